Context: an optimization exercise on an open-source flow, tuned for small area. The choices shown serve that exercise and are no tape-out recipe.
Function was checked by simulation only, so behaviour that the tests miss may differ from the original.
The runs stand in the order in which they began. Some may have run side by side, so a run need not build on the results above it, and the first need not be the original design.
Some runs may be left out. An edit can pass the tests and still lose a function that they never use.
The clock cells of runs 5 to 11 come from the design's own scripts or RTL, not from TritonCTS.
The clock input has no modelled driver; a real chip could not lean on it and would need a root buffer or a full tree.

--- flow/design.v ---
module fade #(
    parameter INC_DEC_INTERVAL = 12000,
    parameter INC_DEC_MAX = 200,
    parameter PWM_INTERVAL = 1200
)(
    input logic clk, 
    input logic rst,
    output logic [$clog2(PWM_INTERVAL) - 1:0] pwm_value_r,
    output logic [$clog2(PWM_INTERVAL) - 1:0] pwm_value_g,
    output logic [$clog2(PWM_INTERVAL) - 1:0] pwm_value_b
);
    logic [$clog2(PWM_INTERVAL) - 1:0] hue;
    logic [$clog2(INC_DEC_INTERVAL) - 1:0] count;
    always_ff @(posedge clk) begin
        if (rst) begin
            count <= 0;
            hue <= 0;
        end else if (count == INC_DEC_INTERVAL - 1) begin
            count <= 0;
            hue <= (hue + 1) % 360;
        end else begin
            count <= count + 1;
        end
    end
    always_comb begin
        if (hue < 120) begin
            pwm_value_r = (120 - hue) * (PWM_INTERVAL / 120);
            pwm_value_g = (hue) * (PWM_INTERVAL / 120);
            pwm_value_b = 0;
        end else if (hue < 240) begin
            pwm_value_r = 0;
            pwm_value_g = (240 - hue) * (PWM_INTERVAL / 120);
            pwm_value_b = (hue - 120) * (PWM_INTERVAL / 120);
        end else begin
            pwm_value_r = (hue - 240) * (PWM_INTERVAL / 120);
            pwm_value_g = 0;
            pwm_value_b = (360 - hue) * (PWM_INTERVAL / 120);
        end
    end
endmodule
module pwm #(
    parameter PWM_INTERVAL = 1200        
)(
    input logic clk, 
    input logic rst,
    input logic [$clog2(PWM_INTERVAL) - 1:0] pwm_value, 
    output logic pwm_out
);
    logic [$clog2(PWM_INTERVAL) - 1:0] pwm_count;
    always_ff @(posedge clk) begin
        if (rst) begin
            pwm_count <= 0;
        end
        else if (pwm_count == PWM_INTERVAL - 1) begin
            pwm_count <= 0;
        end
        else begin
            pwm_count <= pwm_count + 1;
        end
    end
    assign pwm_out = (pwm_count > pwm_value) ? 1'b0 : 1'b1;
endmodule
module top #(
    parameter PWM_INTERVAL = 1200        
)(
    input logic clk, 
    input logic rst,
    output logic RGB_R,
    output logic RGB_G,
    output logic RGB_B
);
    logic [$clog2(PWM_INTERVAL) - 1:0] pwm_value_r, pwm_value_g, pwm_value_b;
    logic pwm_out_r, pwm_out_g, pwm_out_b;
    fade #(
        .PWM_INTERVAL   (PWM_INTERVAL)
    ) u1 (
        .clk            (clk), 
        .rst            (rst),
        .pwm_value_r    (pwm_value_r),
        .pwm_value_g    (pwm_value_g),
        .pwm_value_b    (pwm_value_b)
    );
    pwm #(
        .PWM_INTERVAL   (PWM_INTERVAL)
    ) u2 (
        .clk            (clk), 
        .rst            (rst),
        .pwm_value      (pwm_value_r), 
        .pwm_out        (pwm_out_r)
    );
    pwm #(
        .PWM_INTERVAL   (PWM_INTERVAL)
    ) u3 (
        .clk            (clk), 
        .rst            (rst),
        .pwm_value      (pwm_value_g), 
        .pwm_out        (pwm_out_g)
    );
    pwm #(
        .PWM_INTERVAL   (PWM_INTERVAL)
    ) u4 (
        .clk            (clk), 
        .rst            (rst),
        .pwm_value      (pwm_value_b), 
        .pwm_out        (pwm_out_b)
    );
    assign RGB_R = ~pwm_out_r;
    assign RGB_G = ~pwm_out_g;
    assign RGB_B = ~pwm_out_b;
endmodule
--- flow/run.sh ---
#!/bin/bash
# synth_recipe.tcl (not shown) runs the flow's synth.tcl, then flattens the netlist and writes it again
# the make line also repeats each setting of config.mk as NAME=value (left out here)
make -C /OpenROAD-flow-scripts/flow DESIGN_CONFIG=/design/flow/config.mk WORK_HOME=/design/flow/orfs CLKGATE_MAP_FILE= SYNTH_SCRIPT=/design/flow/synth_recipe.tcl finish
--- flow/config.mk ---
export PLATFORM = sky130hd
export DESIGN_NAME = top
export DESIGN_NICKNAME = top
export VERILOG_FILES = /design/flow/design.v
export SDC_FILE = /design/flow/constraint.sdc
export NUM_CORES = 4
export LEC_CHECK = 0
export CAP_MARGIN = 20
export CORE_MARGIN = 2
export CORE_UTILIZATION = 40
export SLEW_MARGIN = 20
--- flow/constraint.sdc ---
create_clock -name core_clock -period 10.0 [get_ports {clk}]
set_input_delay 2.0000 -clock core_clock [delete_from_list [all_inputs] [get_ports {clk}]]
set_output_delay 2.0000 -clock core_clock [all_outputs]
set_load 0.01 [all_outputs]
==> results of run 1 <==
==> final cells by class <==
cell class | count | area [sq um]
Inverter | 41 | 154
Fill cell | 1689 | 9280
Multi-Input combinational cell | 715 | 5430
Timing Repair Buffer | 10 | 85.1
Clock inverter | 3 | 15.0
Clock buffer | 13 | 250
Tap cell | 220 | 275
Sequential cell | 58 | 1160
==> layer usage <==
layer / wire [um] / up-vias
met5: 0 / -
met4: 283 / 0
met3: 442 / 21
met2: 7200 / 71
met1: 8180 / 2626
li1: - / 2999
==> cells by family (layout without fill, tap and decap cells) <==
group / after synthesis / in the layout / synth area share [%]
multiplexers: 9 / 9 / 1.37
buffers and inverters: 67 / 67 / 3.93
flip-flops: 58 / 58 / 17.0
XOR/XNOR: 121 / 121 / 15.6
AND/OR/NAND/NOR: 283 / 283 / 21.5
AO/OA/AOI/OAI: 179 / 179 / 17.5
adder cells (fa/ha/maj): 123 / 123 / 23.1
==> state kept, by name (all words and copies together), names as in the netlist <==
register	count
u2.pwm_count	11
u3.pwm_count	11
u4.pwm_count	11
u1.hue	11
u1.count	14
==> worst max-delay path by stage <==
stage | to | slack [ns] | depth (start not counted)
6_report | RGB_B | 2.61 | 22
3_5_place_dp | RGB_B | 2.98 | 22
5_1_grt | RGB_B | 2.15 | 22
4_1_cts | RGB_B | 2.60 | 22
2_1_floorplan | RGB_B | 4.37 | 21
3_3_place_gp | RGB_B | 3.01 | 22
==> metrics by stage <==
stage,instance area [sq um],hold WS [ns],setup slack [ns]
after floorplan,6850,0.421,4.37
after global placement,7100,0.447,3.01
after detailed placement,7100,0.453,2.98
after CTS,7370,0.463,2.60
after global routing,7370,0.483,2.15
final,7370,0.460,2.61
==> placed cells by master (no fill, tap or decap), types with 4 or more instances in the layout <==
cell               n
a31oi_1            6
nand2_1           47
xnor2_1           69
and4_1             4
and3_1            16
nand2b_1          13
fa_1               6
nor4_1             7
a21oi_1           49
dfxtp_1           58
nand4_1           11
a21o_1            24
a22oi_1           19
nor3_1            18
mux2i_1            6
xor2_1            51
nor2_1            87
a211oi_1           4
o21ai_0           27
o21bai_1           6
nand3_1           23
inv_1             40
ha_1             116
buf_4              6
or3_1             13
o21a_1            10
and2_1             9
clkbuf_16          9
nor2b_1           12
clkdlybuf4s50_1    4
==> cells in the mapped netlist, types with 5 or more instances <==
cell | number | area (sq um)
a21oi_1 | 49 | 245
or3_1 | 13 | 81.3
nand4_1 | 11 | 68.8
nor2b_1 | 12 | 75.1
nand2b_1 | 13 | 81.3
a22oi_1 | 19 | 143
o21bai_1 | 6 | 45.0
nor3_1 | 18 | 90.1
and2_1 | 9 | 56.3
a21o_1 | 24 | 180
and3_1 | 16 | 100
xnor2_1 | 69 | 604
dfxtp_1 | 58 | 1160
fa_1 | 6 | 120
nor4_1 | 8 | 50.1
ha_1 | 116 | 1450
inv_1 | 40 | 150
o21a_1 | 10 | 75.1
o21ai_0 | 27 | 135
xor2_1 | 51 | 447
mux2i_1 | 6 | 60.1
clkbuf_1 | 10 | 37.5
a31oi_1 | 6 | 37.5
buf_1 | 8 | 30.0
buf_2 | 5 | 25.0
nand3_1 | 23 | 115
nand2_1 | 47 | 176
nor2_1 | 87 | 327
==> impl_metrics.ini, run 1 <==
[detailed_routing]
wl_um = 16100
vias_per_cell = 5.39
firstDrtPassIters = 4
wire_per_inst_um = 15.2
drtAntennaViolNets = 0
num_vias = 5717
drt_iter0_drc = 228
drc = 0

[worst_setup_path]
critPathMaxFanout = 11
timing.rr.start = u1.hue[3]$_SDFFE_PP0P_
worstSetupStartpointType = register
cp.buffers_inverters = 5
ff2ff_path_depth = 18
end_kind = output port
arrival_ns = 5.39
crit_top_cell = inv_1
cpMaxStageDelayCell = dfxtp_1
timing.rr.end = u1.hue[4]$_SDFFE_PP0P_
cpPeakStageDelay_ns = 0.59
crit_start = u1.hue[0]$_SDFFE_PP0P_
crit_type = register to output port
crit_family = adder cells
r2r_slack_ns = 4.52
crit_required_ns = 8.00
path_cells = inv_1, ha_1, nand2_1, nand2_1, xnor2_1, inv_1, ha_1, inv_1, fa_1, inv_1, a21oi_1, o21bai_1, a21o_1, a21oi_1, xnor2_1, xnor2_1, o21ai_0, ha_1, nand4b_1, nor3_1, nor2_1, clkdlybuf4s50_1

[min_path]
min-delay-start = u1.count[0]$_SDFF_PP0_
hold_end = u1.count[0]$_SDFF_PP0_
min_path_type = register to register
holdPathStages = 1

[floorplanning]
start_util_pct = 41.2
die_area_sq_mm = 0.0182
ioPinCount = 5
fp.dieH_um = 135
row_count = 47
die_w_um = 135
core_area_sq_mm = 0.0166

[synthesis]
ys.flop_type = dfxtp_1
ys_ff_latch = 58
synth_warnings = 2
synthDistinctLibCells = 75
syn_inst = 840
yosysSeqAreaShare_pct = 17.0
synth_area_per_cell_sq_um = 8.15
async_flop_share_pct = 0
synth_fp_nets = 964
netlist_area_sq_mm = 0.00685
synth_edf_count = 0

[sta]
fin_tns_setup_ns = 0
max_freq_ghz = 0.135
tightest_slew_ns = 1.00
finalCritPeriodShare_pct = 73.9
fin_crit_ns = 7.39
setup_viol = 0
drv_slew = 0
slew_headroom_pct = 32.9
skew_ns = 0.00440
hold_violations = 0
rsz0062_at_grt = no

[grt]
first_global_vias = 5575
grt_use_met2_pct = 30.1
grt_busiest_layer = met2
use_met1_pct = 25.4
grt_pass1_wl_um = 27200
use_met3_pct = 2.36
grt.total_usage_pct = 18.6
antenna_found_initial = 0
grt_max_degree = 31
overflow = 0

[clock_network]
cts_made_buffers = 9
cts_hold_buffers = 0
htreeDepth = 3
clkTransAtPathRegs_ns = 0.05
clockRootBuffer = clkbuf_16
cts_resized = 0
cts_tree = built
cts_sinks = 58
cts_setup_buffers = 0
cts_buffer_depth = 2
clk_latency_ns = 0.34

[cells_and_area]
layout.cells.non_filler = 1060
diodes = 0
drive_gt1_share_pct = 4.52
syn_to_final_growth_pct = 7.54
post-route-util_pct = 44.3
nets = 959

[placed_design]
port_buffers = 4
gp_congestion = 0.882
dpl.hpwl_um = 12300
place_inst = 1044

[run]
cap_violations = 0

[outcome]
outcome = timing/DRC/antenna clean
Power of run 1 is not shown: the default activity estimate is doubtful for this run.
==> inputs of run 2 (changes only) <==
==> flow/design.v (replaced) <==
module top #(
    parameter PWM_INTERVAL = 1200        
)(
    input logic clk,
    input logic rst,
    output logic RGB_R,
    output logic RGB_G,
    output logic RGB_B
);
    logic [3:0] b;
    logic [6:0] A;
    logic [3:0] c;
    logic [6:0] H;
    logic [1:0] s;
    logic b0, b9, p_end, c_end, h_end;
    assign b0    = (b == 4'd0);
    assign b9    = (b == 4'd9);
    assign p_end = b9 && (A == 7'd123);
    assign c_end = (c == 4'd9);
    assign h_end = (H == 7'd122);
    always_ff @(posedge clk) begin
        if (rst) begin
            b <= 4'd0;
            A <= 7'd3;
            c <= 4'd0;
            H <= 7'd3;
            s <= 2'd0;
        end else begin
            b <= b9 ? 4'd0 : b + 4'd1;
            if (p_end)
                A <= 7'd3;
            else if (b0)
                A <= A + 7'd1;
            if (p_end) begin
                c <= c_end ? 4'd0 : c + 4'd1;
                if (c_end) begin
                    H <= h_end ? 7'd3 : H + 7'd1;
                    if (h_end)
                        s <= (s == 2'd2) ? 2'd0 : s + 2'd1;
                end
            end
        end
    end
    logic lit_rise, lit_fall, lit_zero;
    assign lit_rise = (A <= H);
    assign lit_fall = (A < ~H);
    assign lit_zero = (A == 7'd3);
    always_comb begin
        case (s)
            2'd0:    {RGB_R, RGB_G, RGB_B} = ~{lit_fall, lit_rise, lit_zero};
            2'd1:    {RGB_R, RGB_G, RGB_B} = ~{lit_zero, lit_fall, lit_rise};
            default: {RGB_R, RGB_G, RGB_B} = ~{lit_rise, lit_zero, lit_fall};
        endcase
    end
endmodule
==> run 2 against run 1 <==
Still clean. Die area down 75%. Non-clock buffer count is 6 lower. Clock skew grew 0.00091 ns. Area after synthesis is 77% lower. Critical path type unchanged.
==> impl_metrics.ini, run 2 <==
[detailed_routing]
drtAntennaViolNets = 0
drc = 0
vias_per_cell = 5.55
num_vias = 1333
drt_iter0_drc = 76
firstDrtPassIters = 4
wire_per_inst_um = 12.6
wl_um = 3020

[worst_setup_path]
arrival_ns = 2.56
r2r_slack_ns = 7.91
crit_top_cell = nor3_1
critPathMaxFanout = 7
timing.rr.end = H[5]$_SDFFE_PP0P_
worstSetupStartpointType = register
ff2ff_path_depth = 5
cp.buffers_inverters = 2
timing.rr.start = b[0]$_SDFF_PP0_
cpMaxStageDelayCell = clkdlybuf4s50_1
crit_family = buffers and inverters
cpPeakStageDelay_ns = 0.60
path_cells = inv_1, ha_1, nor3_1, o311a_1, nor3_1, o311ai_0, clkdlybuf4s50_1
crit_required_ns = 8.00
end_kind = output port
crit_type = register to output port

[floorplanning]
start_util_pct = 42.4
die_area_sq_mm = 0.00446
core_area_sq_mm = 0.00372
row_count = 22
ioPinCount = 5
die_w_um = 66.8
fp.dieH_um = 66.8

[cells_and_area]
mostFrequentLayoutCell = dfxtp_1
diodes = 0
nets = 215
drive_gt1_share_pct = 2.60
syn_to_final_growth_pct = 8.02
fill_cells = 372
reg_top3 = A x7, H x7
final_cell_mix = dfxtp_1, ha_1, inv_1, nor2_1, a21oi_1

[clock_network]
cts_tree = built
clockRootBuffer = clkbuf_8
cts_setup_buffers = 0
cts_buffer_depth = 2
htreeDepth = 1
cts_made_buffers = 3
cts_resized = 0
clkTransAtPathRegs_ns = 0.08
cts_sinks = 24
cts_hold_buffers = 0
clk_latency_ns = 0.27

[sta]
setup_viol = 0
hold_violations = 0
skew_ns = 0.00531
tightest_slew_ns = 0.731
fin_crit_ns = 4.56
slew_headroom_pct = 51.1
rsz0062_at_grt = no
fin_tns_setup_ns = 0
drv_slew = 0
finalCritPeriodShare_pct = 45.6
max_freq_ghz = 0.219

[placed_design]
port_buffers = 4
dpl.hpwl_um = 2340
gp_congestion = 0.956

[grt]
overflow = 0
grt.total_usage_pct = 15.5
first_global_vias = 1211
grt_pass1_wl_um = 5330
grt_max_degree = 22
antenna_found_initial = 0

[outcome]
outcome = timing/DRC/antenna clean

[synthesis]
netlist_area_sq_mm = 0.00158
yosysMostFrequentCell = dfxtp_1
synth_area_per_cell_sq_um = 8.29
ys_ff_latch = 24
synth_fp_nets = 212
ys.flop_type = dfxtp_1
synth_edf_count = 0
synthDistinctLibCells = 44
synth_warnings = 1
yosysSeqAreaShare_pct = 30.5
netlist_top_cells_area = dfxtp_1, ha_1, a21oi_1
syn_inst = 190
async_flop_share_pct = 0
yosysTopAreaCell = dfxtp_1
synth.top_cell.area_share_pct = 30.5
netlist_top_cells_count = dfxtp_1, ha_1, inv_1, nor2_1, a21oi_1

[min_path]
holdPathStages = 2
hold_end = c[2]$_SDFFE_PP0N_
min_path_type = register to register
min-delay-start = c[2]$_SDFFE_PP0N_

[run]
cap_violations = 0
run 2: changes by cell type after synthesis, moves of 23 or more:
cell     delta
dfxtp_1    -34
inv_1      -25
nor2_1     -72
xor2_1     -46
a21o_1     -23
ha_1       -96
a21oi_1    -35
xnor2_1    -65
nand2_1    -34
run 2: area by class of cell:
class / count / area (sq um) / area share [%]
tap: 48 / 60.1 / 3.53
sequential: 24 / 480 / 28.2
inverter: 15 / 56.3 / 3.31
timing repair buffer: 4 / 40.0 / 2.35
clock buffer: 4 / 55.1 / 3.24
multi-input combinational: 145 / 1010 / 59.3
run 2: layer usage:
layer / part of all wire, % / wire length, um / global-route usage (%)
met1: 47 / 1410 / 19.3
met2: 49 / 1470 / 26.9
met3: 4.0 / 121 / 4.05
met4: 0.63 / 19 / 3.06
met5: 0 / 0 / 0
run 2: kinds of logic after synthesis:
logic type,after synthesis,synth area share (%)
and+or+nand+nor,74,26.1
AOI/OAI and AO/OA,41,16.5
DFF,24,30.5
buffers and inverters,21,5.40
adders and majority gates,20,15.9
xor gates and xnor gates,9,5.00
muxes,1,0.635
run 2: how the worst max path moves through the flow:
| stage | depth (start not counted) | startpoint | to |
|---|---|---|---|
| floorplan | 7 | H[5]$_SDFFE_PP0P_ | RGB_G |
| global placement | 7 | H[2]$_SDFFE_PP0P_ | RGB_R |
| detailed placement | 7 | H[2]$_SDFFE_PP0P_ | RGB_G |
| CTS | 7 | H[2]$_SDFFE_PP0P_ | RGB_G |
| global route | 7 | H[2]$_SDFFE_PP0P_ | RGB_G |
| finish | 7 | H[2]$_SDFFE_PP0P_ | RGB_G |
run 2: per-stage QoR:
stage / util [%] / hold slack (ns) / area [sq um] / setup slack, ns / instances
6_report: 45.8 / 0.514 / 1700 / 5.44 / 240
5_1_grt: 45.8 / 0.558 / 1700 / 5.28 / 240
4_1_cts: 45.8 / 0.514 / 1700 / 5.44 / 240
3_5_place_dp: 44.3 / 0.502 / 1650 / 5.74 / 236
3_3_place_gp: 44.3 / 0.491 / 1650 / 5.80 / 236
2_1_floorplan: - / 0.471 / 1580 / 6.24 / 190
run 2: worst register-to-register path, cell delays in order (launching register included):
cell,delay (ns)
dfxtp_1,0.41
ha_1,0.18
and3b_1,0.31
nand4_1,0.38
or4_1,0.59
a21oi_1,0.15
Power of run 2 is not shown: the default activity estimate is doubtful for this run.
==> inputs of run 3 (changes only) <==
==> flow/design.v (replaced) <==
module top #(
    parameter PWM_INTERVAL = 1200        
)(
    input logic clk,
    input logic rst,
    output logic RGB_R,
    output logic RGB_G,
    output logic RGB_B
);
    logic [3:0] b;
    logic [6:0] A;
    logic [3:0] c;
    logic [6:0] H;
    logic [1:0] s;
    logic b0, b9, p_end, c_end, h_end;
    assign b0    = ~|b;
    assign b9    = b[3] & b[0];
    assign p_end = b9 & A[6] & A[5] & A[4] & A[3] & A[1] & A[0];    
    assign c_end = c[3] & c[0];                                      
    assign h_end = H[6] & H[5] & H[4] & H[3] & H[1];                 
    logic [7:0] ca, ch, cb, cc;
    assign cb[0] = 1'b1;
    assign ca[0] = b0;
    assign cc[0] = p_end;
    assign ch[0] = p_end & c_end;
    genvar i;
    generate
        for (i = 0; i < 7; i++) begin : g_inc7
            assign ca[i+1] = ca[i] & A[i];
            assign ch[i+1] = ch[i] & H[i];
        end
        for (i = 0; i < 4; i++) begin : g_inc4
            assign cb[i+1] = cb[i] & b[i];
            assign cc[i+1] = cc[i] & c[i];
        end
    endgenerate
    always_ff @(posedge clk) begin
        if (rst || b9)
            b <= 4'd0;
        else
            b <= b ^ cb[3:0];
        if (rst || p_end)
            A <= 7'd3;
        else
            A <= A ^ ca[6:0];
        if (rst || (p_end && c_end))
            c <= 4'd0;
        else
            c <= c ^ cc[3:0];
        if (rst || (ch[0] && h_end))
            H <= 7'd3;
        else
            H <= H ^ ch[6:0];
        if (rst || (ch[0] && h_end && s[1]))
            s <= 2'd0;
        else if (ch[0] && h_end)
            s <= {s[0], ~s[0]};
    end
    logic [7:0] gr, lf;
    assign gr[0] = 1'b0;
    assign lf[0] = 1'b0;
    generate
        for (i = 0; i < 7; i++) begin : g_cmp
            assign gr[i+1] = (A[i] & ~H[i]) | ((A[i] | ~H[i]) & gr[i]);
            assign lf[i+1] = (~H[i] & ~A[i]) | ((~H[i] | ~A[i]) & lf[i]);
        end
    endgenerate
    logic lit_rise, lit_fall, lit_zero;
    assign lit_rise = ~gr[7];
    assign lit_fall = lf[7];
    assign lit_zero = ~|A[6:2];      
    always_comb begin
        case (s)
            2'd0:    {RGB_R, RGB_G, RGB_B} = ~{lit_fall, lit_rise, lit_zero};
            2'd1:    {RGB_R, RGB_G, RGB_B} = ~{lit_zero, lit_fall, lit_rise};
            default: {RGB_R, RGB_G, RGB_B} = ~{lit_rise, lit_zero, lit_fall};
        endcase
    end
endmodule
==> flow/flow/run.sh (new file) <==
#!/bin/bash
# Standard ORFS flow with: area-oriented ABC script and no adder-cell
# extraction in synthesis, buf_1 port buffers, a small clock tree.
set -uo pipefail
HERE=$PWD
export MY_ABC_SCRIPT=$HERE/flow/area.abc
bash standard.sh finish \
  SYNTH_SCRIPT=$HERE/flow/synth.tcl \
  ADDER_MAP_FILE= \
  BUFFER_PORTS_ARGS="-buffer_cell sky130_fd_sc_hd__buf_1" \
  CTS_ARGS="-sink_clustering_enable -sink_clustering_size 32 -sink_clustering_max_diameter 300 -repair_clock_nets -buf_list sky130_fd_sc_hd__clkbuf_8 -root_buf sky130_fd_sc_hd__clkbuf_8 -dont_use_dummy_load" \
  > $HERE/flow_make.log 2>&1
==> flow/flow/area.abc (new file) <==
strash
&get -n
&st
&syn2
&dch
&nf -a -R 1000
&put
==> flow/flow/synth.tcl (new file) <==
# synth_recipe.tcl with ABC's script swapped for an area-oriented one
proc synth {args} { yosys synth -nofsm -noshare {*}$args }
proc abc {args} {
  set i [lsearch -exact $args -script]
  if { $i >= 0 } {
    set args [lreplace $args [expr {$i+1}] [expr {$i+1}] $::env(MY_ABC_SCRIPT)]
  }
  yosys abc {*}$args
}
source $::env(SCRIPTS_DIR)/synth.tcl
# left out here: clear keep_hierarchy, flatten, clean up, hide names made inside functions, write 1_2_yosys.v
==> flow/standard.sh (new file) <==
#!/bin/bash
# synth_recipe.tcl (not shown) runs the flow's synth.tcl, then flattens the netlist and writes it again
# the make line also repeats each setting of config.mk as NAME=value (left out here)
make -C /OpenROAD-flow-scripts/flow DESIGN_CONFIG=/design/flow/config.mk WORK_HOME=/design/flow/orfs CLKGATE_MAP_FILE= SYNTH_SCRIPT=/design/flow/synth_recipe.tcl "${@:-finish}"
removed: flow/run.sh
==> run 3 against run 2 <==
Worst hold slack worse by 0.023 ns. Register-to-register slack worse by 0.56 ns. Critical path depth is 5 higher. Routed wire length is 32% lower. Area after synthesis is 32% lower.
==> impl_metrics.ini, run 3 <==
[grt]
grt_pass1_wl_um = 3370
grt_max_degree = 13
overflow = 0
grt.total_usage_pct = 13.3
antenna_found_initial = 0
first_global_vias = 779

[synthesis]
async_flop_share_pct = 0
netlist_top_cells_area = dfxtp_1, a21oi_1, nor2_1
ys.flop_type = dfxtp_1
synth_fp_nets = 129
syn_inst = 127
synth_compound_area_share_pct = 23.1
yosys.area_share.simple_pct = 21.5
synth_mux_area_share_pct = 1.05
yosysMostFrequentCell = dfxtp_1
synth.top_cell.area_share_pct = 44.8
yosysSeqAreaShare_pct = 44.8
synthDistinctLibCells = 28
synth_edf_count = 0
synth_warnings = 1
ys_ff_latch = 24
netlist_top_cells_count = dfxtp_1, a21oi_1, nor2_1, o21ai_0
synth_top_family_by_area = compound AO/OA/AOI/OAI gates
yosysTopAreaCell = dfxtp_1
netlist_area_sq_mm = 0.00107
synth_xor_area_share_pct = 4.08
synth_area_per_cell_sq_um = 8.44
synthAdderAreaFrac_pct = 3.73

[sta]
fin_tns_setup_ns = 0
tightest_slew_ns = 0.907
hold_violations = 0
setup_viol = 0
finalCritPeriodShare_pct = 49.5
max_freq_ghz = 0.202
fin_crit_ns = 4.95
skew_ns = 0.00684
rsz0062_at_grt = no
drv_slew = 0
slew_headroom_pct = 39.0

[cells_and_area]
diodes = 0
mostFrequentLayoutCell = dfxtp_1
drive_gt1_share_pct = 2.24
syn_to_final_growth_pct = 8.75
reg_top3 = A x7, H x7
nets = 138
final_cell_mix = dfxtp_1, a21oi_1, nor2_1, o21ai_0

[clock_network]
clkTransAtPathRegs_ns = 0.08
cts_resized = 0
cts_buffer_depth = 2
clk_latency_ns = 0.26
cts_made_buffers = 3
htreeDepth = 1
cts_setup_buffers = 0
cts_tree = built
clockRootBuffer = clkbuf_8
cts_sinks = 24
cts_hold_buffers = 0

[placed_design]
gp_congestion = 0.787
dpl.hpwl_um = 1500
port_buffers = 4

[min_path]
min_path_type = register to register

[detailed_routing]
wire_per_inst_um = 12.5
num_vias = 919
wl_um = 2040
drtAntennaViolNets = 0
vias_per_cell = 5.60
drt_iter0_drc = 52
drc = 0
firstDrtPassIters = 4

[floorplanning]
fp.dieH_um = 55.8
ioPinCount = 5
die_w_um = 55.8
die_area_sq_mm = 0.00311
start_util_pct = 42.9
core_area_sq_mm = 0.00250
row_count = 18

[run]
cap_violations = 0

[worst_setup_path]
end_kind = output port
crit_required_ns = 8.00
arrival_ns = 2.95
worstSetupStartpointType = register
critPathMaxFanout = 7
crit_type = register to output port

[outcome]
outcome = timing/DRC/antenna clean
-- run 3: cell count changes after synthesis, sizes merged, moves of 5 or more --
| cell | change |
|---|---|
| a21oi | +6 |
| nand4 | -7 |
| clkinv | +5 |
| inv | -15 |
| ha | -20 |
| a211oi | +5 |
| nand2 | -8 |
-- run 3: worst paths after layout --
kind	slack, ns	startpoint	endpoint	depth (start not counted)
setup reg to reg	7.35	A[4]$_SDFF_PP0_	H[3]$_SDFF_PP0_	7
setup / recovery	5.05	H[1]$_SDFF_PP1_	RGB_G	12
hold reg to reg	0.49	c[2]$_SDFF_PP0_	c[2]$_SDFF_PP0_	1
hold / removal	0.49	c[2]$_SDFF_PP0_	c[2]$_SDFF_PP0_	1
-- run 3: through the flow --
stage               worst slack, ns  area, sq um  util [%]  hold slack [ns]  cells
floorplan                      5.52         1070         -            0.455    127
global placement               5.39         1120      45.0            0.471    161
detailed placement             5.34         1120      45.0            0.481    161
CTS                            5.05         1170      46.6            0.498    164
global route                   4.88         1170      46.6            0.535    164
finish                         5.05         1170      46.6            0.491    164
-- run 3: critical path, stage by stage, from the launching register on --
cell	delay, ns
dfxtp_1	0.43
nor2_1	0.08
a21oi_1	0.14
a21oi_1	0.06
maj3_1	0.37
nand2_1	0.08
a21oi_1	0.06
maj3_1	0.36
maj3_1	0.36
maj3_1	0.39
o21ai_0	0.15
o21ai_0	0.10
buf_1	0.13
-- run 3: final cells by class --
class                   instances  area, sq um
inverters                       5         18.8
multi-input cells              98          573
well taps                      30         37.5
repair buffers                  4         15.0
flip-flops and latches         24          480
clock buffers                   3         41.3
fillers                       247         1330
-- run 3: cells by family after synthesis --
group / Yosys count
and+or+nand+nor: 45
AOI/OAI and AO/OA: 43
DFF: 24
xor gates and xnor gates: 5
buffers and inverters: 5
adders and majority gates: 4
muxes: 1
-- run 3: routing by layer --
| layer | global-route usage [%] | vias up | routed length (um) |
|---|---|---|---|
| met1 | 17.3 | 420 | 1020 |
| met2 | 21.6 | 12 | 944 |
| met4 | 3.14 | 0 | 12 |
| li1 | - | 485 | - |
| met5 | 0 | - | 0 |
| met3 | 4.19 | 2 | 66 |
Power of run 3 is not shown: the default activity estimate is doubtful for this run.
==> inputs of run 4 (changes only) <==
==> flow/flow/run.sh (replaced) <==
#!/bin/bash
# Standard ORFS flow with: area-oriented ABC script and no adder-cell
# extraction in synthesis, buf_1 port buffers, a small clock tree.
set -uo pipefail
HERE=$PWD
export MY_ABC_SCRIPT=$HERE/flow/area.abc
bash standard.sh finish \
  SYNTH_SCRIPT=$HERE/flow/synth.tcl \
  ADDER_MAP_FILE= \
  BUFFER_PORTS_ARGS="-buffer_cell sky130_fd_sc_hd__buf_1" \
  CTS_ARGS="-repair_clock_nets -buf_list sky130_fd_sc_hd__clkbuf_8 -root_buf sky130_fd_sc_hd__clkbuf_8 -dont_use_dummy_load" \
  > $HERE/flow_make.log 2>&1
--- a/flow/config.mk
+++ b/flow/config.mk
@@ -6,6 +6,6 @@
 export NUM_CORES = 4
 export LEC_CHECK = 0
 export CAP_MARGIN = 20
-export CORE_MARGIN = 2
-export CORE_UTILIZATION = 40
+export CORE_AREA = 2 2 68 68
+export DIE_AREA = 0 0 70 70
 export SLEW_MARGIN = 20
==> run 4 against run 3 <==
Largest cell class unchanged. Global-route usage decreased by 5.4 points. Maximum frequency decreased by 0.97%. Die area increased by 58%. Critical path type unchanged. Non-clock buffer count unchanged.
==> impl_metrics.ini, run 4 <==
[cells_and_area]
reg_top3 = A x7, H x7
syn_to_final_growth_pct = 11.3
nets = 138
layout.cells.non_filler = 186
mostFrequentLayoutCell = dfxtp_1
final_cell_mix = dfxtp_1, a21oi_1, nor2_1, o21ai_0
diodes = 0
drive_gt1_share_pct = 2.24

[synthesis]
netlist_top_cells_area = dfxtp_1, a21oi_1, nor2_1
yosysMostFrequentCell = dfxtp_1
yosysTopAreaCell = dfxtp_1
synth_warnings = 1
async_flop_share_pct = 0
yosysSeqAreaShare_pct = 44.8
synth_area_per_cell_sq_um = 8.44
synth_top_family_by_area = compound AO/OA/AOI/OAI gates
synth_fp_nets = 129
yosys.area_share.simple_pct = 21.5
ys.flop_type = dfxtp_1
synthAdderAreaFrac_pct = 3.73
ys_ff_latch = 24
netlist_top_cells_count = dfxtp_1, a21oi_1, nor2_1, o21ai_0
syn_inst = 127
synth_xor_area_share_pct = 4.08
synthDistinctLibCells = 28
synth_compound_area_share_pct = 23.1
netlist_area_sq_mm = 0.00107
synth_mux_area_share_pct = 1.05
synth_edf_count = 0
synth.top_cell.area_share_pct = 44.8

[sta]
tightest_slew_ns = 0.899
skew_ns = 0.00788
fin_ws_ns = 5.00
fin_tns_setup_ns = 0
finalCritPeriodShare_pct = 50.0
slew_headroom_pct = 39.5
rsz0062_at_grt = no
setup_viol = 0
drv_slew = 0
max_freq_ghz = 0.200
fin_crit_ns = 5.00
hold_violations = 0

[worst_setup_path]
end_kind = output port
arrival_ns = 3.00
path_cells = nor2_1, a21oi_1, a21oi_1, maj3_1, nor2_1, a21oi_1, maj3_1, maj3_1, maj3_1, o21ai_0, o21ai_0, buf_1
crit_type = register to output port
cp.buffers_inverters = 1
cpPeakStageDelay_ns = 0.44
critPathMaxFanout = 7
crit_family = adder cells
cpMaxStageDelayCell = dfxtp_1
crit_required_ns = 8.00
r2r_slack_ns = 7.35
crit_top_cell = maj3_1
worstSetupStartpointType = register

[floorplanning]
fp.dieH_um = 70
die_w_um = 70
die_area_sq_mm = 0.00490
ioPinCount = 5
row_count = 24
start_util_pct = 25.1
core_area_sq_mm = 0.00426

[placed_design]
place_ws_ns = 5.30
dpl.hpwl_um = 1380
place_inst = 183
port_buffers = 4
gp_congestion = 0.725

[clock_network]
cts_resized = 0
cts_hold_buffers = 0
cts_made_buffers = 3
cts_buffer_depth = 2
clockRootBuffer = clkbuf_8
cts_tree = built
clkTransAtPathRegs_ns = 0.08
clk_latency_ns = 0.26
cts_setup_buffers = 0
cts_sinks = 24
htreeDepth = 1

[detailed_routing]
drt_iter0_drc = 56
wire_per_inst_um = 10.5
drc = 0
num_vias = 884
drtAntennaViolNets = 0
vias_per_cell = 4.75
wl_um = 1960
firstDrtPassIters = 4

[grt]
grt_max_degree = 14
overflow = 0
grt.total_usage_pct = 7.98
first_global_vias = 722
grt_pass1_wl_um = 3280
antenna_found_initial = 0

[outcome]
outcome = timing/DRC/antenna clean

[min_path]
min_path_type = register to register

[run]
cap_violations = 0
-- run 4: per-layer routing --
layer,vias to the layer above,global-route usage [%],part of all wire (%)
met5,-,0,0
met1,392,11.7,57
met4,0,0.641,0
met2,8,11.5,40
li1,484,-,-
met3,0,3.03,3.4
-- run 4: final cells by class --
cell class | count | area, sq um
fillers | 473 | 3070
repair buffers | 4 | 15.0
clock buffers | 3 | 41.3
multi-input cells | 98 | 573
well taps | 52 | 65.1
flip-flops and latches | 24 | 480
inverters | 5 | 18.8
-- run 4: worst reg2reg max path, stage by stage (launching register included) --
cell     delay (ns)
dfxtp_1        0.49
nand4_1        0.12
nor2_1         0.23
and2_0         0.41
nand2_1        0.19
nor4_1         0.71
or2_0          0.31
nor3_1         0.09
-- run 4: worst paths after layout --
check,startpoint,end,depth (start not counted)
worst max register to register,A[4]$_SDFF_PP0_,H[3]$_SDFF_PP0_,7
worst max-delay path,H[1]$_SDFF_PP1_,RGB_G,12
worst min register to register,c[2]$_SDFF_PP0_,c[2]$_SDFF_PP0_,1
worst min-delay path,c[2]$_SDFF_PP0_,c[2]$_SDFF_PP0_,1
-- run 4: metrics by stage --
stage,instance area (sq um),hold WS (ns),utilization (%)
2_1_floorplan,1070,0.455,-
3_3_place_gp,1150,0.474,27.0
3_5_place_dp,1150,0.477,27.0
4_1_cts,1190,0.493,28.0
5_1_grt,1190,0.508,28.0
6_report,1190,0.491,28.0
-- run 4: cell families (layout without fill, tap and decap cells) --
group,count (synthesis),in the layout
multiplexers,1,1
AO/OA/AOI/OAI,43,43
XOR/XNOR,5,5
buffers and inverters,5,12
AND/OR/NAND/NOR,45,45
flip-flops,24,24
adder cells (fa/ha/maj),4,4
Power of run 4 is not shown: the default activity estimate is doubtful for this run.
==> inputs of run 5 (changes only) <==
==> flow/flow/run.sh (replaced) <==
#!/bin/bash
# Standard ORFS flow with: area-oriented ABC script and no adder-cell
# extraction in synthesis, buf_1 port buffers, and a one-level clock tree
# built by flow/cts_pre.tcl in place of TritonCTS.
set -uo pipefail
HERE=$PWD
export MY_ABC_SCRIPT=$HERE/flow/area.abc
export CLK_BUF=${CLK_BUF:-sky130_fd_sc_hd__clkbuf_16}
export CLK_NBUF=${CLK_NBUF:-1}
bash standard.sh finish \
  SYNTH_SCRIPT=$HERE/flow/synth.tcl \
  ADDER_MAP_FILE= \
  BUFFER_PORTS_ARGS="-buffer_cell sky130_fd_sc_hd__buf_1" \
  PRE_CTS_TCL=$HERE/flow/cts_pre.tcl \
  > $HERE/flow_make.log 2>&1
==> flow/flow/cts_pre.tcl (new file) <==
# Replaces TritonCTS with a one-level clock tree: the clock port drives
# CLK_NBUF buffers of type CLK_BUF, each next to the registers it drives
# (registers split into groups by position). The rest of ORFS's cts.tcl
# (legalisation, timing repair) runs as usual.
set clk_buf $::env(CLK_BUF)
set nbuf $::env(CLK_NBUF)
set block [ord::get_db_block]
set clk_net [$block findNet clk]
set sinks {}
foreach it [$clk_net getITerms] {
  set inst [$it getInst]
  set bbox [$inst getBBox]
  set x [expr {([$bbox xMin] + [$bbox xMax]) / 2}]
  set y [expr {([$bbox yMin] + [$bbox yMax]) / 2}]
  lappend sinks [list $x $y "[$inst getName]/[[$it getMTerm] getName]"]
}
set n [llength $sinks]
puts "manual clock tree: $n sinks, $nbuf x $clk_buf"
# split into groups: sort by x, then by y inside each group
set sinks [lsort -integer -index 0 $sinks]
set per [expr {int(ceil(double($n) / $nbuf))}]
set dbu [$block getDbUnitsPerMicron]
for {set g 0} {$g < $nbuf} {incr g} {
  set grp [lrange $sinks [expr {$g * $per}] [expr {($g + 1) * $per - 1}]]
  if {[llength $grp] == 0} { continue }
  set sx 0; set sy 0; set pins {}
  foreach s $grp {
    set sx [expr {$sx + [lindex $s 0]}]
    set sy [expr {$sy + [lindex $s 1]}]
    lappend pins [get_pins [lindex $s 2]]
  }
  set cx [expr {double($sx) / [llength $grp] / $dbu}]
  set cy [expr {double($sy) / [llength $grp] / $dbu}]
  insert_buffer -buffer_cell $clk_buf -net clk -load_pins $pins \
    -location [list $cx $cy] -buffer_name clkbuf_$g -net_name clknet_$g
}
foreach net [$block getNets] {
  if {[string match clknet_* [$net getName]]} { $net setSigType CLOCK }
}
$clk_net setSigType CLOCK
proc clock_tree_synthesis {args} { puts "clock_tree_synthesis skipped: manual clock tree" }
set_propagated_clock [all_clocks]
==> run 5 against run 4 <==
Synthesized cell count stayed put. Final cell count is 1.1% lower. Still clean. Via count is 1.8% lower. Utilization is 0.38 points lower. Worst hold slack better by 0.0018 ns. Maximum frequency is 2.1% higher.
==> impl_metrics.ini, run 5 <==
[outcome]
outcome = timing/DRC/antenna clean

[synthesis]
netlist_top_cells_count = dfxtp_1, a21oi_1, nor2_1, o21ai_0
ys.flop_type = dfxtp_1
synth_edf_count = 0
async_flop_share_pct = 0
synth.top_cell.area_share_pct = 44.8
yosysTopAreaCell = dfxtp_1
yosysMostFrequentCell = dfxtp_1
syn_inst = 127
synth_warnings = 1
netlist_area_sq_mm = 0.00107
synthDistinctLibCells = 28
yosysSeqAreaShare_pct = 44.8
synth_fp_nets = 129
ys_ff_latch = 24
synth_area_per_cell_sq_um = 8.44
netlist_top_cells_area = dfxtp_1, a21oi_1, nor2_1

[detailed_routing]
top_layer = met3
drc = 0
dr_wl_met3_um = 48
wl_um = 1940
wire_per_inst_um = 10.5
num_vias = 868
wl_met2_um = 762
drt_iter0_drc = 44
met1Wirelength_um = 1130
firstDrtPassIters = 4
vias_per_cell = 4.72
drtAntennaViolNets = 0

[clock_network]
clk_latency_ns = 0.16
cts_hold_buffers = 0
cts_resized = 0
clkTransAtPathRegs_ns = 0.10
cts_setup_buffers = 0

[sta]
fin_tns_setup_ns = 0
tightest_slew_ns = 0.899
skew_ns = 0.00848
setup_viol = 0
hold_violations = 0
finalCritPeriodShare_pct = 49.0
max_freq_ghz = 0.204
drv_slew = 0
rsz0062_at_grt = no
slew_headroom_pct = 39.5
fin_crit_ns = 4.90
fin_ws_ns = 5.10

[grt]
grt_max_degree = 25
antenna_found_initial = 0
overflow = 0
grt_pass1_wl_um = 3210
first_global_vias = 701
grt.total_usage_pct = 7.32

[cells_and_area]
diodes = 0
reg_top3 = A x7, H x7
drive_gt1_share_pct = 0.758
final_cell_mix = dfxtp_1, a21oi_1, nor2_1, o21ai_0
post-route-util_pct = 27.6
stdcell_area_sq_mm = 0.00118
nets = 136
mostFrequentLayoutCell = dfxtp_1
syn_to_final_growth_pct = 9.80

[placed_design]
place_ws_ns = 5.30
dpl_cell_area_sq_mm = 0.00115
gp_congestion = 0.725
dpl.hpwl_um = 1380
port_buffers = 4

[worst_setup_path]
ff2ff_path_depth = 7
timing.rr.start = A[4]$_SDFF_PP0_
path_cells = nor2_1, a21oi_1, a21oi_1, maj3_1, nor2_1, a21oi_1, maj3_1, maj3_1, maj3_1, o21ai_0, o21ai_0, buf_1
crit_type = register to output port
r2r_slack_ns = 7.35
arrival_ns = 2.90
crit_top_cell = maj3_1
crit_required_ns = 8.00
critPathMaxFanout = 7
cpPeakStageDelay_ns = 0.44
end_kind = output port
worstSetupStartpointType = register
timing.rr.end = H[3]$_SDFF_PP0_
cpMaxStageDelayCell = dfxtp_1

[min_path]
min_path_type = register to register
min-delay-start = c[2]$_SDFF_PP0_
hold_end = c[2]$_SDFF_PP0_
holdPathStages = 1

[floorplanning]
ioPinCount = 5
die_w_um = 70
die_area_sq_mm = 0.00490
row_count = 24
start_util_pct = 25.1
fp.dieH_um = 70
core_area_sq_mm = 0.00426

[run]
cap_violations = 0
run 5: critical path: cells and delay by family (launching register included):
kind                     cells  cell delay [ns]
adder cells (fa/ha/maj)      4             1.49
AND/OR/NAND/NOR              2             0.18
flip-flops                   1             0.44
buffers and inverters        1             0.14
AO/OA/AOI/OAI                5             0.51
run 5: kinds of logic after synthesis:
| group | synth area share [%] |
|---|---|
| AO/OA/AOI/OAI | 23.1 |
| flip-flops | 44.8 |
| AND/OR/NAND/NOR | 21.5 |
| adder cells (fa/ha/maj) | 3.73 |
| multiplexers | 1.05 |
| buffers and inverters | 1.75 |
| XOR/XNOR | 4.08 |
run 5: worst max path at each step:
stage | start | to | cells past startpoint
6_report | H[1]$_SDFF_PP1_ | RGB_G | 12
5_1_grt | H[1]$_SDFF_PP1_ | RGB_G | 12
4_1_cts | H[1]$_SDFF_PP1_ | RGB_G | 12
3_5_place_dp | H[1]$_SDFF_PP1_ | RGB_G | 12
3_3_place_gp | H[1]$_SDFF_PP1_ | RGB_G | 12
2_1_floorplan | H[1]$_SDFF_PP1_ | RGB_G | 11
run 5: area by class of cell, without the clock buffers:
cell class	count	area, sq um
flip-flops and latches	24	480
fillers	468	3090
well taps	52	65.1
inverters	5	18.8
multi-input cells	98	573
repair buffers	4	15.0
run 5: metrics by stage:
step | std cells | hold WS [ns]
finish | 184 | 0.493
detailed placement | 183 | 0.477
global placement | 183 | 0.474
CTS | 184 | 0.494
global route | 184 | 0.509
floorplan | 127 | 0.455
run 5: layer usage:
| layer | vias to the layer above | global-route usage, % |
|---|---|---|
| met4 | 0 | 0 |
| met5 | - | 0 |
| met1 | 381 | 12.0 |
| li1 | 482 | - |
| met2 | 5 | 10.9 |
| met3 | 0 | 0.722 |
Power of run 5 is not shown: the default activity estimate is doubtful for this run.
==> inputs of run 6 (changes only) <==
--- a/flow/flow/run.sh
+++ b/flow/flow/run.sh
@@ -5,7 +5,7 @@
 set -uo pipefail
 HERE=$PWD
 export MY_ABC_SCRIPT=$HERE/flow/area.abc
-export CLK_BUF=${CLK_BUF:-sky130_fd_sc_hd__clkbuf_16}
+export CLK_BUF=${CLK_BUF:-sky130_fd_sc_hd__buf_8}
 export CLK_NBUF=${CLK_NBUF:-1}
 bash standard.sh finish \
   SYNTH_SCRIPT=$HERE/flow/synth.tcl \
--- a/flow/config.mk
+++ b/flow/config.mk
@@ -8,4 +8,5 @@
 export CAP_MARGIN = 20
 export CORE_AREA = 2 2 68 68
 export DIE_AREA = 0 0 70 70
+export PLACE_DENSITY = 0.85
 export SLEW_MARGIN = 20
==> run 6 against run 5 <==
Still clean on timing, DRC and antenna. Clock skew shrank 0.0063 ns. Worst setup slack got worse by 0.071 ns. Maximum frequency decreased by 1.4%. Critical endpoint unchanged.
==> impl_metrics.ini, run 6 <==
[outcome]
outcome = timing/DRC/antenna clean

[synthesis]
synthDistinctLibCells = 28
syn_inst = 127
synth_fp_nets = 129
ys.flop_type = dfxtp_1
yosysSeqAreaShare_pct = 44.8
netlist_top_cells_count = dfxtp_1, a21oi_1, nor2_1, o21ai_0
netlist_area_sq_mm = 0.00107
yosysTopAreaCell = dfxtp_1
yosysMostFrequentCell = dfxtp_1
synth_edf_count = 0
async_flop_share_pct = 0
synth_area_per_cell_sq_um = 8.44
netlist_top_cells_area = dfxtp_1, a21oi_1, nor2_1
ys_ff_latch = 24
synth.top_cell.area_share_pct = 44.8
synth_warnings = 1

[detailed_routing]
drc = 0
drt_iter0_drc = 87
wire_per_inst_um = 10.8
vias_per_cell = 4.97
wl_um = 1990
drtAntennaViolNets = 0
num_vias = 914
firstDrtPassIters = 4

[floorplanning]
start_util_pct = 25.1
die_w_um = 70
core_area_sq_mm = 0.00426
row_count = 24
die_area_sq_mm = 0.00490
fp.dieH_um = 70
ioPinCount = 5

[grt]
overflow = 0
grt_max_degree = 25
grt_pass1_wl_um = 3720
antenna_found_initial = 0
first_global_vias = 889
grt.total_usage_pct = 8.44

[cells_and_area]
diodes = 0
nets = 136
reg_top3 = A x7, H x7
final_cell_mix = dfxtp_1, a21oi_1, nor2_1, o21ai_0
drive_gt1_share_pct = 0.758
mostFrequentLayoutCell = dfxtp_1
syn_to_final_growth_pct = 8.87

[worst_setup_path]
arrival_ns = 2.97
crit_type = register to output port
crit_required_ns = 8.00
cpMaxStageDelayCell = dfxtp_1
end_kind = output port
path_cells = nor2_1, a21oi_1, a21oi_1, maj3_1, nor2_1, a21oi_1, maj3_1, maj3_1, maj3_1, o21ai_0, o21ai_0, buf_1
cpPeakStageDelay_ns = 0.46
crit_top_cell = maj3_1
crit_family = adder cells
worstSetupStartpointType = register
cp.buffers_inverters = 1
critPathMaxFanout = 7

[sta]
setup_viol = 0
rsz0062_at_grt = no
hold_violations = 0
drv_slew = 0
max_freq_ghz = 0.201
skew_ns = 0.00221
tightest_slew_ns = 0.915
slew_headroom_pct = 38.4
fin_tns_setup_ns = 0
finalCritPeriodShare_pct = 49.7
fin_crit_ns = 4.97

[min_path]
min_path_type = register to register

[clock_network]
cts_hold_buffers = 0
clk_latency_ns = 0.14
cts_setup_buffers = 0
cts_resized = 0
clkTransAtPathRegs_ns = 0.12

[placed_design]
port_buffers = 4
dpl.hpwl_um = 1490
gp_congestion = 0.784

[run]
cap_violations = 0
[run 6: final cells by class, without the clock buffers]
cell class	instances	area, sq um
well taps	52	65.1
fillers	456	3100
repair buffers	4	15.0
flip-flops and latches	24	480
inverters	5	18.8
multi-input cells	98	573
[run 6: tightest hold or removal path, stage by stage (launching register included)]
cell,delay (ns)
dfxtp_1,0.33
nor2_1,0.10
nor3_1,0.05
[run 6: final timing paths]
| kind | start | endpoint | slack [ns] | cells after the start |
|---|---|---|---|---|
| hold / removal | c[0]$_SDFF_PP0_ | c[0]$_SDFF_PP0_ | 0.50 | 2 |
| setup / recovery | H[1]$_SDFF_PP1_ | RGB_G | 5.03 | 12 |
| setup reg to reg | A[4]$_SDFF_PP0_ | H[3]$_SDFF_PP0_ | 7.33 | 7 |
| hold reg to reg | c[0]$_SDFF_PP0_ | c[0]$_SDFF_PP0_ | 0.50 | 2 |
[run 6: through the flow]
step	hold slack [ns]	area, sq um	cells	setup WS, ns	util [%]
3_5_place_dp	0.480	1150	183	5.26	27.0
4_1_cts	0.498	1170	184	5.05	27.4
3_3_place_gp	0.475	1150	183	5.39	27.0
6_report	0.497	1170	184	5.03	27.4
2_1_floorplan	0.455	1070	127	5.52	-
5_1_grt	0.544	1170	184	4.76	27.4
[run 6: cells by family after synthesis]
group	after synthesis	share of synthesized area [%]
AOI/OAI and AO/OA	43	23.1
and+or+nand+nor	45	21.5
xor gates and xnor gates	5	4.08
muxes	1	1.05
DFF	24	44.8
buffers and inverters	5	1.75
adders and majority gates	4	3.73
[run 6: per-layer routing]
layer / wire length, um / GRT usage, % / up-vias
met5: 0 / 0 / -
met4: 23 / 0.855 / 0
met3: 38 / 0.144 / 2
met2: 952 / 15.9 / 16
met1: 980 / 11.2 / 419
li1: - / - / 477
Power of run 6 is not shown: the default activity estimate is doubtful for this run.
==> inputs of run 7 (changes only) <==
--- a/flow/flow/run.sh
+++ b/flow/flow/run.sh
@@ -5,8 +5,8 @@
 set -uo pipefail
 HERE=$PWD
 export MY_ABC_SCRIPT=$HERE/flow/area.abc
-export CLK_BUF=${CLK_BUF:-sky130_fd_sc_hd__buf_8}
-export CLK_NBUF=${CLK_NBUF:-1}
+export CLK_BUF=${CLK_BUF:-sky130_fd_sc_hd__clkbuf_4}
+export CLK_NBUF=${CLK_NBUF:-3}
 bash standard.sh finish \
   SYNTH_SCRIPT=$HERE/flow/synth.tcl \
   ADDER_MAP_FILE= \
==> run 7 against run 6 <==
Still clean on timing, DRC and antenna. Global-route usage unchanged. Worst setup slack better by 0.0023 ns. Maximum frequency about the same. First-iteration DRC count down 32%. Register-to-register slack improved by 0.03 ns. Die area unchanged. Synthesized cell count stayed put. Utilization grew 0.18 points. Routed wire length rose by 2.7%. Highest routed layer unchanged.
==> impl_metrics.ini, run 7 <==
[outcome]
outcome = timing/DRC/antenna clean

[synthesis]
ys_ff_latch = 24
netlist_area_sq_mm = 0.00107
syn_inst = 127
synth_fp_nets = 129
synth.top_cell.area_share_pct = 44.8
synth_area_per_cell_sq_um = 8.44
yosysMostFrequentCell = dfxtp_1
synth_warnings = 1
netlist_top_cells_area = dfxtp_1, a21oi_1, nor2_1
async_flop_share_pct = 0
yosysTopAreaCell = dfxtp_1
yosysSeqAreaShare_pct = 44.8
ys.flop_type = dfxtp_1
synth_edf_count = 0
netlist_top_cells_count = dfxtp_1, a21oi_1, nor2_1, o21ai_0
synthDistinctLibCells = 28

[clock_network]
cts_setup_buffers = 0
clkTransAtPathRegs_ns = 0.08
cts_hold_buffers = 0
clk_latency_ns = 0.15
cts_resized = 0

[detailed_routing]
wl_um = 2050
num_vias = 934
wire_per_inst_um = 11.0
drt_iter0_drc = 59
drtAntennaViolNets = 0
drc = 0
vias_per_cell = 5.02
firstDrtPassIters = 4

[worst_setup_path]
crit_required_ns = 8.00
crit_type = register to output port
worstSetupStartpointType = register
ff2ff_path_depth = 7
critPathMaxFanout = 7
path_cells = nor2_1, a21oi_1, a21oi_1, maj3_1, nor2_1, a21oi_1, maj3_1, maj3_1, maj3_1, o21ai_0, o21ai_0, buf_1
crit_top_cell = maj3_1
timing.rr.end = H[5]$_SDFF_PP0_
arrival_ns = 2.97
path_depth = 12
end_kind = output port
cpPeakStageDelay_ns = 0.44
cpMaxStageDelayCell = dfxtp_1
timing.rr.start = A[4]$_SDFF_PP0_
r2r_slack_ns = 7.36
crit_family = adder cells
cp.buffers_inverters = 1

[sta]
fin_tns_setup_ns = 0
drv_slew = 0
tightest_slew_ns = 0.919
finalCritPeriodShare_pct = 49.7
hold_violations = 0
max_freq_ghz = 0.201
setup_viol = 0
skew_ns = 0.00717
rsz0062_at_grt = no
slew_headroom_pct = 38.1
fin_crit_ns = 4.97

[grt]
grt.total_usage_pct = 8.44
first_global_vias = 886
overflow = 0
antenna_found_initial = 0
grt_pass1_wl_um = 3720
grt_max_degree = 11

[run]
cap_violations = 0

[cells_and_area]
final_cell_mix = dfxtp_1, a21oi_1, nor2_1, o21ai_0
reg_top3 = A x7, H x7
drive_gt1_share_pct = 2.24
fill_cells = 455
mostFrequentLayoutCell = dfxtp_1
multiInputGateArea_sq_um = 573
register_area_sq_um = 480
syn_to_final_growth_pct = 9.57
nets = 138
diodes = 0

[floorplanning]
die_area_sq_mm = 0.00490
row_count = 24
fp.dieH_um = 70
core_area_sq_mm = 0.00426
ioPinCount = 5
start_util_pct = 25.1
die_w_um = 70

[min_path]
holdPathStages = 2
hold_end = c[0]$_SDFF_PP0_
min_path_type = register to register
min-delay-start = c[0]$_SDFF_PP0_

[placed_design]
gp_congestion = 0.784
dpl.hpwl_um = 1490
port_buffers = 4
## run 7: cell counts after synthesis
No cell type changed its count.
## run 7: metal layers
layer | track usage (%) | routed length, um | vias up
met5 | 0 | 0 | -
met4 | 1.28 | 42 | 0
met3 | 0.722 | 62 | 6
met2 | 15.9 | 987 | 17
met1 | 10.6 | 954 | 427
li1 | - | - | 484
## run 7: worst max-delay path by stage
| stage | endpoint | slack, ns | startpoint |
|---|---|---|---|
| finish | RGB_G | 5.03 | H[1]$_SDFF_PP1_ |
| floorplan | RGB_G | 5.52 | H[1]$_SDFF_PP1_ |
| detailed placement | RGB_G | 5.26 | H[1]$_SDFF_PP1_ |
| global route | RGB_G | 4.78 | H[1]$_SDFF_PP1_ |
| CTS | RGB_G | 5.06 | H[1]$_SDFF_PP1_ |
| global placement | RGB_G | 5.39 | H[1]$_SDFF_PP1_ |
## run 7: tightest hold or removal path, cell delays in order (launching register included)
cell     delay [ns]
dfxtp_1        0.31
nor2_1         0.09
nor3_1         0.05
## run 7: logic make-up (layout without fill, tap and decap cells)
| group | Yosys count | in the layout | share of synthesized area (%) |
|---|---|---|---|
| adders and majority gates | 4 | 4 | 3.73 |
| buffers and inverters | 5 | 12 | 1.75 |
| DFF | 24 | 24 | 44.8 |
| and+or+nand+nor | 45 | 45 | 21.5 |
| AOI/OAI and AO/OA | 43 | 43 | 23.1 |
| muxes | 1 | 1 | 1.05 |
| xor gates and xnor gates | 5 | 5 | 4.08 |
## run 7: layout make-up, without the clock buffers
type,count,area share (%)
Multi-Input combinational cell,98,48.8
Sequential cell,24,40.9
Tap cell,52,5.54
Inverter,5,1.60
Timing Repair Buffer,4,1.28
## run 7: stage by stage
stage                     setup WS (ns)  cell area (sq um)  cells  utilization (%)  hold WS (ns)
after floorplan                    5.52               1070    127                -         0.455
after global placement             5.39               1150    183             27.0         0.475
after detailed placement           5.26               1150    183             27.0         0.480
after CTS                          5.06               1170    186             27.6         0.493
after global routing               4.78               1170    186             27.6         0.538
final                              5.03               1170    186             27.6         0.490
Power of run 7 is not shown: the default activity estimate is doubtful for this run.
==> inputs of run 8 (changes only) <==
==> flow/flow/run.sh (replaced) <==
#!/bin/bash
# Standard ORFS flow with these changes:
#  - synthesis: no adder-cell extraction, and ABC run with several
#    area-oriented scripts (flow/abc_*.abc); the smallest netlist is kept
#  - buf_1 port buffers
#  - a one-level clock tree built by flow/cts_pre.tcl in place of TritonCTS
set -uo pipefail
HERE=$PWD
export CLK_BUF=${CLK_BUF:-sky130_fd_sc_hd__buf_8}
export CLK_NBUF=${CLK_NBUF:-1}
best=""; best_area=""
for s in $HERE/flow/abc_*.abc; do
  n=$(basename $s .abc)
  MY_ABC_SCRIPT=$s make -C $FLOW_HOME DESIGN_CONFIG=$HERE/config.mk \
    WORK_HOME=$HERE/try/$n CLKGATE_MAP_FILE= SYNTH_SCRIPT=$HERE/flow/synth.tcl \
    ADDER_MAP_FILE= synth > $HERE/try_$n.log 2>&1
  a=$(grep "Chip area for module" $HERE/try/$n/reports/*/*/*/synth_stat.txt | awk '{print $NF}')
  echo "$n $a" >> $HERE/abc_choice.log
  if [[ -n "$a" ]] && { [[ -z "$best" ]] || awk "BEGIN{exit !($a < $best_area)}"; }; then
    best=$s; best_area=$a
  fi
done
echo "chosen $best $best_area" >> $HERE/abc_choice.log
rm -rf $HERE/try
export MY_ABC_SCRIPT=$best
bash standard.sh finish \
  SYNTH_SCRIPT=$HERE/flow/synth.tcl \
  ADDER_MAP_FILE= \
  BUFFER_PORTS_ARGS="-buffer_cell sky130_fd_sc_hd__buf_1" \
  PRE_CTS_TCL=$HERE/flow/cts_pre.tcl \
  > $HERE/flow_make.log 2>&1
==> flow/flow/abc_a1.abc (new file) <==
strash
dch
map -a
topo
==> flow/flow/abc_a4.abc (new file) <==
strash
dch
amap
topo
==> flow/flow/abc_a7.abc (new file) <==
strash
&get -n
&st
&syn2
&dch
&nf -a -R 1000
&put
==> flow/flow/abc_b2.abc (new file) <==
strash
&get -n
&st
&dch -f
&nf -a -R 1000
&put
==> flow/flow/abc_b4.abc (new file) <==
strash
balance
rewrite
refactor
balance
rewrite -z
rewrite -z
balance
dch -f
amap
topo
==> flow/flow/abc_b5.abc (new file) <==
strash
&get -n
&st
&syn2
&synch2
&dch
&nf -a -R 1000
&put
removed: flow/flow/area.abc
==> run 8 against run 7 <==
Synthesized cell count stayed put. Global-route usage unchanged. Worst setup slack worse by 0.0023 ns. Sequential share of layout area grew 0.26 points.
==> impl_metrics.ini, run 8 <==
[outcome]
outcome = timing/DRC/antenna clean

[min_path]
min_path_type = register to register

[synthesis]
netlist_top_cells_area = dfxtp_1, a21oi_1, nor2_1
ys_ff_latch = 24
synth.top_cell.area_share_pct = 44.8
yosysMostFrequentCell = dfxtp_1
synth_mux_area_share_pct = 1.05
yosys.area_share.simple_pct = 21.5
async_flop_share_pct = 0
synth_warnings = 1
yosysTopAreaCell = dfxtp_1
netlist_top_cells_count = dfxtp_1, a21oi_1, nor2_1, o21ai_0
syn_inst = 127
synth_fp_nets = 129
ys.flop_type = dfxtp_1
synthDistinctLibCells = 28
netlist_area_sq_mm = 0.00107
synth_top_family_by_area = compound AO/OA/AOI/OAI gates
synth_compound_area_share_pct = 23.1
synth_edf_count = 0
synth_area_per_cell_sq_um = 8.44
synth_xor_area_share_pct = 4.08
synthAdderAreaFrac_pct = 3.73
yosysSeqAreaShare_pct = 44.8

[floorplanning]
start_util_pct = 25.1
core_area_sq_mm = 0.00426
row_count = 24
die_area_sq_mm = 0.00490
fp.dieH_um = 70
ioPinCount = 5
die_w_um = 70

[sta]
fin_crit_ns = 4.97
skew_ns = 0.00221
fin_tns_setup_ns = 0
tightest_slew_ns = 0.915
rsz0062_at_grt = no
slew_headroom_pct = 38.4
setup_viol = 0
max_freq_ghz = 0.201
hold_violations = 0
drv_slew = 0
finalCritPeriodShare_pct = 49.7

[worst_setup_path]
crit_type = register to output port
critPathMaxFanout = 7
arrival_ns = 2.97
crit_required_ns = 8.00
end_kind = output port
worstSetupStartpointType = register

[cells_and_area]
nets = 136
diodes = 0
post-route-util_pct = 27.4
fill_cells = 456
mostFrequentLayoutCell = dfxtp_1
layout.cells.non_filler = 184
syn_to_final_growth_pct = 8.87
final_cell_mix = dfxtp_1, a21oi_1, nor2_1, o21ai_0
reg_top3 = A x7, H x7
drive_gt1_share_pct = 0.758

[grt]
grt_max_degree = 25
antenna_found_initial = 0
overflow = 0
grt_pass1_wl_um = 3720
grt.total_usage_pct = 8.44
first_global_vias = 889

[placed_design]
port_buffers = 4
place_inst = 183
gp_congestion = 0.784
dpl.hpwl_um = 1490

[detailed_routing]
vias_per_cell = 4.97
drtAntennaViolNets = 0
num_vias = 914
drt_iter0_drc = 87
drc = 0
wire_per_inst_um = 10.8
wl_um = 1990
firstDrtPassIters = 4

[run]
cap_violations = 0

[clock_network]
cts_hold_buffers = 0
clkTransAtPathRegs_ns = 0.12
clk_latency_ns = 0.14
cts_setup_buffers = 0
cts_resized = 0
run 8: cell types whose count changed in the layout (fill, tap and decap cells not counted), sizes merged:
cell / before / now
clkbuf: 3 / 0
buf: 4 / 5
run 8: final timing paths:
path                         from               to  slack (ns)  cells after the start
setup / recovery  H[1]$_SDFF_PP1_            RGB_G        5.03                     12
hold / removal    c[0]$_SDFF_PP0_  c[0]$_SDFF_PP0_        0.50                      2
setup reg to reg  A[4]$_SDFF_PP0_  H[3]$_SDFF_PP0_        7.33                      7
hold reg to reg   c[0]$_SDFF_PP0_  c[0]$_SDFF_PP0_        0.50                      2
run 8: layout make-up, without the clock buffers:
cell class	instances	area, sq um	share of cell area [%]
Timing Repair Buffer	4	15.0	1.29
Sequential cell	24	480	41.2
Tap cell	52	65.1	5.57
Multi-Input combinational cell	98	573	49.1
Inverter	5	18.8	1.61
run 8: critical path, cell delays in order, from the launching register on:
cell and delay, ns:
dfxtp_1 0.46, nor2_1 0.08, a21oi_1 0.18, a21oi_1 0.07, maj3_1 0.37, nor2_1 0.10
a21oi_1 0.05, maj3_1 0.36, maj3_1 0.37, maj3_1 0.39, o21ai_0 0.15, o21ai_0 0.10
buf_1 0.13
run 8: routing by layer:
| layer | vias up | global-route usage, % | part of all wire, % |
|---|---|---|---|
| li1 | 477 | - | - |
| met1 | 419 | 11.2 | 49 |
| met2 | 16 | 15.9 | 48 |
| met3 | 2 | 0.144 | 1.9 |
| met4 | 0 | 0.855 | 1.2 |
| met5 | - | 0 | 0 |
run 8: logic make-up after synthesis:
group | after synthesis
and+or+nand+nor | 45
AOI/OAI and AO/OA | 43
DFF | 24
xor gates and xnor gates | 5
buffers and inverters | 5
adders and majority gates | 4
muxes | 1
run 8: stage by stage:
stage | hold WS [ns] | setup slack, ns | area [sq um]
final | 0.497 | 5.03 | 1170
after global routing | 0.544 | 4.76 | 1170
after CTS | 0.498 | 5.05 | 1170
after detailed placement | 0.480 | 5.26 | 1150
after global placement | 0.475 | 5.39 | 1150
after floorplan | 0.455 | 5.52 | 1070
Power of run 8 is not shown: the default activity estimate is doubtful for this run.
==> inputs of run 9 (changes only) <==
--- a/flow/design.v
+++ b/flow/design.v
@@ -69,11 +69,9 @@
     assign lit_rise = ~gr[7];
     assign lit_fall = lf[7];
     assign lit_zero = ~|A[6:2];      
-    always_comb begin
-        case (s)
-            2'd0:    {RGB_R, RGB_G, RGB_B} = ~{lit_fall, lit_rise, lit_zero};
-            2'd1:    {RGB_R, RGB_G, RGB_B} = ~{lit_zero, lit_fall, lit_rise};
-            default: {RGB_R, RGB_G, RGB_B} = ~{lit_rise, lit_zero, lit_fall};
-        endcase
-    end
+    logic seg0;
+    assign seg0  = ~(s[1] | s[0]);
+    assign RGB_R = ~(lit_zero | (seg0 & lit_fall) | (s[1] & lit_rise));
+    assign RGB_G = ~(lit_zero | (seg0 & lit_rise) | (s[0] & lit_fall));
+    assign RGB_B = ~(lit_zero | (s[0] & lit_rise) | (s[1] & lit_fall));
 endmodule
==> flow/flow/run.sh (replaced) <==
#!/bin/bash
# Standard ORFS flow with these changes:
#  - synthesis: no adder-cell extraction, and ABC run with several
#    area-oriented scripts (flow/abc_*.abc, 4 at a time); the smallest
#    netlist is kept and the layout is made from it
#  - buf_1 port buffers
#  - a one-level clock tree built by flow/cts_pre.tcl in place of TritonCTS
set -uo pipefail
HERE=$PWD
export CLK_BUF=${CLK_BUF:-sky130_fd_sc_hd__buf_12}
export CLK_NBUF=${CLK_NBUF:-1}
try_one() {
  local s=$1 n
  n=$(basename $s .abc)
  MY_ABC_SCRIPT=$s make -C $FLOW_HOME DESIGN_CONFIG=$HERE/config.mk \
    WORK_HOME=$HERE/try/$n CLKGATE_MAP_FILE= SYNTH_SCRIPT=$HERE/flow/synth.tcl \
    ADDER_MAP_FILE= NUM_CORES=1 synth > $HERE/try_$n.log 2>&1
  a=$(grep "Chip area for module" $HERE/try/$n/reports/*/*/*/synth_stat.txt | awk '{print $NF}')
  echo "${a:-999999} $s"
}
export -f try_one
export HERE
ls $HERE/flow/abc_*.abc | xargs -P 4 -I{} bash -c 'try_one {}' | sort -n -k1 -s > $HERE/abc_choice.log
best=$(head -1 $HERE/abc_choice.log | awk '{print $2}')
echo "chosen $best" >> $HERE/abc_choice.log
rm -rf $HERE/try
export MY_ABC_SCRIPT=$best
bash standard.sh finish \
  SYNTH_SCRIPT=$HERE/flow/synth.tcl \
  ADDER_MAP_FILE= \
  BUFFER_PORTS_ARGS="-buffer_cell sky130_fd_sc_hd__buf_1" \
  PRE_CTS_TCL=$HERE/flow/cts_pre.tcl \
  > $HERE/flow_make.log 2>&1
==> flow/flow/abc_c2.abc (new file) <==
strash
&get -n
&deepsyn -T 20
&dch -f
&nf -a -R 1000
&put
==> flow/flow/abc_d4.abc (new file) <==
strash
&get -n
&st
&syn2
&dch
&nf -a -R 1000
&put
mfs2
strash
&get -n
&st
&dch
&nf -a -R 1000
&put
==> flow/flow/abc_g_ds_d_am.abc (new file) <==
strash
&get -n
&deepsyn -T 10
&put
dch
amap
topo
==> flow/flow/abc_g_ds_d_nfR.abc (new file) <==
strash
&get -n
&deepsyn -T 10
&dch
&nf -a -R 1000
&put
==> flow/flow/abc_g_ds_df_am.abc (new file) <==
strash
&get -n
&deepsyn -T 10
&put
dch -f
amap
topo
==> flow/flow/abc_g_ds_df_nf.abc (new file) <==
strash
&get -n
&deepsyn -T 10
&dch -f
&nf
&put
==> flow/flow/abc_g_ds_df_nfR.abc (new file) <==
strash
&get -n
&deepsyn -T 10
&dch -f
&nf -a -R 1000
&put
==> flow/flow/abc_g_s2_df_nfR.abc (new file) <==
strash
&get -n
&st
&syn2
&dch -f
&nf -a -R 1000
&put
==> flow/flow/abc_g_s3_d_am.abc (new file) <==
strash
&get -n
&st
&syn3
&put
dch
amap
topo
==> flow/flow/abc_g_s3_d_nfR.abc (new file) <==
strash
&get -n
&st
&syn3
&dch
&nf -a -R 1000
&put
==> flow/flow/abc_g_s3_df_am.abc (new file) <==
strash
&get -n
&st
&syn3
&put
dch -f
amap
topo
==> flow/flow/abc_g_s3_df_nfR.abc (new file) <==
strash
&get -n
&st
&syn3
&dch -f
&nf -a -R 1000
&put
removed: flow/flow/abc_a1.abc
removed: flow/flow/abc_a4.abc
removed: flow/flow/abc_b2.abc
removed: flow/flow/abc_b5.abc
==> run 9 against run 8 <==
Final area is 0.86% lower. First-iteration DRC count is 74% lower. Sequential share of layout area is 0.36 points higher. Register-to-register slack better by 0.03 ns.
==> impl_metrics.ini, run 9 <==
[synthesis]
synth_fp_nets = 144
syn_inst = 142
synth_warnings = 1
yosysMostFrequentCell = nor2_1
netlist_area_sq_mm = 0.00106
netlist_top_cells_count = nor2_1, dfxtp_1, clkinv_1, nand2_1, nor3_1
synth_area_per_cell_sq_um = 7.45
ys_ff_latch = 24
synth_edf_count = 0
synth.top_cell.area_share_pct = 45.4
netlist_top_cells_area = dfxtp_1, nor2_1, clkinv_1
synthDistinctLibCells = 22
yosysSeqAreaShare_pct = 45.4
async_flop_share_pct = 0
yosysTopAreaCell = dfxtp_1
ys.flop_type = dfxtp_1

[grt]
grt.total_usage_pct = 8.56
grt_busiest_layer = met2
grt_pass1_wl_um = 3750
grt_use_met2_pct = 16.2
use_met1_pct = 11.2
grt_max_degree = 25
first_global_vias = 895
overflow = 0
antenna_found_initial = 0
use_met3_pct = 0.433

[detailed_routing]
wl_um = 1940
firstDrtPassIters = 4
drc = 0
drtAntennaViolNets = 0
drt_iter0_drc = 23
num_vias = 954
wire_per_inst_um = 9.72
vias_per_cell = 4.79

[floorplanning]
row_count = 24
fp.dieH_um = 70
ioPinCount = 5
start_util_pct = 24.8
core_area_sq_mm = 0.00426
die_w_um = 70
die_area_sq_mm = 0.00490

[worst_setup_path]
timing.rr.end = s[1]$_SDFFE_PP0P_
timing.rr.start = A[6]$_SDFF_PP0_
ff2ff_path_depth = 8
arrival_ns = 1.82
crit_start = H[1]$_SDFF_PP1_
crit_required_ns = 8.00
r2r_slack_ns = 7.36
end_kind = output port
critPathMaxFanout = 5
crit_type = register to output port
worstSetupStartpointType = register

[placed_design]
port_buffers = 4
gp_congestion = 0.796
dpl.hpwl_um = 1550

[clock_network]
clkTransAtPathRegs_ns = 0.09
cts_hold_buffers = 0
clk_latency_ns = 0.13
cts_resized = 0
cts_setup_buffers = 0

[sta]
finalCritPeriodShare_pct = 38.2
rsz0062_at_grt = no
tightest_slew_ns = 0.591
fin_tns_setup_ns = 0
drv_slew = 0
fin_crit_ns = 3.82
setup_viol = 0
max_freq_ghz = 0.262
slew_headroom_pct = 60.2
hold_violations = 0
skew_ns = 0.00276

[min_path]
min-delay-start = c[3]$_SDFF_PP0_
holdPathStages = 2
hold_end = c[3]$_SDFF_PP0_
min_path_type = register to register

[cells_and_area]
diodes = 0
syn_to_final_growth_pct = 9.47
mostFrequentLayoutCell = nor2_1
nets = 151
reg_top3 = A x7, H x7
drive_gt1_share_pct = 0.680
final_cell_mix = nor2_1, dfxtp_1, clkinv_1, nand2_1, nor3_1

[run]
cap_violations = 0

[outcome]
outcome = timing/DRC/antenna clean
run 9: changes by cell type after synthesis, sizes merged, moves of 3 or more:
| cell | change |
|---|---|
| nand2 | +7 |
| nor2 | +17 |
| o22ai | +4 |
| clkinv | +12 |
| nor3 | +5 |
| xor2 | -3 |
| maj3 | -4 |
| a21oi | -14 |
run 9: worst max-delay path: stages (launching register included):
cell and delay, ns:
dfxtp_1 0.41, clkinv_1 0.12, o211ai_1 0.18, o221ai_1 0.13, a21oi_1 0.14, a221oi_1 0.06, a21oi_1 0.23, nor2_1 0.08
nor3_1 0.18, buf_1 0.17
run 9: worst max-delay path by stage:
stage                 end  slack [ns]
finish              RGB_R        6.18
global placement    RGB_R        6.37
global route        RGB_R        5.83
floorplan           RGB_R        6.52
detailed placement  RGB_R        6.37
CTS                 RGB_R        6.19
run 9: per-layer routing:
layer / routed length, um / vias to the layer above / part of all wire, %
met5: 0 / - / 0
met4: 10 / 0 / 0.52
met3: 27 / 2 / 1.4
met2: 899 / 5 / 46
met1: 997 / 434 / 52
li1: - / 513 / -
run 9: cell families (layout without fill, tap and decap cells):
kind of cell | Yosys count | in the layout | synth area share, %
flip-flops | 24 | 24 | 45.4
AND/OR/NAND/NOR | 70 | 70 | 29.8
AO/OA/AOI/OAI | 31 | 31 | 18.7
buffers and inverters | 17 | 22 | 6.04
run 9: through the flow:
stage	util [%]	hold slack, ns	instance area [sq um]	std cells	setup slack (ns)
floorplan	-	0.440	1060	142	6.52
detailed placement	26.7	0.465	1140	198	6.37
finish	27.1	0.479	1160	199	6.18
CTS	27.1	0.487	1160	199	6.19
global route	27.1	0.528	1160	199	5.83
global placement	26.7	0.455	1140	198	6.37
run 9: layout make-up, without the clock buffers:
class,count,area [sq um]
fillers,477,3110
multi-input cells,101,513
flip-flops and latches,24,480
well taps,52,65.1
inverters,17,63.8
repair buffers,4,15.0
Power of run 9 is not shown: the default activity estimate is doubtful for this run.
==> inputs of run 10 (changes only) <==
--- a/flow/flow/run.sh
+++ b/flow/flow/run.sh
@@ -7,8 +7,8 @@
 #  - a one-level clock tree built by flow/cts_pre.tcl in place of TritonCTS
 set -uo pipefail
 HERE=$PWD
-export CLK_BUF=${CLK_BUF:-sky130_fd_sc_hd__buf_12}
-export CLK_NBUF=${CLK_NBUF:-1}
+export CLK_BUF=${CLK_BUF:-sky130_fd_sc_hd__buf_4}
+export CLK_NBUF=${CLK_NBUF:-2}
 try_one() {
   local s=$1 n
   n=$(basename $s .abc)
--- a/flow/config.mk
+++ b/flow/config.mk
@@ -8,5 +8,5 @@
 export CAP_MARGIN = 20
 export CORE_AREA = 2 2 68 68
 export DIE_AREA = 0 0 70 70
-export PLACE_DENSITY = 0.85
+export PLACE_DENSITY = 0.95
 export SLEW_MARGIN = 20
==> run 10 against run 9 <==
Final cell count up 0.50%. Highest routed layer is now met3. Largest cell class unchanged. Final area down 0.43%. Worst hold slack better by 0.015 ns.
==> impl_metrics.ini, run 10 <==
[outcome]
outcome = timing/DRC/antenna clean

[synthesis]
netlist_top_cells_count = nor2_1, dfxtp_1, clkinv_1, nand2_1, nor3_1
synth_mux_area_share_pct = 0
syn_inst = 142
synth_compound_area_share_pct = 18.7
synthAdderAreaFrac_pct = 0
yosysSeqAreaShare_pct = 45.4
synth_fp_nets = 144
synth.top_cell.area_share_pct = 45.4
ys.flop_type = dfxtp_1
yosysMostFrequentCell = nor2_1
netlist_area_sq_mm = 0.00106
async_flop_share_pct = 0
synth_top_family_by_area = simple AND/OR/NAND/NOR gates
netlist_top_cells_area = dfxtp_1, nor2_1, clkinv_1
synthDistinctLibCells = 22
synth_area_per_cell_sq_um = 7.45
ys_ff_latch = 24
synth_warnings = 1
synth_xor_area_share_pct = 0
synth_edf_count = 0
yosysTopAreaCell = dfxtp_1
yosys.area_share.simple_pct = 29.8

[sta]
fin_tns_setup_ns = 0
fin_crit_ns = 3.89
drv_slew = 0
tightest_slew_ns = 0.614
rsz0062_at_grt = no
slew_headroom_pct = 58.7
holdWs_ns = 0.494
finalCritPeriodShare_pct = 38.9
hold_violations = 0
setup_viol = 0
max_freq_ghz = 0.257
skew_ns = 0.00493

[placed_design]
dpl.hpwl_um = 1620
gp_congestion = 0.841
port_buffers = 4

[clock_network]
cts_resized = 0
clkTransAtPathRegs_ns = 0.11
clk_latency_ns = 0.14
cts_hold_buffers = 0
cts_setup_buffers = 0

[worst_setup_path]
critPathMaxFanout = 4
arrival_ns = 1.89
crit_type = register to output port
worstSetupStartpointType = register
crit_required_ns = 8.00
timing.rr.start = A[6]$_SDFF_PP0_
crit_start = A[1]$_SDFF_PP1_
end_kind = output port

[detailed_routing]
dr_wl_met3_um = 92
wl_met2_um = 1050
wire_per_inst_um = 10.5
drc = 0
drtAntennaViolNets = 0
met1Wirelength_um = 952
wl_um = 2090
drt_iter0_drc = 47
top_layer = met3
num_vias = 1007
firstDrtPassIters = 4
vias_per_cell = 5.04

[min_path]
min_path_type = register to register
min-delay-start = b[0]$_SDFF_PP0_

[floorplanning]
row_count = 24
start_util_pct = 24.8
die_area_sq_mm = 0.00490
fp.dieH_um = 70
die_w_um = 70
core_area_sq_mm = 0.00426
ioPinCount = 5

[grt]
grt.total_usage_pct = 8.82
grt_pass1_wl_um = 3870
first_global_vias = 934
overflow = 0
grt_max_degree = 13
antenna_found_initial = 0

[cells_and_area]
mostFrequentLayoutCell = nor2_1
reg_top3 = A x7, H x7
syn_to_final_growth_pct = 8.99
nets = 152
fill_cells = 465
diodes = 0
drive_gt1_share_pct = 1.35
final_cell_mix = nor2_1, dfxtp_1, clkinv_1, nand2_1, nor3_1
post-route-util_pct = 27.0

[run]
cap_violations = 0
run 10: per-stage QoR:
stage / instance area, sq um / std cells / worst slack, ns
2_1_floorplan: 1060 / 142 / 6.52
3_3_place_gp: 1140 / 198 / 6.38
3_5_place_dp: 1140 / 198 / 6.33
4_1_cts: 1150 / 200 / 6.15
5_1_grt: 1150 / 200 / 5.88
6_report: 1150 / 200 / 6.11
run 10: final timing paths:
check | end | slack, ns | depth (start not counted)
max | RGB_G | 6.11 | 9
min | b[0]$_SDFF_PP0_ | 0.49 | 1
max reg2reg | s[1]$_SDFFE_PP0P_ | 7.34 | 8
min reg2reg | b[0]$_SDFF_PP0_ | 0.49 | 1
run 10: cells by family (layout without fill, tap and decap cells):
logic type,after synthesis,after routing
buf+inv,17,23
compound gates,31,31
simple gates,70,70
flops,24,24
run 10: final cells by class, without the clock buffers:
class,count,area [sq um],area share (%)
inverter,17,63.8,5.54
multi-input combinational,101,513,44.5
sequential,24,480,41.7
tap,52,65.1,5.65
timing repair buffer,4,15.0,1.30
run 10: critical path: stages, from the launching register on:
cell	delay [ns]
dfxtp_1	0.40
clkinv_1	0.15
o211ai_1	0.18
o221ai_1	0.13
a21oi_1	0.14
a221oi_1	0.07
a21oi_1	0.24
nor2_1	0.09
nor3_1	0.18
buf_1	0.17
run 10: layer usage:
| layer | up-vias | global-route usage (%) |
|---|---|---|
| met5 | - | 0 |
| met4 | 0 | 1.07 |
| met3 | 0 | 0.866 |
| met2 | 19 | 16.7 |
| met1 | 477 | 11.0 |
| li1 | 511 | - |
Power of run 10 is not shown: the default activity estimate is doubtful for this run.
==> inputs of run 11 (changes only) <==
--- a/flow/design.v
+++ b/flow/design.v
@@ -10,7 +10,9 @@
     logic [3:0] b;
     logic [6:0] A;
     logic [3:0] c;
+    logic [6:0] Hn;    
     logic [6:0] H;
+    assign H = ~Hn;
     logic [1:0] s;
     logic b0, b9, p_end, c_end, h_end;
     assign b0    = ~|b;
@@ -48,9 +50,9 @@
         else
             c <= c ^ cc[3:0];
         if (rst || (ch[0] && h_end))
-            H <= 7'd3;
+            Hn <= ~(7'd3);
         else
-            H <= H ^ ch[6:0];
+            Hn <= ~(H ^ ch[6:0]);
         if (rst || (ch[0] && h_end && s[1]))
             s <= 2'd0;
         else if (ch[0] && h_end)
==> run 11 against run 10 <==
Sequential share of layout area up 0.091 points. Clock skew up 0.0041 ns. Worst hold slack better by 0.0032 ns. Flip-flop and latch count unchanged. Maximum frequency down 27%. First-iteration DRC count up 110%. Critical endpoint is now RGB_B. Largest cell class unchanged. Highest routed layer is now met4.
==> impl_metrics.ini, run 11 <==
[worst_setup_path]
timing.rr.end = Hn[5]$_SDFF_PP1_
ff2ff_path_depth = 9
cpMaxStageDelayCell = dfxtp_1
end_kind = output port
cpPeakStageDelay_ns = 0.44
r2r_slack_ns = 7.33
crit_required_ns = 8.00
arrival_ns = 3.32
crit_type = register to output port
timing.rr.start = A[6]$_SDFF_PP0_
crit_start = A[0]$_SDFF_PP1_
endpoint = RGB_B
path_cells = nor2b_1, maj3_1, maj3_1, maj3_1, maj3_1, maj3_1, maj3_1, a221oi_1, buf_1
crit_top_cell = maj3_1
worstSetupStartpointType = register
critPathMaxFanout = 6

[synthesis]
netlist_area_sq_mm = 0.00105
synth.top_cell.area_share_pct = 45.6
synthDistinctLibCells = 26
syn_inst = 124
synth_edf_count = 0
yosysTopAreaCell = dfxtp_1
yosysSeqAreaShare_pct = 45.6
netlist_top_cells_area = dfxtp_1, a21oi_1, maj3_1
async_flop_share_pct = 0
ys.flop_type = dfxtp_1
synth_area_per_cell_sq_um = 8.51
synth_warnings = 1
netlist_top_cells_count = dfxtp_1, nor2_1, a21oi_1, nor3_1, o21ai_0
synth_fp_nets = 126
yosysMostFrequentCell = dfxtp_1
ys_ff_latch = 24

[grt]
antenna_found_initial = 0
grt_pass1_wl_um = 3310
grt_max_degree = 13
overflow = 0
first_global_vias = 765
grt.total_usage_pct = 7.62

[placed_design]
dpl.hpwl_um = 1390
gp_congestion = 0.768
port_buffers = 4

[floorplanning]
die_w_um = 70
core_area_sq_mm = 0.00426
start_util_pct = 24.7
die_area_sq_mm = 0.00490
fp.dieH_um = 70
ioPinCount = 5
row_count = 24

[outcome]
outcome = timing/DRC/antenna clean

[sta]
fin_crit_ns = 5.32
rsz0062_at_grt = no
slew_headroom_pct = 40.0
fin_tns_setup_ns = 0
drv_slew = 0
max_freq_ghz = 0.188
setup_viol = 0
skew_ns = 0.00902
tightest_slew_ns = 0.891
finalCritPeriodShare_pct = 53.2
hold_violations = 0

[detailed_routing]
wire_per_inst_um = 10.1
met1Wirelength_um = 898
vias_per_cell = 4.76
dr_wl_met3_um = 90
drc = 0
wl_met2_um = 835
drt_iter0_drc = 97
top_layer = met4
drtAntennaViolNets = 0
num_vias = 866
firstDrtPassIters = 4
wl_um = 1840

[cells_and_area]
multiInputGateArea_sq_um = 552
drive_gt1_share_pct = 1.54
syn_to_final_growth_pct = 9.02
fill_cells = 449
register_area_sq_um = 480
diodes = 0
reg_top3 = A x7, Hn x7
mostFrequentLayoutCell = dfxtp_1
post-route-util_pct = 27.0
final_cell_mix = dfxtp_1, nor2_1, a21oi_1, o21ai_0, nor3_1
nets = 134

[min_path]
min_path_type = register to register
holdPathStages = 2

[clock_network]
cts_hold_buffers = 0
clkTransAtPathRegs_ns = 0.10
cts_setup_buffers = 0
clk_latency_ns = 0.15
cts_resized = 0

[run]
cap_violations = 0
-- run 11: cell count changes after synthesis, sizes merged, moves of 3 or more --
cell,before,now
xnor2,0,4
nor3,10,7
nand2,12,6
clkinv,17,6
maj3,0,6
nor2,31,16
a21oi,6,12
o22ai,6,2
-- run 11: kinds of logic after synthesis --
| family | after synthesis | synth area share [%] |
|---|---|---|
| AOI/OAI and AO/OA | 31 | 17.8 |
| xor gates and xnor gates | 6 | 4.98 |
| adders and majority gates | 6 | 5.69 |
| buffers and inverters | 6 | 2.14 |
| DFF | 24 | 45.6 |
| and+or+nand+nor | 51 | 23.8 |
-- run 11: worst max-delay path, delay by kind of cell (launching register included) --
kind / cells / cell delay [ns]
simple gates: 1 / 0.08
buf+inv: 1 / 0.18
compound gates: 1 / 0.28
fa+ha+maj: 6 / 2.20
flops: 1 / 0.44
-- run 11: metrics by stage --
stage               instance area, sq um  setup WS (ns)  instances  hold slack [ns]
floorplan                           1050           5.01        124            0.440
global placement                    1130           4.94        180            0.451
detailed placement                  1130           4.87        180            0.479
CTS                                 1150           4.68        182            0.498
global route                        1150           4.51        182            0.510
finish                              1150           4.68        182            0.497
-- run 11: how the worst min path moves through the flow --
stage / startpoint / to
finish: c[3]$_SDFF_PP0_ / c[3]$_SDFF_PP0_
floorplan: c[3]$_SDFF_PP0_ / c[3]$_SDFF_PP0_
global placement: c[3]$_SDFF_PP0_ / c[3]$_SDFF_PP0_
global route: c[3]$_SDFF_PP0_ / c[3]$_SDFF_PP0_
detailed placement: c[3]$_SDFF_PP0_ / c[3]$_SDFF_PP0_
CTS: c[3]$_SDFF_PP0_ / c[3]$_SDFF_PP0_
-- run 11: layout make-up, without the clock buffers --
class,count,area share (%)
inverter,6,1.96
multi-input combinational,94,48.0
sequential,24,41.8
tap,52,5.66
timing repair buffer,4,1.31
-- run 11: metal layers --
| layer | vias up | GRT usage [%] |
|---|---|---|
| li1 | 459 | - |
| met1 | 394 | 10.8 |
| met2 | 11 | 12.8 |
| met3 | 2 | 1.01 |
| met4 | 0 | 0.855 |
| met5 | - | 0 |
Power of run 11 is not shown: the default activity estimate is doubtful for this run.

## afterwards: timing with drivers on the ports
The flow's constraints put no driver on any port. The routed layouts listed below were extracted and timed again, unchanged, in two steps.
Step 1 assumes that a clkbuf_16 drives the clock port and a buf_2 every other input.
Step 2 moves the port delays by t, midway between the first and last clock arrival at a register: inputs arrive t later, outputs are due t later. That takes back most of the time a late clock gives input paths.
Three values: ideal ports, drivers, drivers and shift; two values: the first two.
| run | shift t [ns] | setup WS [ns] | hold slack, ns | worst setup path at the end | worst register clock-pin slew, ns |
|---|---|---|---|---|---|
| run 1 | 0.377 | 2.606 / 2.566 / 2.943 | 0.460 / 0.460 / 0.460 | register to output | 0.05 / 0.05 |
| run 2 | 0.288 | 5.440 / 5.417 / 5.705 | 0.514 / 0.514 / 0.514 | register to output | 0.08 / 0.08 |
| run 3 | 0.283 | 5.045 / 5.021 / 5.305 | 0.491 / 0.491 / 0.491 | register to output | 0.08 / 0.08 |
| run 4 | 0.281 | 4.997 / 4.975 / 5.257 | 0.491 / 0.491 / 0.491 | register to output | 0.08 / 0.08 |
| run 5 | 0.182 | 5.102 / 5.075 / 5.258 | 0.493 / 0.493 / 0.493 | register to output | 0.10 / 0.10 |
| run 6 | 0.167 | 5.031 / 5.004 / 5.171 | 0.497 / 0.497 / 0.497 | register to output | 0.12 / 0.12 |
| run 7 | 0.184 | 5.033 / 5.000 / 5.184 | 0.490 / 0.490 / 0.490 | register to output | 0.09 / 0.09 |
| run 8 | 0.167 | 5.031 / 5.004 / 5.171 | 0.497 / 0.497 / 0.497 | register to output | 0.12 / 0.12 |
| run 9 | 0.155 | 6.177 / 6.147 / 6.302 | 0.479 / 0.479 / 0.479 | register to output | 0.09 / 0.09 |
| run 10 | 0.168 | 6.108 / 6.082 / 6.250 | 0.494 / 0.494 / 0.494 | register to output | 0.11 / 0.11 |
| run 11 | 0.171 | 4.683 / 4.654 / 4.825 | 0.497 / 0.497 / 0.497 | register to output | 0.11 / 0.11 |
After both steps setup and hold are still met in every run listed.
